This design comes from an exercise in tuning for small area on the open sky130 flow, not from production work. Only simulation tests tie the RTL to the original design; equivalence was not proved. The runs stand in the order in which they began. Some may have run side by side, so a run need not build on the results above it, and the first need not be the original design. Not every run is shown, and edits may drop behaviour that the tests do not exercise. The flow treats the clock pin as an ideal source, which a real chip does not have.

--- config.mk ---
export PLATFORM = sky130hd
export DESIGN_NAME = ctrl_microondas
export DESIGN_NICKNAME = ctrl_microondas
export VERILOG_FILES = /design/flow/design.v
export SDC_FILE = /design/flow/constraint.sdc
export NUM_CORES = 4
export LEC_CHECK = 0
export CAP_MARGIN = 20
export CORE_MARGIN = 2
export CORE_UTILIZATION = 40
export SLEW_MARGIN = 20
--- constraint.sdc ---
create_clock -name core_clock -period 10.0 [get_ports {clock}]
set_input_delay 2.0000 -clock core_clock [delete_from_list [all_inputs] [get_ports {clock}]]
set_output_delay 2.0000 -clock core_clock [all_outputs]
set_load 0.01 [all_outputs]
--- design.v ---
module edge_detector
  #(parameter DEBOUNCE = 130000)
(
  input clock, reset, din,
  output reg rising
);
  reg [16:0] contador;
  reg [1:0] EA;
  always @(posedge clock or posedge reset)
  begin
    if (reset == 1'b1) begin
	  EA <= 2'd0;
      rising <= 1'b0;
	  contador <= 17'd0;
    end
    else begin
      case (EA)
        2'd0 : begin
          if (din == 1'b1) begin
            contador <= 17'd0;
			EA <= 2'd1;
			rising <= 1'b1;
          end
        end
        2'd1 : begin
	      EA <= 2'd2;
	      rising <= 1'b0;
        end	
        default : begin
          if (din == 1'b0 && contador > DEBOUNCE) begin  
            EA <= 2'd0;
		  end
		  else begin
		    contador <= contador + 1;
          end
        end
      endcase
    end
  end
endmodule
module dspl_drv_NexysA7 
#(parameter HALF_MS_COUNT = 50000)
(
  input clock, reset,
  input [5:0] d1, d2, d3, d4, d5, d6, d7, d8,
  output reg [7:0] an, dec_cat
);
  reg ck_1KHz;
  reg [2:0] dig_selection;
  reg [4:0] selected_dig;
  reg [31:0] count_50K;
  wire ck_1KHz_rise = (count_50K == HALF_MS_COUNT-1) && (ck_1KHz == 1'b0);
  always @(posedge clock or posedge reset)
  begin
    if (reset == 1'b1) begin
      ck_1KHz   <= 1'b0;
      count_50K <= 32'd0;
    end
    else begin
      if (count_50K == HALF_MS_COUNT-1) begin
        ck_1KHz   <= ~ck_1KHz;
        count_50K <= 32'd0;
      end
      else begin
        count_50K <= count_50K + 1;
      end
    end
  end
  always @(posedge clock or posedge reset)
  begin
    if (reset == 1'b1) begin
      dig_selection <= 3'd0;
      selected_dig  <= 5'd0;
      an            <= 8'b11111111;  
    end
    else if (ck_1KHz_rise) begin
      if (dig_selection == 3'b111) begin
        dig_selection <= 3'd0;
      end
      else begin
        dig_selection <= dig_selection + 1;
      end
      case (dig_selection)
        3'd0 : begin
          selected_dig <= d1[4:0];
          an <= {7'b1111111, ~d1[5]};
        end
        3'd1 : begin
          selected_dig <= d2[4:0];
          an <= {6'b111111, ~d2[5], 1'b1};
        end
        3'd2 : begin
          selected_dig <= d3[4:0];
          an <= {5'b11111, ~d3[5], 2'b11};
        end
        3'd3 : begin
          selected_dig <= d4[4:0];
          an <= {4'b1111, ~d4[5], 3'b111};
        end
        3'd4 : begin
          selected_dig <= d5[4:0];
          an <= {3'b111, ~d5[5], 4'b1111};
        end
        3'd5 : begin
          selected_dig <= d6[4:0];
          an <= {2'b11, ~d6[5], 5'b11111};
        end
        3'd6 : begin
          selected_dig <= d7[4:0];
          an <= {1'b1, ~d7[5], 6'b111111};
        end
        default : begin
          selected_dig <= d8[4:0];
          an <= {~d8[5], 7'b1111111};
        end
      endcase
    end
  end
  always @*
  begin
    case (selected_dig[4:1])
      4'h0 : dec_cat[7:1] = 7'b0000001;
      4'h1 : dec_cat[7:1] = 7'b1001111;
      4'h2 : dec_cat[7:1] = 7'b0010010;
      4'h3 : dec_cat[7:1] = 7'b0000110;
      4'h4 : dec_cat[7:1] = 7'b1001100;
      4'h5 : dec_cat[7:1] = 7'b0100100;
      4'h6 : dec_cat[7:1] = 7'b0100000;
      4'h7 : dec_cat[7:1] = 7'b0001111;
      4'h8 : dec_cat[7:1] = 7'b0000000;
      4'h9 : dec_cat[7:1] = 7'b0000100;
      4'hA : dec_cat[7:1] = 7'b0001000;
      4'hB : dec_cat[7:1] = 7'b1100000;
      4'hC : dec_cat[7:1] = 7'b0110001;
      4'hD : dec_cat[7:1] = 7'b1000010;
      4'hE : dec_cat[7:1] = 7'b0110000;
      default : dec_cat[7:1] = 7'b0111000;
    endcase
    dec_cat[0] = ~selected_dig[0];
  end
endmodule
module timer
  #(parameter HALF_MS_CONT = 50000000,
    parameter HALF_MS_COUNT = 50000,
    parameter DEBOUNCE = 130000)
(
  input start,
  input pause,
  input stop,
  input [6:0] min,  
  input [6:0] sec,  
  input reset,
  input clock,
  output [7:0] an,   
  output [7:0] dec_cat,  
  output done 
);
    wire start_ed;
    wire pause_ed;
    wire stop_ed;
    wire [3:0] uni_min, dez_min, uni_seg, dez_seg;
    reg clk_1;
    reg [31:0] cont_50K;
    wire clk_1_rise = (cont_50K == HALF_MS_CONT-1) && (clk_1 == 1'b0);
    reg [6:0] min_left, sec_left;
    reg [1:0] EA;
  edge_detector #(.DEBOUNCE(DEBOUNCE)) startf (.clock(clock), .reset(reset), .din(start), .rising(start_ed));  
  edge_detector #(.DEBOUNCE(DEBOUNCE)) pausef (.clock(clock), .reset(reset), .din(pause), .rising(pause_ed));
  edge_detector #(.DEBOUNCE(DEBOUNCE)) stopf (.clock(clock), .reset(reset), .din(stop), .rising(stop_ed));
    always @(posedge clock or posedge reset)
    begin
      if (reset == 1'b1) begin  
        clk_1   <= 1'b0;
        cont_50K <= 32'd0;  
      end
      else begin
        if (cont_50K == HALF_MS_CONT-1) begin
          clk_1  <= ~clk_1;  
          cont_50K <= 32'd0;  
       end
      else begin
        if (EA == 2'd1 || EA == 2'd0) begin
        cont_50K <= cont_50K + 1;  
        end
      end
    end
end
always @(posedge clock or posedge reset)
begin
  if (reset == 1) begin
    EA <= 2'd00;  
  end
  else begin
    case (EA)
      2'd0:  
        begin
          if (start_ed == 1) begin  
            EA <= 2'd1;  
          end
        end
      2'd1:  
        begin
          if (stop_ed == 1 || (min_left == 7'd0 && sec_left == 7'd0)) begin  
            EA <= 2'd00;  
          end
          else if (pause_ed == 1) begin  
            EA <= 2'd02;  
          end
        end
      2'd2:  
        begin
          if (pause_ed == 1 || start_ed == 1) begin  
            EA <= 2'd01;  
          end
          else if (stop_ed == 1) begin  
            EA <= 2'd00;  
          end
        end
    endcase
  end
end
assign done = (EA == 2'd0) ? 1'b1 : 1'b0;
assign uni_min = (min_left%10);
assign dez_min = (min_left/10);
assign uni_seg = (sec_left%10);
assign dez_seg = (sec_left/10);
always @(posedge clock or posedge reset) begin
  if(reset)begin    
    min_left <= 7'd0;
    sec_left <= 7'd0;
  end
  else if (clk_1_rise) begin
    if(EA == 2'd0)begin
      if(min > 7'd99)begin
        min_left <= 7'd99;
        sec_left <= 7'd59;
      end
      else begin
        min_left <= min;
      end
      if(sec > 7'd59)begin
       sec_left <= 7'd59;
      end
      else begin
       sec_left <= sec;
      end
    end
    else if(EA == 2'd1)begin
      if(sec_left == 7'd0)begin
          min_left <= min_left - 1;  
          sec_left <= 7'd59;
        end
      else begin
       sec_left <=sec_left - 1;  
      end
    end
  end
end 
  dspl_drv_NexysA7 #(.HALF_MS_COUNT(HALF_MS_COUNT)) driver (.reset(reset), .clock(clock), .d1({1'b1,uni_seg[3:0],1'b0}), .d2({1'b1,dez_seg[3:0],1'b0}), .d3({1'b1,uni_min[3:0],1'b0}), .d4({1'b1,dez_min[3:0],1'b0}), .d5(6'd0), .d6(6'd0), .d7(6'd0), .d8(6'd0), .an(an), .dec_cat(dec_cat));
endmodule                                                  
module ctrl_microondas
(
  input start,
  input stop,
  input pause,
  input porta,
  input mais,
  input menos,
  input potencia,
  input [1:0] min_mode,
  input sec_mode,
  input reset,
  input clock,
  output [7:0] an,
  output [7:0] dec_cat,  
  output [2:0] potencia_rgb
);
  localparam HALF_S_COUNT  = 500;  
  localparam HALF_MS_COUNT = 5;    
  localparam DEBOUNCE      = 13;   
  wire start_ed;
  wire pause_ed;
  wire stop_ed;
  wire mais_ed;
  wire menos_ed;
  wire [7:0]an_s;  
  wire [7:0]dec_cat_timer, dec_cat_pot;
  wire done_ed;
  reg [1:0] EA;
  reg [6:0] min, sec;
  reg [1:0] sel_potencia;
  reg [1:0]porta_pause;
  timer #(.HALF_MS_CONT(HALF_S_COUNT), .HALF_MS_COUNT(HALF_MS_COUNT), .DEBOUNCE(DEBOUNCE)) timepp (.clock(clock), .stop(stop_ed), .pause(porta_pause[0]),.start(start_ed), .reset(reset), .done(done_ed), .min(min), .sec(sec), .an(an_s), .dec_cat(dec_cat_timer));  
  assign an = an_s;
  edge_detector #(.DEBOUNCE(DEBOUNCE)) startf (.clock(clock), .reset(reset), .din(start), .rising(start_ed));  
  edge_detector #(.DEBOUNCE(DEBOUNCE)) pausef (.clock(clock), .reset(reset), .din(pause), .rising(pause_ed));
  edge_detector #(.DEBOUNCE(DEBOUNCE)) stopf (.clock(clock), .reset(reset), .din(stop), .rising(stop_ed));
  edge_detector #(.DEBOUNCE(DEBOUNCE)) menosf (.clock(clock), .reset(reset), .din(menos), .rising(menos_ed));
  edge_detector #(.DEBOUNCE(DEBOUNCE)) maisf (.clock(clock), .reset(reset), .din(mais), .rising(mais_ed));
   always @(posedge clock or posedge reset)begin
   if(reset == 1)begin 
    porta_pause <= 1'b0;
   end 
   else if(pause_ed == 1 || porta == 1)begin  
        porta_pause <= 1'b1;
   end
   else begin
        porta_pause <= 1'b0;
   end
   end
  always @(posedge clock or posedge reset)begin
  if(reset == 1)begin
   EA <= 2'd0;
  end
  else begin
    case(EA)
      2'd0:  
        begin
          if(start_ed == 1)begin  
            EA <= 2'd3;
          end
        end
      2'd1:  
        begin
          if(porta_pause == 1'b1)begin  
            EA <= 2'd2;  
          end
          else if(stop_ed == 1 || done_ed == 1 )begin   
              EA <= 2'd0;  
          end
        end
      2'd2:  
        begin
          if(start_ed == 1 || porta_pause == 1 )begin  
            EA <= 2'd1;  
          end
        end
      2'd3:  
      begin
          if(done_ed == 0)begin  
            EA <= 2'd1;  
          end 
          else begin
            EA <= 2'd3;  
          end
       end
       default: begin
            EA <= 2'd0;  
       end 
    endcase
    end
  end
always@(posedge clock or posedge reset) begin
if(reset == 1)begin  
     min <= 7'd0;
     sec <= 7'd0;
end
else if( EA == 2'd1)begin  
    min <= 7'd0;
     sec <= 7'd0;
end
else begin
if(potencia == 0)begin  
if(min_mode[1])begin  
    if(mais_ed == 1)begin  
        if(min >= 7'd90) begin  
            min <= 7'd99;  
            sec <= 7'd59;  
        end
        else begin 
        min <= min + 7'd10;  
        end
    end
    else if(menos_ed == 1)begin   
      min <= min - 10;  
    end
end 
else if(min_mode[0])begin  
    if(mais_ed == 1)begin  
      min <= min + 1;  
    end
    else if(menos_ed == 1)begin   
        if(min == 7'd0)begin  
        min <= 7'd0;
        end
      min <= min - 1;
    end
end
else if(sec_mode == 1)begin  
  if(mais_ed == 1)begin  
       if(sec >= 7'd59) begin  
          sec <= 7'd59;  
        end
      sec <= sec + 10;  
    end
    else if(menos_ed == 1)begin   
        if(sec == 7'd0)begin  
        sec <= 7'd0;  
        end
      sec <= sec - 10;  
    end
  end
else if(sec_mode == 0)begin  
   if(mais_ed == 1)begin  
      sec <= sec + 1;  
    end
        else if(menos_ed == 1)begin   
         sec <= sec - 1;  
        end
      end
    end
  end
end
assign dec_cat_pot = (sel_potencia == 2'd0) ?  8'b11101111:
                      (sel_potencia == 2'd1) ? 8'b11111101:
                      8'b01111111 ;
always @(posedge clock or posedge reset)begin
    if(reset == 1)begin
      sel_potencia <= 2'd0;  
    end
    else begin
    if(potencia == 1 && EA == 2'd0)begin
      case(sel_potencia)
        2'd0:
          begin
            if(mais_ed == 1)begin
              sel_potencia <= 2'd1;
            end 
            else if(menos_ed == 1)begin
              sel_potencia <= 2'd0; 
            end
          end
        2'd1:
          begin
            if(mais_ed == 1)begin
              sel_potencia <= 2'd2;
            end
            else if(menos_ed == 1)begin
              sel_potencia <= 2'd0;   
            end
          end
        2'd2:
          begin
            if(mais_ed == 1)begin
              sel_potencia <= 2'd2;
            end
            else if(menos_ed == 1)begin
              sel_potencia <= 2'd1; 
            end
          end
        endcase
    end
  end 
end
assign dec_cat = (an_s[5] == 0) ? dec_cat_pot :
                  dec_cat_timer;
assign potencia_rgb = (EA == 2'd0 || EA == 2'd2 || porta_pause == 1'b1) ? 3'b000:  
                      (sel_potencia == 2'd0) ? 3'b001:  
                      (sel_potencia == 2'd1) ? 3'b010:  
                      3'b100;  
endmodule
--- run.sh ---
#!/bin/bash
# synth_recipe.tcl (not shown) runs the flow's synth.tcl, then flattens the netlist and writes it again
# the make line also repeats each setting of config.mk as NAME=value (left out here)
make -C /OpenROAD-flow-scripts/flow DESIGN_CONFIG=/design/flow/config.mk WORK_HOME=/design/flow/orfs CLKGATE_MAP_FILE= SYNTH_SCRIPT=/design/flow/synth_recipe.tcl finish
==> results of run 1 <==
-- synth_stat cells (4+ instances only) --
library cell	number	area share, %
a211oi_1	8	0.39
a21o_1	10	0.49
a21oi_1	78	2.6
a31oi_1	16	0.66
and2_1	6	0.25
and3_1	45	1.8
buf_4	6	0.29
clkbuf_1	47	1.2
dfrtp_1	268	44
dfstp_2	4	0.69
ha_1	56	4.6
inv_1	82	2.0
mux2_2	4	0.29
mux2i_1	15	0.98
nand2_1	119	2.9
nand2b_1	8	0.33
nand3_1	107	3.5
nand4_1	39	1.6
nor2_1	246	6.0
nor2b_1	16	0.66
nor3_1	42	1.4
nor3b_1	12	0.59
nor4_1	31	1.3
nor4b_1	8	0.46
o211ai_1	11	0.54
o21a_1	4	0.20
o21ai_0	97	3.2
o22a_1	4	0.23
o22ai_1	6	0.25
o31ai_1	6	0.29
or2_2	4	0.16
or3_1	16	0.66
or4_1	4	0.20
xnor2_1	92	5.3
xor2_1	101	5.8
-- worst max-delay path by stage --
| stage | startpoint | end | slack (ns) | cells past startpoint |
|---|---|---|---|---|
| detailed placement | timepp.driver.dig_selection[0] | timepp.driver.selected_dig[3] | 5.14 | 17 |
| global route | timepp.driver.dig_selection[0] | timepp.driver.selected_dig[3] | 4.73 | 17 |
| finish | timepp.driver.dig_selection[0] | timepp.driver.selected_dig[3] | 5.10 | 17 |
| global placement | timepp.driver.dig_selection[0] | timepp.driver.selected_dig[3] | 5.34 | 17 |
| floorplan | reset | EA[0] | 0.51 | 1 |
| CTS | timepp.driver.dig_selection[0] | timepp.driver.selected_dig[3] | 5.12 | 17 |
-- layout make-up --
type | instances | area [um2]
Timing Repair Buffer | 32 | 312.8
Clock buffer | 42 | 865.8
Inverter | 84 | 322.8
Multi-Input combinational cell | 1278 | 7890
Tap cell | 511 | 639.4
Clock inverter | 14 | 235.2
Sequential cell | 272 | 6812
Fill cell | 3653 | 20590
-- through the flow --
step / setup slack [ns] / cell area (um2)
global route: 4.728 / 17080
detailed placement: 5.141 / 15970
global placement: 5.339 / 15970
finish: 5.096 / 17080
CTS: 5.118 / 17070
floorplan: 0.5112 / 15290
-- kinds of logic (layout without fill, tap and decap cells) --
group	count (synthesis)	in the layout	share of synthesized area [%]
AND/OR/NAND/NOR	722	722	22.96
buffers and inverters	145	172	3.881
adder cells (fa/ha/maj)	59	59	4.979
AO/OA/AOI/OAI	277	277	10.89
multiplexers	22	22	1.621
flip-flops	272	272	44.58
XOR/XNOR	193	193	11.06
other	1	5	0.02454
-- metal layers --
metal | part of all wire, % | up-vias | track usage (%)
li1 | - | 5868 | -
met4 | 2.1 | 0 | 3.896
met3 | 3.3 | 53 | 2.667
met1 | 49 | 5611 | 21.72
met2 | 46 | 134 | 26.92
met5 | 0 | - | 0
-- registers in the layout, indices dropped and copies added (netlist names), 3 cells and up --
register / flops
timepp.stopf.contador: 17
timepp.driver.dig_selection: 3
timepp.driver.count_50K: 32
min: 7
stopf.contador: 17
timepp.pausef.contador: 17
timepp.min_left: 7
timepp.driver.selected_dig: 4
timepp.sec_left: 7
maisf.contador: 17
sec: 7
timepp.startf.contador: 17
timepp.driver.an: 4
timepp.cont_50K: 32
startf.contador: 17
menosf.contador: 17
pausef.contador: 17
==> out/metrics.csv, run 1 <==
metric,value,unit
routed_wl,30.47,mm
critical_path_required,10.46,ns
worst_hold_slack,0.4406,ns
rr_worst_depth,17,
holdPathEnd,stopf.rising,
tritoncts,built,
status,timing/DRC/antenna clean,
first_iter_violations,638,
path_buf_inv,1,
clk_pin_slew_worst_paths,0.06,ns
die_w,199.4,um
syn_inst,1691,
antenna_found_initial,0,
ys_types,79,
timing.rr.start,timepp.driver.dig_selection[0],
vias,11666,
start_kind,register,
worstMarginPinSlew,1.042,ns
dp_hpwl,20.70,mm
via_per_inst,5.224,
min_path_type,reg2reg,
yosysWarnings,4,
cp_top_family,compound AO/OA/AOI/OAI gates,
regToRegEndpoint,timepp.driver.selected_dig[3],
insertion_delay,0.58,ns
cts_hold_buf,0,
maxSlewHeadroom,29.78,%
finalSetupViolations,0,
crit_top_cell,ha_1,
initial_core_util,40.57,%
cts_made_buffers,30,
maxCapViolCount,0,
critPathMaxFanout,8,
setup-tns-final,0,ns
period_share,49.04,%
final_cell_mix,"268 x dfrtp_1, 246 x nor2_1, 119 x nand2_1",
critPathKind,reg2reg,
hold_start,stopf.EA[0],
post_drt_wl_per_cell,13.64,um
synth-seq-area-share,44.58,%
ys.flop_type,dfrtp_1,
rsz0062_at_grt,false,
place.port_buffers,25,
crit_slowest_cell,nor2b_1,
mostFrequentLayoutCell,dfrtp_1,
worstSetupEndpointType,register,
ios,31,
synth-edff-count,0,
rrSetupSlack,5.10,ns
clock.fmax,203.9,MHz
h-tree-depth,1,
ant_nets,0,
coreArea,37670,um2
drive_above_1_share,5.052,%
syn_area_per_cell,9.036,um2
syn2layout_area_growth,11.77,%
slew_viol_final,0,
path_cells,inv_1 -> ha_1 -> nor2b_1 -> mux2_4 -> ha_1 -> nor3_1 -> nor3_1 -> o32a_1 -> o21ai_0 -> o31ai_1 -> ha_1 -> a21boi_0 -> a31oi_1 -> o21ai_0 -> a211oi_2 -> mux2_4 -> o31ai_2,
grt_overflow,0,
drc,0,
place.gp.congestion,0.8398,
syn_area,15280,um2
clock_path_buffers,3,
min_period,4.904,ns
cpPeakStageDelay,0.54,ns
fin_skew,0.02712,ns
nets,1769,
fp-row-count,71,
die_h,199.4,um
grt_usage,16.07,%
cts_setup_buffers,0,
dr.pass1.iters,5,
grt_max_degree,149,
cts_root_buffer,clkbuf_16,
grt_pass1_wl,54.17,mm
die_area,39780,um2
critPathArrivalTime,5.37,ns
cts_resized,0,
ys_async_sr_fraction,100.0,%
stdcell_count,2233,
placedCellCount,2176,
antenna_cells,0,
final_core_util,45.34,%
clkSinkCount,272,
hold_path_depth,1,
hold_viol,0,
ys_seq_elements,272,
grt_pass1_vias,11616,
Power of run 1 is not shown: the default activity estimate is doubtful for this run.
==> run 2, diff against run 1 <==
==> design.v (replaced) <==
module edge_detector
  #(parameter DEBOUNCE = 13)
(
  input clock, reset, din,
  output rising
);
  reg a, c0;
  reg [16:1] chi;
  wire [16:0] cnt = {chi, c0};
  wire leave = ~din & (cnt > DEBOUNCE);
  assign rising = ~a & c0;
  always @(posedge clock or posedge reset)
    if (reset) begin
      a  <= 1'b0;
      c0 <= 1'b0;
    end
    else begin
      a  <= a ? ~leave : c0;
      c0 <= ~c0 & (a ? ~leave : din);
    end
  wire [16:1] inc = chi + {15'd0, c0};
  always @(posedge clock)
    chi <= a ? inc : 16'd0;
endmodule
module dspl_drv_NexysA7
(
  input clock, reset,
  input [3:0] d1, d2, d3, d4,
  output [7:0] an, dec_cat
);
  reg [3:0] div;           
  reg [2:0] dig_selection;
  reg [3:0] selected_dig;
  wire rise = (div == 4'd4);
  always @(posedge clock or posedge reset)
    if (reset) begin
      div           <= 4'd0;
      dig_selection <= 3'd0;
      selected_dig  <= 4'd0;
    end
    else begin
      div <= (div == 4'd9) ? 4'd0 : div + 4'd1;
      if (rise) begin
        dig_selection <= dig_selection + 3'd1;
        case (dig_selection)
          3'd0: selected_dig <= d1;
          3'd1: selected_dig <= d2;
          3'd2: selected_dig <= d3;
          3'd3: selected_dig <= d4;
          default: selected_dig <= 4'd0;
        endcase
      end
    end
  assign an = {4'b1111,
               dig_selection != 3'd4, dig_selection != 3'd3,
               dig_selection != 3'd2, dig_selection != 3'd1};
  reg [6:0] seg;
  always @*
    case (selected_dig)
      4'h0 : seg = 7'b0000001;
      4'h1 : seg = 7'b1001111;
      4'h2 : seg = 7'b0010010;
      4'h3 : seg = 7'b0000110;
      4'h4 : seg = 7'b1001100;
      4'h5 : seg = 7'b0100100;
      4'h6 : seg = 7'b0100000;
      4'h7 : seg = 7'b0001111;
      4'h8 : seg = 7'b0000000;
      4'h9 : seg = 7'b0000100;
      4'hA : seg = 7'b0001000;
      4'hB : seg = 7'b1100000;
      4'hC : seg = 7'b0110001;
      4'hD : seg = 7'b1000010;
      4'hE : seg = 7'b0110000;
      default : seg = 7'b0111000;
    endcase
  assign dec_cat = {seg, 1'b1};
endmodule
module timer
(
  input start,         
  input pause,         
  input stop,          
  input [6:0] min,
  input [6:0] sec,
  input reset,
  input clock,
  output [7:0] an,
  output [7:0] dec_cat,
  output done
);
  reg clk_1;
  reg [8:0] cont;
  reg [6:0] min_left, sec_left;
  reg [1:0] EA;
  wire wrap = (cont == 9'd499);
  wire tick = wrap & ~clk_1;
  always @(posedge clock or posedge reset)
    if (reset) begin
      clk_1 <= 1'b0;
      cont  <= 9'd0;
    end
    else if (wrap) begin
      clk_1 <= ~clk_1;
      cont  <= 9'd0;
    end
    else if (~EA[1])
      cont <= cont + 9'd1;
  always @(posedge clock or posedge reset)
    if (reset)
      EA <= 2'd0;
    else
      case (EA)
        2'd0: if (start) EA <= 2'd1;
        2'd1: if (stop || (min_left == 7'd0 && sec_left == 7'd0)) EA <= 2'd0;
              else if (pause) EA <= 2'd2;
        default: if (pause || start) EA <= 2'd1;
                 else if (stop) EA <= 2'd0;
      endcase
  assign done = (EA == 2'd0);
  always @(posedge clock or posedge reset)
    if (reset) begin
      min_left <= 7'd0;
      sec_left <= 7'd0;
    end
    else if (tick) begin
      if (EA == 2'd0) begin
        min_left <= (min > 7'd99) ? 7'd99 : min;
        sec_left <= (sec > 7'd59) ? 7'd59 : sec;
      end
      else if (EA == 2'd1) begin
        if (sec_left == 7'd0) begin
          min_left <= min_left - 7'd1;
          sec_left <= 7'd59;
        end
        else
          sec_left <= sec_left - 7'd1;
      end
    end
  wire [6:0] uni_min = min_left % 10;
  wire [6:0] dez_min = min_left / 10;
  wire [6:0] uni_seg = sec_left % 10;
  wire [6:0] dez_seg = sec_left / 10;
  dspl_drv_NexysA7 driver (.reset(reset), .clock(clock),
    .d1(uni_seg[3:0]), .d2(dez_seg[3:0]), .d3(uni_min[3:0]), .d4(dez_min[3:0]),
    .an(an), .dec_cat(dec_cat));
endmodule
module ctrl_microondas
(
  input start,
  input stop,
  input pause,
  input porta,
  input mais,
  input menos,
  input potencia,
  input [1:0] min_mode,
  input sec_mode,
  input reset,
  input clock,
  output [7:0] an,
  output [7:0] dec_cat,
  output [2:0] potencia_rgb
);
  localparam DEBOUNCE = 13;   
  wire start_ed, pause_ed, stop_ed, mais_ed, menos_ed;
  wire t_pause_ed, done_ed;
  reg [1:0] EA;
  reg [6:0] min, sec;
  reg [1:0] sel_potencia;
  reg porta_pause;
  reg t_start_ed, t_stop_ed;    
  edge_detector #(.DEBOUNCE(DEBOUNCE)) startf (.clock(clock), .reset(reset), .din(start), .rising(start_ed));
  edge_detector #(.DEBOUNCE(DEBOUNCE)) pausef (.clock(clock), .reset(reset), .din(pause), .rising(pause_ed));
  edge_detector #(.DEBOUNCE(DEBOUNCE)) stopf (.clock(clock), .reset(reset), .din(stop), .rising(stop_ed));
  edge_detector #(.DEBOUNCE(DEBOUNCE)) menosf (.clock(clock), .reset(reset), .din(menos), .rising(menos_ed));
  edge_detector #(.DEBOUNCE(DEBOUNCE)) maisf (.clock(clock), .reset(reset), .din(mais), .rising(mais_ed));
  edge_detector #(.DEBOUNCE(DEBOUNCE)) tpausef (.clock(clock), .reset(reset), .din(porta_pause), .rising(t_pause_ed));
  timer timepp (.clock(clock), .reset(reset), .start(t_start_ed), .pause(t_pause_ed), .stop(t_stop_ed),
                .min(min), .sec(sec), .done(done_ed), .an(an), .dec_cat(dec_cat));
  always @(posedge clock or posedge reset)
    if (reset) begin
      porta_pause <= 1'b0;
      t_start_ed  <= 1'b0;
      t_stop_ed   <= 1'b0;
    end
    else begin
      porta_pause <= pause_ed | porta;
      t_start_ed  <= start_ed;
      t_stop_ed   <= stop_ed;
    end
  always @(posedge clock or posedge reset)
    if (reset)
      EA <= 2'd0;
    else
      case (EA)
        2'd0: if (start_ed) EA <= 2'd3;
        2'd1: if (porta_pause) EA <= 2'd2;
              else if (stop_ed || done_ed) EA <= 2'd0;
        2'd2: if (start_ed || porta_pause) EA <= 2'd1;
        default: if (!done_ed) EA <= 2'd1;
      endcase
  always @(posedge clock or posedge reset)
    if (reset) begin
      min <= 7'd0;
      sec <= 7'd0;
    end
    else if (EA == 2'd1) begin
      min <= 7'd0;
      sec <= 7'd0;
    end
    else if (!potencia) begin
      if (min_mode[1]) begin
        if (mais_ed) begin
          if (min >= 7'd90) begin
            min <= 7'd99;
            sec <= 7'd59;
          end
          else
            min <= min + 7'd10;
        end
        else if (menos_ed)
          min <= min - 7'd10;
      end
      else if (min_mode[0]) begin
        if (mais_ed) min <= min + 7'd1;
        else if (menos_ed) min <= min - 7'd1;
      end
      else if (sec_mode) begin
        if (mais_ed) sec <= sec + 7'd10;
        else if (menos_ed) sec <= sec - 7'd10;
      end
      else begin
        if (mais_ed) sec <= sec + 7'd1;
        else if (menos_ed) sec <= sec - 7'd1;
      end
    end
  always @(posedge clock or posedge reset)
    if (reset)
      sel_potencia <= 2'd0;
    else if (potencia && EA == 2'd0) begin
      if (mais_ed)
        sel_potencia <= (sel_potencia == 2'd0) ? 2'd1 : 2'd2;
      else if (menos_ed)
        sel_potencia <= (sel_potencia == 2'd2) ? 2'd1 : 2'd0;
    end
  assign potencia_rgb = (EA[0] && !porta_pause) ?
                        {sel_potencia[1], sel_potencia == 2'd1, sel_potencia == 2'd0} : 3'b000;
endmodule
==> out/metrics.csv, run 2 <==
metric,value,unit,change
place.port_buffers,25,,unchanged
via_per_inst,5.266,,+0.79%
fin_skew,0.01192,ns,-0.01521 ns
maxSlewHeadroom,36.12,%,+6.3 points
vias,7693,,-34%
finalSetupViolations,0,,unchanged
cp_top_family,buffers and inverters,,
coreArea,24110,um2,-36%
ant_nets,0,,unchanged
hold_viol,0,,unchanged
clock.fmax,225.7,MHz,+11%
ys_seq_elements,166,,-39%
grt_pass1_vias,7213,,-38%
n_fill_cell,2473,,-32%
final_cell_mix,"112 x nor2_1, 96 x dfxtp_1, 86 x nand2_1",,
path_buf_inv,3,,+2
syn_area,9747,um2,-36%
seq_area,3674,um2,-46%
routed_wl,20.16,mm,-34%
drive_above_1_share,5.189,%,+0.14 points
critPathMaxFanout,14,,+6
min_path_type,reg2reg,,
antenna_found_initial,0,,unchanged
synth-seq-area-share,37.69,%,-6.9 points
place.gp.congestion,0.8283,,-1.4%
clkSinkCount,166,,-39%
critPathArrivalTime,2.43,ns,-2.94 ns
cts_setup_buffers,0,,unchanged
h-tree-depth,4,,+3
die_h,160.1,um,-20%
die_w,160.1,um,-20%
ys.flop_type,dfxtp_1,,
dp_hpwl,13.82,mm,-33%
worstSetupEndpointType,output pin,,
post_drt_wl_per_cell,13.80,um,+1.1%
synth-edff-count,0,,unchanged
tritoncts,built,,
syn_inst,1127,,-33%
initial_core_util,40.43,%,-0.13 points
fp-row-count,57,,-20%
maxCapViolCount,0,,unchanged
syn2layout_area_growth,10.36,%,
hold_start,timepp.cont[8],,
synth_largest_area_cell,dfxtp_1,,
cts_resized,0,,unchanged
grt_usage,16.15,%,+0.084 points
ios,31,,unchanged
place_area,10190,um2,-36%
path_cells,inv_1 -> ha_1 -> nor2b_4 -> inv_2 -> clkdlybuf4s50_1,,
clock_path_buffers,2,,-1
nets,1187,,-33%
ys_types,82,,+3.8%
antenna_cells,0,,unchanged
grt_overflow,0,,unchanged
cts_root_buffer,clkbuf_16,,
yosysWarnings,4,,unchanged
cts_hold_buf,0,,unchanged
min_period,4.431,ns,-0.4724 ns
rsz0062_at_grt,false,,
start_kind,register,,
cp-startpoint,timepp.driver.dig_selection[0],,
dr.pass1.iters,4,,-1
synth_most_common_cell,nor2_1,,
first_iter_violations,438,,-31%
setup-tns-final,0,ns,unchanged
slew_viol_final,0,,unchanged
worstMarginPinSlew,0.9582,ns,-0.08409 ns
netlist_top_cells_count,"112 x nor2_1, 96 x dfxtp_1, 86 x nand2_1",,
cpPeakStageDelay,0.53,ns,about the same
mostFrequentLayoutCell,nor2_1,,
drc,0,,unchanged
grt_pass1_wl,34.69,mm,-36%
status,timing/DRC/antenna clean,,
clk_pin_slew_worst_paths,0.07,ns,about the same
ys_async_sr_fraction,42.17,%,-58 points
critical_path_required,8.00,ns,-2.46 ns
crit_slowest_cell,clkdlybuf4s50_1,,
insertion_delay,0.43,ns,-0.15 ns
netlist_top_cells_area,"dfxtp_1 20%, dfrtp_1 18%, ha_1 6.2%",,
grt_max_degree,71,,-52%
die_area,25630,um2,-36%
multiInputGateArea,5685,um2,-28%
synth.top_cell.area_share,19.72,%,-24 points
design_area,10760,um2,-37%
period_share,44.31,%,-4.7 points
syn_area_per_cell,8.648,um2,-4.3%
timing.rr.start,timepp.driver.dig_selection[0],,
cts_made_buffers,17,,-43%
critPathKind,reg2out,,
## run 2: cell count changes after synthesis, moves of 19 or more
cell and change:
nor4_1 -19, o21ai_0 -33, dfrtp_1 -198, inv_1 -40, nand2_1 -33, nand3_1 -64, and2_1 +47, and3_1 -19
xnor2_1 -38, dfxtp_1 +96, a21oi_1 -35, nor2_1 -134, xor2_1 -53
## run 2: worst reg2reg max path, stage by stage, from the launching register on
cell and delay [ns]:
dfrtp_1 0.47, inv_1 0.17, ha_1 0.28, nor2b_4 0.35, inv_2 0.20, a31oi_1 0.46
a21oi_1 0.11, a311oi_1 0.30, a21oi_1 0.09, ha_1 0.30, o311a_1 0.16, a311o_1 0.30
a221oi_2 0.34, mux2_1 0.36, o21ai_1 0.11
## run 2: area by class of cell
class | instances | area share (%)
Inverter | 44 | 1.547
Clock buffer | 19 | 4.118
Timing Repair Buffer | 28 | 2.536
Clock inverter | 13 | 1.024
Sequential cell | 166 | 34.15
Multi-Input combinational cell | 867 | 52.86
Tap cell | 324 | 3.769
## run 2: through the flow
| stage | std cells | setup WS (ns) | utilization, % | hold slack, ns |
|---|---|---|---|---|
| floorplan | 1131 | 6.232 | - | 0.4232 |
| global placement | 1428 | 5.772 | 42.28 | 0.4595 |
| detailed placement | 1428 | 5.699 | 42.28 | 0.4614 |
| CTS | 1460 | 5.574 | 44.57 | 0.4769 |
| global route | 1461 | 5.438 | 44.62 | 0.4988 |
| finish | 1461 | 5.569 | 44.62 | 0.4770 |
## run 2: per-layer routing
| metal | track usage [%] | wire length, um | up-vias |
|---|---|---|---|
| met4 | 4.259 | 216 | 0 |
| met2 | 26.60 | 9289 | 95 |
| met3 | 2.883 | 505 | 15 |
| met1 | 21.95 | 10150 | 3620 |
| met5 | 0 | 0 | - |
| li1 | - | - | 3963 |
## run 2: logic make-up (layout without fill, tap and decap cells)
group / count (synthesis) / count (layout) / synth area share, %
muxes: 26 / 26 / 2.927
and+or+nand+nor: 465 / 465 / 24.62
xor gates and xnor gates: 102 / 102 / 9.166
DFF: 166 / 166 / 37.69
other: 1 / 5 / 0.03847
adders and majority gates: 51 / 51 / 6.778
buffers and inverters: 98 / 104 / 4.185
AOI/OAI and AO/OA: 218 / 218 / 14.60
## run 2: final timing paths
path	to	slack (ns)	cells after the start
setup reg to reg	timepp.driver.selected_dig[2]	5.94	14
hold reg to reg	timepp.cont[8]	0.48	1
hold / removal	timepp.cont[8]	0.48	1
min in group asynchronous	stopf.c0	2.17	3
max in group asynchronous	timepp.cont[4]	7.19	3
setup / recovery	an[1]	5.57	5
Power of run 2 is not shown: the default activity estimate is doubtful for this run.
==> run 3, diff against run 2 <==
--- a/design.v
+++ b/design.v
@@ -1,3 +1,2 @@
 module edge_detector
-  #(parameter DEBOUNCE = 13)
 (
@@ -6,19 +5,26 @@
 );
-  reg a, c0;
-  reg [16:1] chi;
-  wire [16:0] cnt = {chi, c0};
-  wire leave = ~din & (cnt > DEBOUNCE);
-  assign rising = ~a & c0;
-  always @(posedge clock or posedge reset)
-    if (reset) begin
-      a  <= 1'b0;
-      c0 <= 1'b0;
+  reg a;
+  reg [16:0] Ln;    
+  reg old;
+  wire [16:0] L = Ln ^ 17'h0aaaa;
+  wire lo_zero = ~|L[11:0];
+  wire mid_zero = ~|L[15:13];
+  wire wrap = lo_zero & mid_zero & ~L[12];              
+  wire at13 = lo_zero & mid_zero & L[12] & ~L[16];      
+  wire fb = L[16] ^ L[13] ^ wrap;
+  wire leave = ~din & old;
+  assign rising = ~a & L[0];
+  always @(posedge clock or posedge reset)
+    if (reset) begin
+      a     <= 1'b0;
+      Ln[0] <= 1'b0;
     end
     else begin
-      a  <= a ? ~leave : c0;
-      c0 <= ~c0 & (a ? ~leave : din);
-    end
-  wire [16:1] inc = chi + {15'd0, c0};
-  always @(posedge clock)
-    chi <= a ? inc : 16'd0;
+      a     <= a ? ~leave : L[0];
+      Ln[0] <= a ? (fb & ~leave) : (~L[0] & din);
+    end
+  always @(posedge clock) begin
+    Ln[16:1] <= (a ? L[15:0] : 16'd0) ^ 16'h5555;
+    old <= a & ~wrap & (old | at13);
+  end
 endmodule
@@ -83,4 +89,4 @@
   input stop,          
-  input [6:0] min,
-  input [6:0] sec,
+  input [3:0] min_t, min_u,    
+  input [3:0] sec_t, sec_u,
   input reset,
@@ -93,3 +99,4 @@
   reg [8:0] cont;
-  reg [6:0] min_left, sec_left;
+  reg [3:0] mt, mu, su;
+  reg [2:0] st;
   reg [1:0] EA;
@@ -108,2 +115,4 @@
       cont <= cont + 9'd1;
+  wire sec_zero = (st == 3'd0) && (su == 4'd0);
+  wire min_zero = (mt == 4'd0) && (mu == 4'd0);
   always @(posedge clock or posedge reset)
@@ -114,3 +123,3 @@
         2'd0: if (start) EA <= 2'd1;
-        2'd1: if (stop || (min_left == 7'd0 && sec_left == 7'd0)) EA <= 2'd0;
+        2'd1: if (stop || (min_zero && sec_zero)) EA <= 2'd0;
               else if (pause) EA <= 2'd2;
@@ -122,4 +131,4 @@
     if (reset) begin
-      min_left <= 7'd0;
-      sec_left <= 7'd0;
+      mt <= 4'd0; mu <= 4'd0;
+      st <= 3'd0; su <= 4'd0;
     end
@@ -127,20 +136,20 @@
       if (EA == 2'd0) begin
-        min_left <= (min > 7'd99) ? 7'd99 : min;
-        sec_left <= (sec > 7'd59) ? 7'd59 : sec;
+        if (min_t >= 4'd10) begin mt <= 4'd9; mu <= 4'd9; end
+        else begin mt <= min_t; mu <= min_u; end
+        if (sec_t >= 4'd6) begin st <= 3'd5; su <= 4'd9; end
+        else begin st <= sec_t[2:0]; su <= sec_u; end
       end
       else if (EA == 2'd1) begin
-        if (sec_left == 7'd0) begin
-          min_left <= min_left - 7'd1;
-          sec_left <= 7'd59;
+        if (sec_zero) begin
+          st <= 3'd5; su <= 4'd9;
+          if (min_zero) begin mt <= 4'd12; mu <= 4'd7; end
+          else if (mu == 4'd0) begin mt <= mt - 4'd1; mu <= 4'd9; end
+          else mu <= mu - 4'd1;
         end
-        else
-          sec_left <= sec_left - 7'd1;
-      end
-    end
-  wire [6:0] uni_min = min_left % 10;
-  wire [6:0] dez_min = min_left / 10;
-  wire [6:0] uni_seg = sec_left % 10;
-  wire [6:0] dez_seg = sec_left / 10;
+        else if (su == 4'd0) begin st <= st - 3'd1; su <= 4'd9; end
+        else su <= su - 4'd1;
+      end
+    end
   dspl_drv_NexysA7 driver (.reset(reset), .clock(clock),
-    .d1(uni_seg[3:0]), .d2(dez_seg[3:0]), .d3(uni_min[3:0]), .d4(dez_min[3:0]),
+    .d1(su), .d2({1'b0, st}), .d3(mu), .d4(mt),
     .an(an), .dec_cat(dec_cat));
@@ -164,3 +173,2 @@
 );
-  localparam DEBOUNCE = 13;   
   wire start_ed, pause_ed, stop_ed, mais_ed, menos_ed;
@@ -168,3 +176,2 @@
   reg [1:0] EA;
-  reg [6:0] min, sec;
   reg [1:0] sel_potencia;
@@ -172,10 +179,12 @@
   reg t_start_ed, t_stop_ed;    
-  edge_detector #(.DEBOUNCE(DEBOUNCE)) startf (.clock(clock), .reset(reset), .din(start), .rising(start_ed));
-  edge_detector #(.DEBOUNCE(DEBOUNCE)) pausef (.clock(clock), .reset(reset), .din(pause), .rising(pause_ed));
-  edge_detector #(.DEBOUNCE(DEBOUNCE)) stopf (.clock(clock), .reset(reset), .din(stop), .rising(stop_ed));
-  edge_detector #(.DEBOUNCE(DEBOUNCE)) menosf (.clock(clock), .reset(reset), .din(menos), .rising(menos_ed));
-  edge_detector #(.DEBOUNCE(DEBOUNCE)) maisf (.clock(clock), .reset(reset), .din(mais), .rising(mais_ed));
-  edge_detector #(.DEBOUNCE(DEBOUNCE)) tpausef (.clock(clock), .reset(reset), .din(porta_pause), .rising(t_pause_ed));
+  reg [3:0] min_t, min_u, sec_t, sec_u;
+  edge_detector startf (.clock(clock), .reset(reset), .din(start), .rising(start_ed));
+  edge_detector pausef (.clock(clock), .reset(reset), .din(pause), .rising(pause_ed));
+  edge_detector stopf (.clock(clock), .reset(reset), .din(stop), .rising(stop_ed));
+  edge_detector menosf (.clock(clock), .reset(reset), .din(menos), .rising(menos_ed));
+  edge_detector maisf (.clock(clock), .reset(reset), .din(mais), .rising(mais_ed));
+  edge_detector tpausef (.clock(clock), .reset(reset), .din(porta_pause), .rising(t_pause_ed));
   timer timepp (.clock(clock), .reset(reset), .start(t_start_ed), .pause(t_pause_ed), .stop(t_stop_ed),
-                .min(min), .sec(sec), .done(done_ed), .an(an), .dec_cat(dec_cat));
+                .min_t(min_t), .min_u(min_u), .sec_t(sec_t), .sec_u(sec_u),
+                .done(done_ed), .an(an), .dec_cat(dec_cat));
   always @(posedge clock or posedge reset)
@@ -202,36 +211,47 @@
       endcase
-  always @(posedge clock or posedge reset)
-    if (reset) begin
-      min <= 7'd0;
-      sec <= 7'd0;
+  function [7:0] step(input [3:0] t, input [3:0] u, input ten, input up);
+    case ({ten, up})
+      2'b01:  
+        if (t == 4'd12 && u == 4'd7) step = {4'd0, 4'd0};
+        else if (u == 4'd9) step = {t + 4'd1, 4'd0};
+        else step = {t, u + 4'd1};
+      2'b00:  
+        if (t == 4'd0 && u == 4'd0) step = {4'd12, 4'd7};
+        else if (u == 4'd0) step = {t - 4'd1, 4'd9};
+        else step = {t, u - 4'd1};
+      2'b11:  
+        if (t == 4'd12) step = {4'd0, u + 4'd2};
+        else if (t == 4'd11 && u >= 4'd8) step = {4'd0, u - 4'd8};
+        else step = {t + 4'd1, u};
+      default:  
+        if (t != 4'd0) step = {t - 4'd1, u};
+        else if (u <= 4'd1) step = {4'd11, u + 4'd8};
+        else step = {4'd12, u - 4'd2};
+    endcase
+  endfunction
+  wire sel_min = min_mode[1] | min_mode[0];
+  wire ten = min_mode[1] | (~min_mode[0] & sec_mode);
+  wire [3:0] op_t = sel_min ? min_t : sec_t;
+  wire [3:0] op_u = sel_min ? min_u : sec_u;
+  wire [7:0] res = step(op_t, op_u, ten, mais_ed);
+  wire go = (mais_ed | menos_ed) & ~potencia;
+  wire to99 = min_mode[1] & mais_ed & (min_t >= 4'd9);
+  always @(posedge clock or posedge reset)
+    if (reset) begin
+      {min_t, min_u} <= 8'd0;
+      {sec_t, sec_u} <= 8'd0;
     end
     else if (EA == 2'd1) begin
-      min <= 7'd0;
-      sec <= 7'd0;
-    end
-    else if (!potencia) begin
-      if (min_mode[1]) begin
-        if (mais_ed) begin
-          if (min >= 7'd90) begin
-            min <= 7'd99;
-            sec <= 7'd59;
-          end
-          else
-            min <= min + 7'd10;
-        end
-        else if (menos_ed)
-          min <= min - 7'd10;
-      end
-      else if (min_mode[0]) begin
-        if (mais_ed) min <= min + 7'd1;
-        else if (menos_ed) min <= min - 7'd1;
-      end
-      else if (sec_mode) begin
-        if (mais_ed) sec <= sec + 7'd10;
-        else if (menos_ed) sec <= sec - 7'd10;
-      end
-      else begin
-        if (mais_ed) sec <= sec + 7'd1;
-        else if (menos_ed) sec <= sec - 7'd1;
-      end
+      {min_t, min_u} <= 8'd0;
+      {sec_t, sec_u} <= 8'd0;
+    end
+    else if (go) begin
+      if (to99) begin
+        {min_t, min_u} <= {4'd9, 4'd9};
+        {sec_t, sec_u} <= {4'd5, 4'd9};
+      end
+      else if (sel_min)
+        {min_t, min_u} <= res;
+      else
+        {sec_t, sec_u} <= res;
     end
--- a/config.mk
+++ b/config.mk
@@ -10,2 +10,5 @@
 export CORE_UTILIZATION = 40
+export CTS_BUF_LIST = sky130_fd_sc_hd__clkbuf_4 sky130_fd_sc_hd__clkbuf_8
+export CTS_CLUSTER_DIAMETER = 60
+export CTS_CLUSTER_SIZE = 40
 export SLEW_MARGIN = 20
==> out/metrics.csv, run 3 <==
metric,value,unit,change
die_w,143.7,um,-10%
clk_pin_slew_worst_paths,0.09,ns,+0.02 ns
via_per_inst,5.174,,-1.7%
grt_overflow,0,,unchanged
syn_area,7811,um2,-20%
insertion_delay,0.45,ns,+0.02 ns
ys.flop_type,dfxtp_1,,
drive_above_1_share,7.512,%,+2.3 points
mostFrequentLayoutCell,nand2_1,,
cts_hold_buf,0,,unchanged
maxCapViolCount,0,,unchanged
synth-edff-count,0,,unchanged
use_met3,3.266,%,+0.38 points
finalSetupViolations,0,,unchanged
holdPathEnd,tpausef.Ln[15],,
routed_wl,15.56,mm,-23%
clock.fmax,194.3,MHz,-14%
crit_slowest_cell,clkdlybuf4s50_1,,
n_fill_cell,1893,,-23%
cts_resized,0,,unchanged
syn2layout_area_growth,12.09,%,
ios,31,,unchanged
nets,875,,-26%
critical_path_required,10.29,ns,+2.29 ns
syn_inst,823,,-27%
vias,5779,,-25%
hold_start,tpausef.Ln[14],,
yosysWarnings,4,,unchanged
rrSetupSlack,6.97,ns,+1.03 ns
worstMarginPinSlew,0.9563,ns,-0.001922 ns
rr_worst_depth,8,,-6
dr.pass1.iters,5,,+1
drc,0,,unchanged
status,timing/DRC/antenna clean,,
crit_top_cell,o22ai_1,,
grt_pass1_wl,26.10,mm,-25%
regToRegEndpoint,timepp.mt[2],,
place.port_buffers,25,,unchanged
netlist_top_cells_count,"105 x nand2_1, 102 x dfxtp_1, 88 x nor2_1",,
busiest_layer,met2,,
rsz0062_at_grt,false,,
syn_area_per_cell,9.491,um2,+9.7%
worstSetupEndpointType,register,,
critPathMaxFanout,17,,+3
post_drt_wl_per_cell,13.93,um,+0.99%
maxSlewHeadroom,36.25,%,+0.13 points
setup-tns-final,0,ns,unchanged
period_share,51.46,%,+7.1 points
first_iter_violations,265,,-39%
grt_use_met2,24.29,%,-2.3 points
place.gp.congestion,0.8783,,+6.0%
hold_path_depth,1,,unchanged
path_cells,clkdlybuf4s50_1 -> or2_1 -> mux2_2 -> ha_1 -> or3b_2 -> o22ai_1 -> a22oi_1 -> o21ai_0 -> a221oi_1 -> o22ai_1,,
synth-seq-area-share,49.53,%,+12 points
grt_pass1_vias,5467,,-24%
grt_usage,15.81,%,-0.34 points
finalWorstSetupSlack,4.854,ns,-0.7145 ns
final_core_util,45.29,%,+0.66 points
fp-row-count,51,,-11%
antenna_found_initial,0,,unchanged
coreArea,19330,um2,-20%
min_path_type,reg2reg,,
initial_core_util,40.40,%,about the same
cp_top_family,compound AO/OA/AOI/OAI gates,,
min_period,5.146,ns,+0.7145 ns
netlist_top_cells_area,"dfxtp_1 26%, dfrtp_1 23%, nand2_1 5.0%",,
die_area,20660,um2,-19%
synth.top_cell.area_share,26.14,%,+6.4 points
synth_largest_area_cell,dfxtp_1,,
ys_seq_elements,175,,+5.4%
cts_setup_buffers,0,,unchanged
critPathKind,in2reg,,
grt_max_degree,74,,+4.2%
ys_types,81,,-1.2%
timing.rr.start,timepp.cont[0],,
cts_made_buffers,17,,unchanged
ys_async_sr_fraction,41.71,%,-0.45 points
antenna_cells,0,,unchanged
cpPeakStageDelay,0.77,ns,+0.24 ns
cts_root_buffer,clkbuf_8,,
post-place-ws,4.524,ns,-1.175 ns
hold_viol,0,,unchanged
grt_util_met1,21.61,%,-0.34 points
start_kind,primary input,,
tritoncts,built,,
clock_path_buffers,2,,unchanged
h-tree-depth,4,,unchanged
clkSinkCount,175,,+5.4%
die_h,143.7,um,-10%
ant_nets,0,,unchanged
final_cell_mix,"105 x nand2_1, 102 x dfxtp_1, 88 x nor2_1",,
slew_viol_final,0,,unchanged
path_buf_inv,1,,-2
synth_most_common_cell,nand2_1,,
critPathArrivalTime,5.44,ns,+3.01 ns
fin_skew,0.01003,ns,-0.001887 ns
dp_hpwl,11.02,mm,-20%
## run 3: layout make-up
cell class,count,area [um2],share of cell area [%]
sequential,175,3869,44.18
clock inverter,12,225.2,2.572
timing repair buffer,28,272.8,3.115
multi-input combinational,584,3664,41.84
inverter,33,125.1,1.429
tap,265,331.6,3.787
clock buffer,20,269.0,3.072
## run 3: through the flow
step                      cell area, um2  instances  hold WS (ns)
after floorplan                     7826        827        0.3611
after global placement              8262       1085        0.3670
after detailed placement            8262       1085        0.3684
after CTS                           8756       1117        0.3919
after global routing                8756       1117        0.3999
final                               8756       1117        0.3900
## run 3: cells by family after synthesis
group / after synthesis / synth area share, %
and+or+nand+nor: 341 / 21.85
DFF: 175 / 49.53
AOI/OAI and AO/OA: 163 / 14.69
buffers and inverters: 68 / 3.764
xor gates and xnor gates: 34 / 3.812
adders and majority gates: 24 / 3.844
muxes: 17 / 2.467
other: 1 / 0.04801
## run 3: per-layer routing
metal  share of wire (%)  vias up
li1                    -     2911
met1                  49     2729
met2                  45      105
met3                 3.4       34
met4                 2.5        0
met5                   0        -
## run 3: how the worst max path moves through the flow
stage | startpoint | end | slack [ns] | cells after the start
2_1_floorplan | min_mode[1] | sec_t[3] | 5.55 | 10
4_1_cts | min_mode[1] | sec_t[0] | 5.01 | 11
5_1_grt | min_mode[1] | sec_t[3] | 4.69 | 10
3_3_place_gp | min_mode[1] | sec_t[0] | 4.60 | 11
6_report | min_mode[1] | sec_t[3] | 4.85 | 10
3_5_place_dp | min_mode[1] | sec_t[0] | 4.52 | 11
Power of run 3 is not shown: the default activity estimate is doubtful for this run.
==> run 4, diff against run 3 <==
--- a/design.v
+++ b/design.v
@@ -33,3 +33,4 @@
   input clock, reset,
-  input [3:0] d1, d2, d3, d4,
+  input [6:0] min_left,
+  input [5:0] sec_left,
   output [7:0] an, dec_cat
@@ -40,2 +41,6 @@
   wire rise = (div == 4'd4);
+  wire [6:0] val = dig_selection[1] ? min_left : {1'b0, sec_left};
+  wire [3:0] tens = val / 7'd10;
+  wire [3:0] units = val - tens * 7'd10;
+  wire [3:0] digit = dig_selection[2] ? 4'd0 : (dig_selection[0] ? tens : units);
   always @(posedge clock or posedge reset)
@@ -50,9 +55,3 @@
         dig_selection <= dig_selection + 3'd1;
-        case (dig_selection)
-          3'd0: selected_dig <= d1;
-          3'd1: selected_dig <= d2;
-          3'd2: selected_dig <= d3;
-          3'd3: selected_dig <= d4;
-          default: selected_dig <= 4'd0;
-        endcase
+        selected_dig  <= digit;
       end
@@ -89,4 +88,4 @@
   input stop,          
-  input [3:0] min_t, min_u,    
-  input [3:0] sec_t, sec_u,
+  input [6:0] min,
+  input [6:0] sec,
   input reset,
@@ -99,4 +98,4 @@
   reg [8:0] cont;
-  reg [3:0] mt, mu, su;
-  reg [2:0] st;
+  reg [6:0] min_left;
+  reg [5:0] sec_left;    
   reg [1:0] EA;
@@ -115,4 +114,4 @@
       cont <= cont + 9'd1;
-  wire sec_zero = (st == 3'd0) && (su == 4'd0);
-  wire min_zero = (mt == 4'd0) && (mu == 4'd0);
+  wire sec_zero = (sec_left == 6'd0);
+  wire min_zero = (min_left == 7'd0);
   always @(posedge clock or posedge reset)
@@ -131,4 +130,4 @@
     if (reset) begin
-      mt <= 4'd0; mu <= 4'd0;
-      st <= 3'd0; su <= 4'd0;
+      min_left <= 7'd0;
+      sec_left <= 6'd0;
     end
@@ -136,6 +135,4 @@
       if (EA == 2'd0) begin
-        if (min_t >= 4'd10) begin mt <= 4'd9; mu <= 4'd9; end
-        else begin mt <= min_t; mu <= min_u; end
-        if (sec_t >= 4'd6) begin st <= 3'd5; su <= 4'd9; end
-        else begin st <= sec_t[2:0]; su <= sec_u; end
+        min_left <= (min > 7'd99) ? 7'd99 : min;
+        sec_left <= (sec > 7'd59) ? 6'd59 : sec[5:0];
       end
@@ -143,9 +140,7 @@
         if (sec_zero) begin
-          st <= 3'd5; su <= 4'd9;
-          if (min_zero) begin mt <= 4'd12; mu <= 4'd7; end
-          else if (mu == 4'd0) begin mt <= mt - 4'd1; mu <= 4'd9; end
-          else mu <= mu - 4'd1;
+          min_left <= min_left - 7'd1;
+          sec_left <= 6'd59;
         end
-        else if (su == 4'd0) begin st <= st - 3'd1; su <= 4'd9; end
-        else su <= su - 4'd1;
+        else
+          sec_left <= sec_left - 6'd1;
       end
@@ -153,4 +148,3 @@
   dspl_drv_NexysA7 driver (.reset(reset), .clock(clock),
-    .d1(su), .d2({1'b0, st}), .d3(mu), .d4(mt),
-    .an(an), .dec_cat(dec_cat));
+    .min_left(min_left), .sec_left(sec_left), .an(an), .dec_cat(dec_cat));
 endmodule
@@ -179,3 +173,3 @@
   reg t_start_ed, t_stop_ed;    
-  reg [3:0] min_t, min_u, sec_t, sec_u;
+  reg [6:0] min, sec;
   edge_detector startf (.clock(clock), .reset(reset), .din(start), .rising(start_ed));
@@ -187,3 +181,3 @@
   timer timepp (.clock(clock), .reset(reset), .start(t_start_ed), .pause(t_pause_ed), .stop(t_stop_ed),
-                .min_t(min_t), .min_u(min_u), .sec_t(sec_t), .sec_u(sec_u),
+                .min(min), .sec(sec),
                 .done(done_ed), .an(an), .dec_cat(dec_cat));
@@ -211,37 +205,17 @@
       endcase
-  function [7:0] step(input [3:0] t, input [3:0] u, input ten, input up);
-    case ({ten, up})
-      2'b01:  
-        if (t == 4'd12 && u == 4'd7) step = {4'd0, 4'd0};
-        else if (u == 4'd9) step = {t + 4'd1, 4'd0};
-        else step = {t, u + 4'd1};
-      2'b00:  
-        if (t == 4'd0 && u == 4'd0) step = {4'd12, 4'd7};
-        else if (u == 4'd0) step = {t - 4'd1, 4'd9};
-        else step = {t, u - 4'd1};
-      2'b11:  
-        if (t == 4'd12) step = {4'd0, u + 4'd2};
-        else if (t == 4'd11 && u >= 4'd8) step = {4'd0, u - 4'd8};
-        else step = {t + 4'd1, u};
-      default:  
-        if (t != 4'd0) step = {t - 4'd1, u};
-        else if (u <= 4'd1) step = {4'd11, u + 4'd8};
-        else step = {4'd12, u - 4'd2};
-    endcase
-  endfunction
   wire sel_min = min_mode[1] | min_mode[0];
   wire ten = min_mode[1] | (~min_mode[0] & sec_mode);
-  wire [3:0] op_t = sel_min ? min_t : sec_t;
-  wire [3:0] op_u = sel_min ? min_u : sec_u;
-  wire [7:0] res = step(op_t, op_u, ten, mais_ed);
+  wire [6:0] op = sel_min ? min : sec;
+  wire [6:0] k = ten ? (mais_ed ? 7'd10 : -7'd10) : (mais_ed ? 7'd1 : -7'd1);
+  wire [6:0] res = op + k;
   wire go = (mais_ed | menos_ed) & ~potencia;
-  wire to99 = min_mode[1] & mais_ed & (min_t >= 4'd9);
-  always @(posedge clock or posedge reset)
-    if (reset) begin
-      {min_t, min_u} <= 8'd0;
-      {sec_t, sec_u} <= 8'd0;
+  wire to99 = min_mode[1] & mais_ed & (min >= 7'd90);
+  always @(posedge clock or posedge reset)
+    if (reset) begin
+      min <= 7'd0;
+      sec <= 7'd0;
     end
     else if (EA == 2'd1) begin
-      {min_t, min_u} <= 8'd0;
-      {sec_t, sec_u} <= 8'd0;
+      min <= 7'd0;
+      sec <= 7'd0;
     end
@@ -249,9 +223,9 @@
       if (to99) begin
-        {min_t, min_u} <= {4'd9, 4'd9};
-        {sec_t, sec_u} <= {4'd5, 4'd9};
+        min <= 7'd99;
+        sec <= 7'd59;
       end
       else if (sel_min)
-        {min_t, min_u} <= res;
+        min <= res;
       else
-        {sec_t, sec_u} <= res;
+        sec <= res;
     end
==> out/metrics.csv, run 4 <==
metric,value,unit,change
status,timing/DRC/antenna clean,,
critPathKind,in2reg,,
grt_pass1_vias,5067,,-7.3%
maxCapViolCount,0,,unchanged
via_per_inst,5.202,,+0.55%
initial_core_util,40.71,%,+0.31 points
ys_seq_elements,171,,-2.3%
synth-seq-area-share,51.53,%,+2.0 points
synth_most_common_cell,dfxtp_1,,
critPathMaxFanout,11,,-6
vias,5280,,-8.6%
synth.top_cell.area_share,27.92,%,+1.8 points
rsz0062_at_grt,false,,
rr_worst_depth,15,,+7
synth-edff-count,0,,unchanged
ys_types,69,,-15%
worstMarginPinSlew,0.9459,ns,-0.01036 ns
netlist_top_cells_area,"dfxtp_1 28%, dfrtp_1 24%, nand2_1 5.0%",,
syn2layout_area_growth,11.10,%,
maxSlewHeadroom,36.94,%,+0.69 points
ios,31,,unchanged
die_h,139.2,um,-3.1%
routed_wl,13.99,mm,-10%
post_drt_wl_per_cell,13.79,um,-1.1%
mostFrequentLayoutCell,dfxtp_1,,
cpPeakStageDelay,0.67,ns,-0.10 ns
clock.fmax,207.8,MHz,+6.9%
rrSetupSlack,6.18,ns,-0.79 ns
dr.pass1.iters,7,,+2
critPathArrivalTime,5.14,ns,-0.30 ns
worstSetupEndpointType,register,,
cts_made_buffers,17,,unchanged
insertion_delay,0.46,ns,about the same
syn_area,7313,um2,-6.4%
syn_area_per_cell,9.686,um2,+2.1%
first_iter_violations,400,,+51%
regToRegEndpoint,timepp.driver.selected_dig[2],,
critical_path_required,10.32,ns,+0.03 ns
clkSinkCount,171,,-2.3%
nets,811,,-7.3%
period_share,48.12,%,-3.3 points
synth_largest_area_cell,dfxtp_1,,
cts_resized,0,,unchanged
clk_pin_slew_worst_paths,0.09,ns,about the same
slew_viol_final,0,,unchanged
crit_slowest_cell,nor2_1,,
fin_skew,0.01138,ns,+0.001353 ns
hold_viol,0,,unchanged
crit_top_cell,nor2_1,,
drc,0,,unchanged
antenna_cells,0,,unchanged
syn_inst,755,,-8.3%
final_core_util,45.23,%,-0.053 points
grt_pass1_wl,23.92,mm,-8.4%
holdPathEnd,menosf.Ln[15],,
hold_path_depth,1,,unchanged
setup-tns-final,0,ns,unchanged
tritoncts,built,,
path_buf_inv,1,,unchanged
cts_setup_buffers,0,,unchanged
cts_hold_buf,0,,unchanged
ys.flop_type,dfxtp_1,,
netlist_top_cells_count,"102 x dfxtp_1, 97 x nand2_1, 69 x dfrtp_1",,
die_area,19380,um2,-6.2%
cp-startpoint,min_mode[1],,
ant_nets,0,,unchanged
final_cell_mix,"102 x dfxtp_1, 97 x nand2_1, 69 x dfrtp_1",,
place.port_buffers,25,,unchanged
grt_overflow,0,,unchanged
die_w,139.2,um,-3.1%
drive_above_1_share,8.270,%,+0.76 points
fp-row-count,49,,-3.9%
grt_max_degree,70,,-5.4%
path_cells,clkdlybuf4s50_1 -> nor2_1 -> mux2_2 -> ha_1 -> fa_1 -> a21o_1 -> a21oi_1 -> o21ai_0 -> xnor2_1 -> o22a_1 -> nor2_1,,
timing.rr.start,timepp.driver.dig_selection[1],,
min_path_type,reg2reg,,
start_kind,primary input,,
coreArea,17960,um2,-7.1%
h-tree-depth,4,,unchanged
dp_hpwl,9.805,mm,-11%
finalSetupViolations,0,,unchanged
min_period,4.812,ns,-0.3337 ns
hold_start,menosf.Ln[14],,
cts_root_buffer,clkbuf_8,,
antenna_found_initial,0,,unchanged
clock_path_buffers,2,,unchanged
yosysWarnings,4,,unchanged
cp_top_family,simple AND/OR/NAND/NOR gates,,
place.gp.congestion,0.8180,,-6.9%
ys_async_sr_fraction,40.35,%,-1.4 points
grt_usage,14.81,%,-1.0 points
## run 4: cell count changes after synthesis, moves of 6 or more
cell	delta
a22o_1	-6
o21ai_0	-7
nor2b_1	+10
nand2_1	-8
o221a_2	+7
nor2_1	-20
## run 4: worst max path at each step
stage / slack (ns) / endpoint / depth (start not counted)
CTS: 5.25 / sec[6] / 11
global route: 5.07 / sec[6] / 11
floorplan: 5.62 / sec[6] / 11
detailed placement: 4.74 / sec[6] / 11
finish: 5.19 / sec[6] / 11
global placement: 4.86 / sec[6] / 11
## run 4: metrics by stage
step	setup WS (ns)	std cells	cell area, um2	hold slack, ns
after floorplan	5.616	759	7328	0.3611
after global placement	4.862	983	7724	0.3684
after detailed placement	4.742	983	7724	0.3719
after CTS	5.249	1015	8125	0.3978
after global routing	5.068	1015	8125	0.4047
final	5.188	1015	8125	0.3929
## run 4: per-layer routing
layer	up-vias	track usage, %	part of all wire [%]
met2	82	24.35	49
met1	2548	19.21	47
li1	2634	-	-
met4	0	5.901	1.4
met3	16	3.063	3.1
met5	-	0	0
## run 4: cells by family (layout without fill, tap and decap cells)
group	Yosys count	count (layout)	synth area share [%]
simple gates	310	310	21.11
compound gates	136	136	12.83
mux	17	17	2.566
fa+ha+maj	26	26	4.654
xor+xnor	29	29	3.473
flops	171	171	51.53
other cells	1	5	0.05128
buf+inv	65	92	3.781
## run 4: area by class of cell
type                            count  area (um2)
Fill cell                        1677        9838
Sequential cell                   171        3769
Multi-Input combinational cell    523        3283
Tap cell                          229       286.5
Timing Repair Buffer               26       257.7
Clock buffer                       18       247.7
Clock inverter                     14       153.9
Inverter                           34       127.6
## run 4: worst reg2reg max path, stage by stage, from the launching register on
cell	delay, ns
dfrtp_1	0.66
mux2i_1	0.59
inv_2	0.10
nand2_1	0.13
o21ai_0	0.11
a22oi_2	0.25
ha_1	0.31
a221oi_2	0.25
a22oi_1	0.10
o22a_1	0.26
nand2_1	0.08
ha_1	0.16
fa_1	0.41
a21oi_1	0.15
nand3_1	0.09
nand2_1	0.10
Power of run 4 is not shown: the default activity estimate is doubtful for this run.
==> run 5, diff against run 4 <==
==> flow/run.sh (new file) <==
#!/bin/bash
# Own layout flow: the standard ORFS flow with
#  - synthesis: the standard synthesis script, but an area-oriented ABC script
#    for the combinational logic and no separate adder extraction (registers
#    come from the same dfflibmap step, so they keep their names and cells);
#  - port buffers of the smallest buffer cell;
#  - clock tree without dummy loads, from small clock buffers.
# Each tool's full output goes to a log of its own under logs/.
set -euo pipefail
W=$(pwd)
mkdir -p logs
F=$W/flow

# synthesis script: synth_recipe.tcl with synth.tcl's ABC script swapped
sed -e "s|^source \$::env(SCRIPTS_DIR)/synth_preamble.tcl\$|source \$::env(SCRIPTS_DIR)/synth_preamble.tcl\nset abc_args [lreplace \$abc_args 1 1 $F/area.abc]|" \
  "$FLOW_HOME/scripts/synth.tcl" > "$W/synth_own.tcl"
grep -q "area.abc" "$W/synth_own.tcl"
sed -e "s|^source \$::env(SCRIPTS_DIR)/synth.tcl\$|source $W/synth_own.tcl|" "$W/synth_recipe.tcl" > "$W/own_synth.tcl"
grep -q "synth_own.tcl" "$W/own_synth.tcl"

make -C "$FLOW_HOME" DESIGN_CONFIG="$W/config.mk" WORK_HOME="$W/orfs" CLKGATE_MAP_FILE= \
  SYNTH_SCRIPT="$W/own_synth.tcl" ADDER_MAP_FILE= \
  BUFFER_PORTS_ARGS="-buffer_cell sky130_fd_sc_hd__buf_1" \
  CTS_ARGS="$(cat $F/cts_args.txt)" \
  finish > logs/make_finish.log 2>&1

R=$W/orfs/results/sky130hd/ctrl_microondas/base
: # left out here: write the final layout as DEF
==> flow/area.abc (new file) <==
strash
dch -f
map -a
mfs2
strash
dch -f
map -a
topo
==> flow/cts_args.txt (new file) <==
-sink_clustering_enable -repair_clock_nets -dont_use_dummy_load -buf_list {sky130_fd_sc_hd__clkbuf_4 sky130_fd_sc_hd__clkbuf_8}
==> standard.sh (new file) <==
#!/bin/bash
# synth_recipe.tcl (not shown) runs the flow's synth.tcl, then flattens the netlist and writes it again
# the make line also repeats each setting of config.mk as NAME=value (left out here)
make -C /OpenROAD-flow-scripts/flow DESIGN_CONFIG=/design/flow/config.mk WORK_HOME=/design/flow/orfs CLKGATE_MAP_FILE= SYNTH_SCRIPT=/design/flow/synth_recipe.tcl "${@:-finish}"
--- a/config.mk
+++ b/config.mk
@@ -10,5 +10,2 @@
 export CORE_UTILIZATION = 40
-export CTS_BUF_LIST = sky130_fd_sc_hd__clkbuf_4 sky130_fd_sc_hd__clkbuf_8
-export CTS_CLUSTER_DIAMETER = 60
-export CTS_CLUSTER_SIZE = 40
 export SLEW_MARGIN = 20
removed: run.sh
==> out/metrics.csv, run 5 <==
metric,value,unit,change
initial_core_util,40.55,%,-0.16 points
die_w,133.2,um,-4.3%
netlist_top_cells_area,"dfxtp_1 31%, dfrtp_1 26%, nor2_1 8.0%",,
maxSlewHeadroom,32.78,%,-4.2 points
min_path_type,reg2reg,,
dr.pass1.iters,4,,-3
start_kind,primary input,,
critPathArrivalTime,4.69,ns,-0.45 ns
ios,31,,unchanged
routed_wl,12.56,mm,-10%
cts_made_buffers,17,,unchanged
netlist_top_cells_count,"142 x nor2_1, 132 x nand2_1, 102 x dfxtp_1",,
grt_pass1_wl,22.35,mm,-6.6%
finalSetupViolations,0,,unchanged
syn_area_per_cell,8.325,um2,-14%
place.port_buffers,25,,unchanged
ys_seq_elements,171,,unchanged
tritoncts,built,,
antenna_cells,0,,unchanged
post-place-ws,5.228,ns,+0.4859 ns
grt_max_degree,70,,unchanged
via_per_inst,4.733,,-9.0%
clock.fmax,229.8,MHz,+11%
drive_above_1_share,2.962,%,-5.3 points
drt-met1-wl,6.523,mm,about the same
final_cell_mix,"142 x nor2_1, 132 x nand2_1, 102 x dfxtp_1",,
cts_root_buffer,clkbuf_8,,
critPathMaxFanout,14,,+3
ys_types,30,,-57%
antenna_found_initial,0,,unchanged
stdcell_count,1064,,+4.8%
cts_resized,0,,unchanged
critPathKind,in2reg,,
status,timing/DRC/antenna clean,,
synth_most_common_cell,nor2_1,,
dp_hpwl,9.062,mm,-7.6%
clk_pin_slew_worst_paths,0.09,ns,about the same
slew_viol_final,0,,unchanged
insertion_delay,0.44,ns,-0.02 ns
fin_skew,0.02801,ns,+0.01663 ns
syn_area,6676,um2,-8.7%
grt_pass1_vias,4847,,-4.3%
post_drt_wl_per_cell,11.81,um,-14%
die_area,17740,um2,-8.5%
place.gp.congestion,0.8750,,+7.0%
grt_overflow,0,,unchanged
cts_hold_buf,0,,unchanged
h-tree-depth,4,,unchanged
dr_wl_met2,5.498,mm,-20%
grt_usage,15.45,%,+0.64 points
nets,858,,+5.8%
worstMarginPinSlew,1.005,ns,+0.05868 ns
highest_layer,met4,,
setup-tns-final,0,ns,unchanged
synth_largest_area_cell,dfxtp_1,,
period_share,43.52,%,-4.6 points
coreArea,16470,um2,-8.3%
ys_async_sr_fraction,40.35,%,unchanged
ant_nets,0,,unchanged
min_period,4.352,ns,-0.4603 ns
finalWorstSetupSlack,5.648,ns,+0.4603 ns
ys.flop_type,dfxtp_1,,
mostFrequentLayoutCell,nor2_1,,
synth.top_cell.area_share,30.58,%,+2.7 points
placedCellCount,1047,,+6.5%
rsz0062_at_grt,false,,
clkSinkCount,171,,unchanged
drc,0,,unchanged
synth-seq-area-share,56.45,%,+4.9 points
synth-edff-count,0,,unchanged
maxCapViolCount,0,,unchanged
worstSetupEndpointType,register,,
yosysWarnings,4,,unchanged
first_iter_violations,263,,-34%
critical_path_required,10.33,ns,about the same
wl_met3,431,um,+0.70%
clock_path_buffers,2,,unchanged
hold_viol,0,,unchanged
syn_inst,802,,+6.2%
syn2layout_area_growth,8.808,%,
fp-row-count,47,,-4.1%
cts_setup_buffers,0,,unchanged
die_h,133.2,um,-4.3%
vias,5036,,-4.6%
-- run 5: changes by cell type after synthesis, sizes merged, moves of 12 or more --
cell,previous run,this run
clkinv,0,101
clkbuf,21,0
ha,24,0
nor2,69,142
inv,34,0
nor2b,52,0
xnor2,18,3
o21ai,33,81
o22ai,5,17
nand2,97,132
-- run 5: per-stage QoR --
stage / hold WS (ns) / cell area, um2 / util (%)
after floorplan: 0.3660 / 6691 / -
after global placement: 0.3726 / 7030 / 42.70
after detailed placement: 0.3715 / 7030 / 42.70
after CTS: 0.3786 / 7264 / 44.12
after global routing: 0.3844 / 7264 / 44.12
final: 0.3796 / 7264 / 44.12
-- run 5: routing by layer --
layer / up-vias / GRT usage, %
li1: 2703 / -
met1: 2261 / 21.62
met2: 63 / 23.23
met3: 9 / 4.909
met4: 0 / 4.196
met5: - / 0
-- run 5: cell type report --
class	instances	area, um2
Fill cell	1688	9201
Timing Repair Buffer	26	101.3
Tap cell	220	275.3
Clock buffer	17	234.0
Sequential cell	171	3769
Inverter	101	379.1
Multi-Input combinational cell	529	2506
-- run 5: cells by family (layout without fill, tap and decap cells) --
| group | after synthesis | after routing | synth area share, % |
|---|---|---|---|
| simple gates | 351 | 351 | 21.74 |
| flops | 171 | 171 | 56.45 |
| compound gates | 148 | 148 | 12.24 |
| buf+inv | 106 | 144 | 6.241 |
| xor+xnor | 25 | 25 | 3.280 |
| other cells | 1 | 5 | 0.05617 |
-- run 5: path summary, 6_finish.rpt --
check                                from              to  slack, ns  cells past startpoint
min                        tpausef.Ln[12]  tpausef.Ln[13]       0.38                      1
max in group asynchronous           reset    timepp.clk_1       7.61                      3
min in group asynchronous           reset  timepp.cont[5]       1.81                      3
max reg2reg                       maisf.a          min[6]       6.35                     17
min reg2reg                tpausef.Ln[12]  tpausef.Ln[13]       0.38                      1
max                           min_mode[1]          min[6]       5.65                     18
-- run 5: critical path, cell delays in order --
cell	delay, ns
buf_1	0.10
nor2_1	0.59
a21oi_1	0.18
nor2_1	0.16
clkinv_1	0.11
nor3_1	0.23
nor2_1	0.11
a21oi_1	0.21
nand2_1	0.10
nand2_1	0.07
nand3_1	0.08
nand2_1	0.11
nor2_1	0.05
o21ai_0	0.19
xor2_1	0.20
nand2_1	0.08
nand2_1	0.06
o21ai_0	0.07
Power of run 5 is not shown: the default activity estimate is doubtful for this run.
==> run 6, diff against run 5 <==
--- a/design.v
+++ b/design.v
@@ -40,3 +40,3 @@
   reg [3:0] selected_dig;
-  wire rise = (div == 4'd4);
+  wire rise = &div;
   wire [6:0] val = dig_selection[1] ? min_left : {1'b0, sec_left};
@@ -47,3 +47,3 @@
     if (reset) begin
-      div           <= 4'd0;
+      div           <= 4'd11;
       dig_selection <= 3'd0;
@@ -52,3 +52,3 @@
     else begin
-      div <= (div == 4'd9) ? 4'd0 : div + 4'd1;
+      div <= rise ? 4'd6 : div + 4'd1;
       if (rise) begin
@@ -101,15 +101,10 @@
   reg [1:0] EA;
-  wire wrap = (cont == 9'd499);
+  wire wrap = &cont;
   wire tick = wrap & ~clk_1;
-  always @(posedge clock or posedge reset)
-    if (reset) begin
-      clk_1 <= 1'b0;
-      cont  <= 9'd0;
-    end
-    else if (wrap) begin
-      clk_1 <= ~clk_1;
-      cont  <= 9'd0;
-    end
-    else if (~EA[1])
-      cont <= cont + 9'd1;
+  wire [9:0] half_next = {clk_1, cont} + 10'd1;
+  always @(posedge clock or posedge reset)
+    if (reset)
+      {clk_1, cont} <= 10'd12;
+    else if (wrap | ~EA[1])
+      {clk_1, cont} <= half_next | {6'd0, wrap, wrap, 2'd0};
   wire sec_zero = (sec_left == 6'd0);
==> flow/area.abc (replaced) <==
strash
dc2
dch -f
amap
mfs2
strash
dc2
dch -f
amap
topo
==> out/metrics.csv, run 6 <==
metric,value,unit,change
placedCellCount,1000,,-4.5%
grt_usage,15.34,%,-0.10 points
setup-tns-final,0,ns,unchanged
place.gp.congestion,0.8321,,-4.9%
routed_wl,12.46,mm,-0.81%
ios,31,,unchanged
period_share,46.78,%,+3.3 points
insertion_delay,0.44,ns,about the same
clk_pin_slew_worst_paths,0.09,ns,about the same
ys.flop_type,dfxtp_1,,
syn2layout_area_growth,9.051,%,
slew_viol_final,0,,unchanged
cts_root_buffer,clkbuf_8,,
die_w,131.7,um,-1.1%
yosysWarnings,4,,unchanged
cts_hold_buf,0,,unchanged
netlist_top_cells_area,"dfxtp_1 31%, dfrtp_1 25%, nor2_1 9.4%",,
hold_path_depth,1,,unchanged
syn_inst,758,,-5.5%
crit_slowest_cell,nor2_1,,
tritoncts,built,,
clock_path_buffers,2,,unchanged
critPathArrivalTime,4.97,ns,+0.28 ns
critPathMaxFanout,10,,-4
critical_path_required,10.29,ns,-0.04 ns
holdPathEnd,tpausef.Ln[13],,
maxSlewHeadroom,36.95,%,+4.2 points
ys_async_sr_fraction,40.35,%,unchanged
rr_worst_depth,23,,+6
synth-edff-count,0,,unchanged
h-tree-depth,4,,unchanged
min_period,4.678,ns,+0.3263 ns
drc,0,,unchanged
ant_nets,0,,unchanged
initial_core_util,40.93,%,+0.38 points
drive_above_1_share,3.121,%,+0.16 points
grt_pass1_vias,4841,,-0.12%
clkSinkCount,171,,unchanged
regToRegEndpoint,timepp.driver.selected_dig[2],,
dr.pass1.iters,4,,unchanged
vias,4986,,-0.99%
min_path_type,reg2reg,,
worstMarginPinSlew,0.9371,ns,-0.06748 ns
grt_max_degree,70,,unchanged
final_core_util,44.63,%,+0.51 points
die_h,131.7,um,-1.1%
finalSetupViolations,0,,unchanged
synth_most_common_cell,nor2_1,,
seq_area,3775,um2,+0.17%
post_drt_wl_per_cell,12.25,um,+3.8%
fp-row-count,46,,-2.1%
grt_overflow,0,,unchanged
die_area,17350,um2,-2.2%
path_cells,buf_1 -> nor2_1 -> clkinv_1 -> o22ai_1 -> o21ai_0 -> o21ai_0 -> nand2_1 -> o21ai_0 -> nor2b_1 -> nor2_1 -> o22ai_1 -> clkinv_1 -> a22oi_1 -> nor2_1 -> o21ai_0 -> a31oi_1,,
nets,815,,-5.0%
timing.rr.start,timepp.driver.dig_selection[1],,
synth_largest_area_cell,dfxtp_1,,
maxCapViolCount,0,,unchanged
clock.fmax,213.8,MHz,-7.0%
start_kind,primary input,,
cts_made_buffers,17,,unchanged
antenna_cells,0,,unchanged
ys_types,36,,+20%
cpPeakStageDelay,0.46,ns,-0.13 ns
final_cell_mix,"164 x nor2_1, 102 x dfxtp_1, 95 x nand2_1",,
stdcell_count,1017,,-4.4%
hold_viol,0,,unchanged
hold_start,tpausef.Ln[12],,
dp_hpwl,8.997,mm,-0.72%
place.port_buffers,25,,unchanged
status,timing/DRC/antenna clean,,
grt_pass1_wl,22.09,mm,-1.2%
cts_resized,0,,unchanged
synth.top_cell.area_share,31.29,%,+0.71 points
critPathKind,in2reg,,
rsz0062_at_grt,false,,
mostFrequentLayoutCell,nor2_1,,
n_fill_cell,1610,,-4.6%
multiInputGateArea,2397,um2,-4.3%
via_per_inst,4.903,,+3.6%
synth-seq-area-share,57.85,%,+1.4 points
syn_area,6525,um2,-2.3%
cts_setup_buffers,0,,unchanged
first_iter_violations,215,,-18%
antenna_found_initial,0,,unchanged
coreArea,15940,um2,-3.2%
worstSetupEndpointType,register,,
crit_top_cell,o21ai_0,,
syn_area_per_cell,8.608,um2,+3.4%
netlist_top_cells_count,"164 x nor2_1, 102 x dfxtp_1, 95 x nand2_1",,
ys_seq_elements,171,,unchanged
rrSetupSlack,5.39,ns,-0.96 ns
fin_skew,0.03044,ns,+0.002428 ns
==> run 6: layout make-up <==
| cell class | count | share of cell area (%) |
|---|---|---|
| clock buffers | 17 | 3.288 |
| inverters | 88 | 4.642 |
| multi-input cells | 498 | 33.69 |
| flip-flops and latches | 171 | 53.05 |
| well taps | 216 | 3.798 |
| repair buffers | 27 | 1.530 |
==> run 6: cells by family after synthesis <==
group | count (synthesis) | share of synthesized area, %
and+or+nand+nor | 333 | 21.30
DFF | 171 | 57.85
AOI/OAI and AO/OA | 158 | 14.88
buffers and inverters | 93 | 5.638
xor gates and xnor gates | 2 | 0.2685
other | 1 | 0.05747
==> run 6: worst max path at each step <==
stage	from	end	slack [ns]	cells after the start
final	min_mode[1]	min[6]	5.32	16
after detailed placement	min_mode[1]	min[6]	4.96	16
after global routing	timepp.driver.dig_selection[1]	timepp.driver.selected_dig[2]	4.74	23
after CTS	timepp.driver.dig_selection[1]	timepp.driver.selected_dig[2]	5.40	23
after floorplan	min_mode[1]	min[6]	5.44	15
after global placement	min_mode[1]	min[6]	5.04	16
==> run 6: worst max-delay path: cells and delay by family <==
| kind | cells | cell delay [ns] |
|---|---|---|
| compound gates | 8 | 1.47 |
| simple gates | 5 | 0.95 |
| buf+inv | 3 | 0.56 |
==> run 6: stage by stage <==
step                hold slack (ns)  setup WS (ns)  cell area, um2
detailed placement           0.3714          4.958            6882
floorplan                    0.3660          5.443            6540
finish                       0.3706          5.322            7116
global placement             0.3694          5.045            6882
global route                 0.3845          4.743            7116
CTS                          0.3735          5.398            7116
==> run 6: layer usage <==
metal	GRT usage [%]	up-vias	part of all wire [%]
li1	-	2636	-
met1	20.45	2277	51
met2	24.43	63	45
met3	4.321	10	3.4
met4	4.529	0	1.1
met5	0	-	0
Power of run 6 is not shown: the default activity estimate is doubtful for this run.
==> run 7, diff against run 6 <==
--- a/design.v
+++ b/design.v
@@ -1,5 +1,7 @@
 module edge_detector
+  #(parameter DELAYED = 0)    
 (
   input clock, reset, din,
-  output rising
+  output rising,
+  output rising_d      
 );
@@ -12,6 +14,8 @@
   wire wrap = lo_zero & mid_zero & ~L[12];              
+  wire zero = wrap & ~L[16];
   wire at13 = lo_zero & mid_zero & L[12] & ~L[16];      
   wire fb = L[16] ^ L[13] ^ wrap;
-  wire leave = ~din & old;
+  wire leave = DELAYED ? ~din & old & ~zero : ~din & old;
   assign rising = ~a & L[0];
+  assign rising_d = a & zero & ~old;
   always @(posedge clock or posedge reset)
@@ -27,3 +31,3 @@
     Ln[16:1] <= (a ? L[15:0] : 16'd0) ^ 16'h5555;
-    old <= a & ~wrap & (old | at13);
+    old <= DELAYED ? a & ((old & ~zero) | at13) : a & ~wrap & (old | at13);
   end
@@ -123,2 +127,6 @@
   assign done = (EA == 2'd0);
+  wire [5:0] sec_dec = sec_zero ? 6'd59 : sec_left - 6'd1;
+  wire [6:0] min_dec = sec_zero ? min_left - 7'd1 : min_left;
+  wire [5:0] sec_ld = (sec > 7'd59) ? 6'd59 : sec[5:0];
+  wire [6:0] min_ld = (min > 7'd99) ? 7'd99 : min;
   always @(posedge clock or posedge reset)
@@ -128,15 +136,5 @@
     end
-    else if (tick) begin
-      if (EA == 2'd0) begin
-        min_left <= (min > 7'd99) ? 7'd99 : min;
-        sec_left <= (sec > 7'd59) ? 6'd59 : sec[5:0];
-      end
-      else if (EA == 2'd1) begin
-        if (sec_zero) begin
-          min_left <= min_left - 7'd1;
-          sec_left <= 6'd59;
-        end
-        else
-          sec_left <= sec_left - 6'd1;
-      end
+    else if (tick & ~EA[1]) begin
+      min_left <= EA[0] ? min_dec : min_ld;
+      sec_left <= EA[0] ? sec_dec : sec_ld;
     end
@@ -167,10 +165,10 @@
   reg porta_pause;
-  reg t_start_ed, t_stop_ed;    
+  wire t_start_ed, t_stop_ed;    
   reg [6:0] min, sec;
-  edge_detector startf (.clock(clock), .reset(reset), .din(start), .rising(start_ed));
-  edge_detector pausef (.clock(clock), .reset(reset), .din(pause), .rising(pause_ed));
-  edge_detector stopf (.clock(clock), .reset(reset), .din(stop), .rising(stop_ed));
-  edge_detector menosf (.clock(clock), .reset(reset), .din(menos), .rising(menos_ed));
-  edge_detector maisf (.clock(clock), .reset(reset), .din(mais), .rising(mais_ed));
-  edge_detector tpausef (.clock(clock), .reset(reset), .din(porta_pause), .rising(t_pause_ed));
+  edge_detector #(.DELAYED(1)) startf (.clock(clock), .reset(reset), .din(start), .rising(start_ed), .rising_d(t_start_ed));
+  edge_detector pausef (.clock(clock), .reset(reset), .din(pause), .rising(pause_ed), .rising_d());
+  edge_detector #(.DELAYED(1)) stopf (.clock(clock), .reset(reset), .din(stop), .rising(stop_ed), .rising_d(t_stop_ed));
+  edge_detector menosf (.clock(clock), .reset(reset), .din(menos), .rising(menos_ed), .rising_d());
+  edge_detector maisf (.clock(clock), .reset(reset), .din(mais), .rising(mais_ed), .rising_d());
+  edge_detector tpausef (.clock(clock), .reset(reset), .din(porta_pause), .rising(t_pause_ed), .rising_d());
   timer timepp (.clock(clock), .reset(reset), .start(t_start_ed), .pause(t_pause_ed), .stop(t_stop_ed),
@@ -181,4 +179,2 @@
       porta_pause <= 1'b0;
-      t_start_ed  <= 1'b0;
-      t_stop_ed   <= 1'b0;
     end
@@ -186,4 +182,2 @@
       porta_pause <= pause_ed | porta;
-      t_start_ed  <= start_ed;
-      t_stop_ed   <= stop_ed;
     end
--- a/flow/run.sh
+++ b/flow/run.sh
@@ -6,3 +6,4 @@
 #  - port buffers of the smallest buffer cell;
-#  - clock tree without dummy loads, from small clock buffers.
+#  - a clock tree built by hand (clock_tree.tcl, run before CTS): a root
+#    buffer and one leaf buffer per group of nearby registers.
 # Each tool's full output goes to a log of its own under logs/.
@@ -23,2 +24,3 @@
   BUFFER_PORTS_ARGS="-buffer_cell sky130_fd_sc_hd__buf_1" \
+  PRE_CTS_TCL="$F/clock_tree.tcl" \
   CTS_ARGS="$(cat $F/cts_args.txt)" \
==> flow/clock_tree.tcl (new file) <==
# Builds the clock tree by hand before clock_tree_synthesis runs: the
# registers are split into 4 x 3 groups of nearby registers (columns by x,
# then rows by y), and each group gets one clock buffer placed at its
# centre, driven from one root buffer. That root buffer, between the
# port and these buffers is the port's only load; clock_tree_synthesis is
# told to leave these nets alone.
set ngroup_x 4
set ngroup_y 3
set bufcell sky130_fd_sc_hd__clkbuf_8
set rootcell sky130_fd_sc_hd__clkbuf_8
set block [ord::get_db_block]
set clknet [$block findNet clock]
set sinks {}
foreach it [$clknet getITerms] {
  set inst [$it getInst]
  set bb [$inst getBBox]
  lappend sinks [list $it [expr {([$bb xMin] + [$bb xMax]) / 2}] [expr {([$bb yMin] + [$bb yMax]) / 2}]]
}
proc split_list {l n} {
  set out {}
  set len [llength $l]
  for {set i 0} {$i < $n} {incr i} {
    lappend out [lrange $l [expr {$i * $len / $n}] [expr {($i + 1) * $len / $n - 1}]]
  }
  return $out
}
set groups {}
foreach col [split_list [lsort -integer -index 1 $sinks] $ngroup_x] {
  foreach g [split_list [lsort -integer -index 2 $col] $ngroup_y] {
    lappend groups $g
  }
}
set master [[ord::get_db] findMaster $bufcell]
# the root buffer, at the centre of the registers, is the clock port's only load
set sx 0; set sy 0
foreach s $sinks { incr sx [lindex $s 1]; incr sy [lindex $s 2] }
set root [odb::dbInst_create $block [[ord::get_db] findMaster $rootcell] clkbuf_own_root]
set rootnet [odb::dbNet_create $block clknet_own_root]
$rootnet setSigType CLOCK
[$root findITerm A] connect $clknet
[$root findITerm X] connect $rootnet
$root setLocation [expr {$sx / [llength $sinks]}] [expr {$sy / [llength $sinks]}]
$root setPlacementStatus PLACED
set skip [list clock clknet_own_root]
set k 0
foreach g $groups {
  set sx 0; set sy 0
  foreach s $g { incr sx [lindex $s 1]; incr sy [lindex $s 2] }
  set cx [expr {$sx / [llength $g]}]
  set cy [expr {$sy / [llength $g]}]
  set bi [odb::dbInst_create $block $master clkbuf_own_$k]
  set n [odb::dbNet_create $block clknet_own_$k]
  $n setSigType CLOCK
  foreach s $g {
    set it [lindex $s 0]
    $it disconnect
    $it connect $n
  }
  [$bi findITerm A] connect $rootnet
  lappend skip clknet_own_$k
  [$bi findITerm X] connect $n
  $bi setLocation $cx $cy
  $bi setPlacementStatus PLACED
  puts "clock group $k: [llength $g] registers, buffer at $cx $cy"
  incr k
}
# clock_tree_synthesis leaves these nets as they are
set_cts_config -skip_nets $skip
==> out/metrics.csv, run 7 <==
metric,value,unit,change
status,timing/DRC/antenna clean,,
hold_viol,0,,unchanged
via_per_inst,5.024,,+2.5%
worstSetupEndpointType,register,,
critPathMaxFanout,9,,-1
cts_resized,0,,unchanged
place.gp.congestion,0.8536,,+2.6%
clock.fmax,207.7,MHz,-2.8%
netlist_top_cells_count,"159 x nor2_1, 108 x nand2_1, 102 x dfxtp_1",,
dp_hpwl,8.826,mm,-1.9%
synth_most_common_cell,nor2_1,,
synth.top_cell.area_share,31.38,%,+0.090 points
syn_inst,760,,+0.26%
synth-edff-count,0,,unchanged
cp_top_family,simple AND/OR/NAND/NOR gates,,
antenna_found_initial,0,,unchanged
yosysWarnings,5,,+1
coreArea,15890,um2,-0.36%
slew_viol_final,0,,unchanged
grt_usage,14.48,%,-0.87 points
critical_path_required,10.33,ns,+0.04 ns
first_iter_violations,279,,+30%
mostFrequentLayoutCell,nor2_1,,
drive_above_1_share,2.628,%,-0.49 points
grt_pass1_wl,22.05,mm,-0.19%
min_path_type,reg2reg,,
crit_top_cell,nor2_1,,
path_cells,buf_1 -> nor2_1 -> clkinv_1 -> o22ai_1 -> nand2_1 -> o21a_1 -> nand2_1 -> and3_1 -> nor2_1 -> nor2_1 -> nor2_1 -> a21oi_1 -> and3_1 -> o22ai_1 -> o21ai_0 -> a21oi_1 -> nor2_1 -> a21oi_1 -> a32o_1,,
ys_async_sr_fraction,39.64,%,-0.71 points
place.port_buffers,25,,unchanged
syn2layout_area_growth,8.231,%,
dr.pass1.iters,4,,unchanged
final_cell_mix,"159 x nor2_1, 108 x nand2_1, 102 x dfxtp_1",,
vias,5099,,+2.3%
period_share,48.14,%,+1.4 points
crit_slowest_cell,nor2_1,,
rsz0062_at_grt,false,,
syn_area,6506,um2,-0.29%
post_drt_wl_per_cell,12.24,um,-0.12%
critPathArrivalTime,5.15,ns,+0.18 ns
drc,0,,unchanged
die_area,17300,um2,-0.28%
cts_hold_buf,0,,unchanged
die_h,131.5,um,-0.14%
initial_core_util,40.96,%,about the same
synth_largest_area_cell,dfxtp_1,,
fp-row-count,46,,unchanged
setup-tns-final,0,ns,unchanged
grt_pass1_vias,4874,,+0.68%
nets,813,,-0.25%
start_kind,primary input,,
cts_setup_buffers,0,,unchanged
fin_skew,0.009886,ns,-0.02056 ns
antenna_cells,0,,unchanged
worstMarginPinSlew,0.8771,ns,-0.06001 ns
netlist_top_cells_area,"dfxtp_1 31%, dfrtp_1 24%, nor2_1 9.2%",,
maxCapViolCount,0,,unchanged
ant_nets,0,,unchanged
grt_max_degree,68,,-2.9%
synth-seq-area-share,57.25,%,-0.60 points
min_period,4.814,ns,+0.1354 ns
clk_pin_slew_worst_paths,0.09,ns,about the same
critPathKind,in2reg,,
insertion_delay,0.43,ns,about the same
path_buf_inv,2,,-1
maxSlewHeadroom,41.52,%,+4.6 points
ios,31,,unchanged
ys.flop_type,dfxtp_1,,
grt_overflow,0,,unchanged
cpPeakStageDelay,0.42,ns,-0.04 ns
finalSetupViolations,0,,unchanged
ys_types,42,,+17%
routed_wl,12.42,mm,-0.31%
ys_seq_elements,169,,-1.2%
die_w,131.5,um,-0.14%
syn_area_per_cell,8.561,um2,-0.55%
[run 7: changes by cell type in the layout (fill, tap and decap cells not counted), sizes merged, moves of 5 or more]
| cell | delta |
|---|---|
| o32ai | -9 |
| o21ai | +5 |
| nor2 | -5 |
| nand2 | +13 |
[run 7: metal layers]
| metal | vias to the layer above | global-route usage (%) | part of all wire (%) |
|---|---|---|---|
| met4 | 0 | 3.442 | 2.1 |
| met3 | 21 | 1.427 | 3.7 |
| li1 | 2640 | - | - |
| met1 | 2348 | 20.30 | 49 |
| met2 | 90 | 24.20 | 45 |
| met5 | - | 0 | 0 |
[run 7: area by class of cell]
cell class,instances,area (um2)
Multi-Input combinational cell,506,2444
Sequential cell,169,3725
Tap cell,216,270.3
Buffer,13,178.9
Timing Repair Buffer,27,108.9
Fill cell,1609,8843
Inverter,84,315.3
[run 7: cell families (layout without fill, tap and decap cells)]
group	Yosys count	after routing	share of synthesized area, %
compound gates	160	160	15.12
xor+xnor	2	2	0.2693
buf+inv	89	124	5.423
flops	169	169	57.25
other cells	1	5	0.05764
simple gates	339	339	21.88
[run 7: path summary, 6_finish.rpt]
check	slack, ns	start	endpoint	depth (start not counted)
max	5.19	min_mode[1]	sec[6]	19
min	0.38	stopf.Ln[6]	stopf.Ln[7]	1
max reg2reg	6.01	timepp.driver.dig_selection[1]	timepp.driver.selected_dig[2]	20
min reg2reg	0.38	stopf.Ln[6]	stopf.Ln[7]	1
max in group asynchronous	7.63	reset	menosf.a	3
min in group asynchronous	1.78	reset	sel_potencia[1]	3
[run 7: metrics by stage]
stage,cells,hold WS (ns),util [%],setup slack (ns),cell area (um2)
2_1_floorplan,764,0.3527,-,5.291,6521
3_3_place_gp,1002,0.3606,43.20,4.860,6863
3_5_place_dp,1002,0.3648,43.20,4.781,6863
4_1_cts,1015,0.3648,44.33,4.785,7042
5_1_grt,1015,0.4050,44.33,4.748,7042
6_report,1015,0.3836,44.33,5.186,7042
[run 7: worst reg2reg max path, stage by stage, from the launching register on]
cell,delay [ns]
dfrtp_1,0.56
clkinv_1,0.39
o22ai_1,0.30
nand2_1,0.11
nand2_1,0.11
nor2_1,0.05
a21oi_1,0.16
a21oi_1,0.11
nor2_1,0.19
nor2_1,0.08
a21oi_1,0.23
nor3b_1,0.26
or2_0,0.21
nor2_1,0.07
o31ai_1,0.45
nand2_1,0.16
nand2_1,0.11
clkinv_1,0.06
o21ai_0,0.15
nand3_1,0.09
o21ai_0,0.08
Power of run 7 is not shown: the default activity estimate is doubtful for this run.
==> run 8, diff against run 7 <==
==> flow/area.abc (replaced) <==
strash
dc2
dch -f
amap -F 4 -A 8
mfs2
strash
dc2
dch -f
amap -F 4 -A 8
topo
--- a/flow/clock_tree.tcl
+++ b/flow/clock_tree.tcl
@@ -1,3 +1,3 @@
 # Builds the clock tree by hand before clock_tree_synthesis runs: the
-# registers are split into 4 x 3 groups of nearby registers (columns by x,
+# registers are split into 3 x 3 groups of nearby registers (columns by x,
 # then rows by y), and each group gets one clock buffer placed at its
@@ -6,3 +6,3 @@
 # told to leave these nets alone.
-set ngroup_x 4
+set ngroup_x 3
 set ngroup_y 3
==> out/metrics.csv, run 8 <==
metric,value,unit,change
grt_pass1_wl,23.40,mm,+6.1%
grt_pass1_vias,5096,,+4.6%
synth_most_common_cell,nor2_1,,
fin_skew,0.01154,ns,+0.001658 ns
period_share,47.22,%,-0.92 points
hold_viol,0,,unchanged
place.gp.congestion,0.8607,,+0.83%
grt_usage,15.50,%,+1.0 points
place.port_buffers,25,,unchanged
cts_setup_buffers,0,,unchanged
crit_slowest_cell,nor2_1,,
mostFrequentLayoutCell,nor2_1,,
syn_area,6464,um2,-0.65%
synth-seq-area-share,57.63,%,+0.38 points
ys_types,43,,+2.4%
synth.top_cell.area_share,31.59,%,+0.21 points
grt_overflow,0,,unchanged
clk_pin_slew_worst_paths,0.12,ns,+0.03 ns
min_path_type,reg2reg,,
insertion_delay,0.42,ns,about the same
critPathMaxFanout,9,,unchanged
start_kind,primary input,,
netlist_top_cells_count,"135 x nor2_1, 102 x dfxtp_1, 89 x clkinv_1, 89 x nand2_1, 70 x o21ai_0",,
cp_top_family,compound AO/OA/AOI/OAI gates,,
drive_above_1_share,2.185,%,-0.44 points
maxSlewHeadroom,32.99,%,-8.5 points
worstSetupEndpointType,register,,
syn2layout_area_growth,7.530,%,
finalSetupViolations,0,,unchanged
dr.pass1.iters,5,,+1
grt_util_met1,20.91,%,+0.61 points
ios,31,,unchanged
worstMarginPinSlew,0.9921,ns,+0.1150 ns
drc,0,,unchanged
ant_nets,0,,unchanged
antenna_found_initial,0,,unchanged
dp_hpwl,9.890,mm,+12%
critPathArrivalTime,5.01,ns,-0.14 ns
cts_hold_buf,0,,unchanged
maxCapViolCount,0,,unchanged
busiest_layer,met2,,
post_drt_wl_per_cell,13.53,um,+11%
syn_area_per_cell,8.699,um2,+1.6%
initial_core_util,40.84,%,-0.12 points
ys_async_sr_fraction,39.64,%,unchanged
cpPeakStageDelay,0.43,ns,about the same
routed_wl,13.45,mm,+8.3%
grt_max_degree,68,,unchanged
nets,792,,-2.6%
use_met3,1.852,%,+0.42 points
rsz0062_at_grt,false,,
final_cell_mix,"135 x nor2_1, 102 x dfxtp_1, 89 x nand2_1",,
synth_largest_area_cell,dfxtp_1,,
vias,5184,,+1.7%
status,timing/DRC/antenna clean,,
critical_path_required,10.29,ns,-0.04 ns
die_h,131.1,um,-0.32%
coreArea,15830,um2,-0.36%
ys_seq_elements,169,,unchanged
ys.flop_type,dfxtp_1,,
clock.fmax,211.8,MHz,+1.9%
via_per_inst,5.215,,+3.8%
cts_resized,0,,unchanged
setup-tns-final,0,ns,unchanged
first_iter_violations,346,,+24%
fp-row-count,46,,unchanged
grt_use_met2,27.11,%,+2.9 points
yosysWarnings,5,,unchanged
netlist_top_cells_area,"dfxtp_1 32%, dfrtp_1 24%, nor2_1 7.8%",,
min_period,4.722,ns,-0.09185 ns
critPathKind,in2reg,,
antenna_cells,0,,unchanged
path_cells,buf_1 -> nor2_1 -> clkinv_1 -> o22ai_1 -> o21ai_0 -> o21ai_0 -> o22ai_1 -> o22ai_1 -> a21boi_0 -> nor2_1 -> o221ai_1 -> nor2_1 -> a21oi_1 -> a311oi_1,,
synth-edff-count,0,,unchanged
die_area,17190,um2,-0.63%
syn_inst,743,,-2.2%
path_buf_inv,2,,unchanged
die_w,131.1,um,-0.32%
slew_viol_final,0,,unchanged
## run 8: area by class of cell
class / count / area (um2)
flip-flops and latches: 169 / 3725
inverters: 89 / 334.1
repair buffers: 26 / 101.3
well taps: 216 / 270.3
plain buffers: 10 / 137.6
fillers: 1580 / 8877
multi-input cells: 484 / 2382
## run 8: routing by layer
layer	vias up	wire length (um)
met5	-	0
met4	0	279
met3	19	513
met2	76	6454
met1	2488	6205
li1	2601	-
## run 8: through the flow
step | setup slack (ns) | instance area (um2) | utilization [%] | instances | hold WS (ns)
global route | 4.787 | 6950 | 43.91 | 994 | 0.4111
finish | 5.278 | 6950 | 43.91 | 994 | 0.3928
CTS | 4.889 | 6950 | 43.91 | 994 | 0.3696
global placement | 5.065 | 6813 | 43.04 | 984 | 0.3633
detailed placement | 4.896 | 6813 | 43.04 | 984 | 0.3694
floorplan | 5.533 | 6479 | - | 747 | 0.3527
## run 8: path summary, 6_finish.rpt
| path | start | endpoint | slack [ns] | depth (start not counted) |
|---|---|---|---|---|
| min reg2reg | startf.Ln[14] | startf.Ln[15] | 0.39 | 1 |
| min in group asynchronous | reset | startf.a | 1.81 | 3 |
| max | min_mode[1] | min[6] | 5.28 | 14 |
| max reg2reg | timepp.driver.dig_selection[1] | timepp.driver.selected_dig[3] | 5.38 | 23 |
| max in group asynchronous | reset | timepp.driver.selected_dig[0] | 7.62 | 3 |
| min | startf.Ln[14] | startf.Ln[15] | 0.39 | 1 |
## run 8: kinds of logic after synthesis
group / Yosys count / synth area share [%]
buffers and inverters: 94 / 5.749
XOR/XNOR: 2 / 0.2711
AND/OR/NAND/NOR: 289 / 18.70
AO/OA/AOI/OAI: 188 / 17.60
other: 1 / 0.05802
flip-flops: 169 / 57.63
Power of run 8 is not shown: the default activity estimate is doubtful for this run.
==> run 9, diff against run 8 <==
--- a/flow/clock_tree.tcl
+++ b/flow/clock_tree.tcl
@@ -1,3 +1,3 @@
 # Builds the clock tree by hand before clock_tree_synthesis runs: the
-# registers are split into 3 x 3 groups of nearby registers (columns by x,
+# registers are split into 4 x 3 groups of nearby registers (columns by x,
 # then rows by y), and each group gets one clock buffer placed at its
@@ -6,3 +6,3 @@
 # told to leave these nets alone.
-set ngroup_x 3
+set ngroup_x 4
 set ngroup_y 3
==> out/metrics.csv, run 9 <==
metric,value,unit,change
status,timing/DRC/antenna clean,,
mostFrequentLayoutCell,nor2_1,,
seq_area,3725,um2,unchanged
drc,0,,unchanged
clk_pin_slew_worst_paths,0.09,ns,-0.03 ns
critPathKind,in2reg,,
finalSetupViolations,0,,unchanged
ys_types,43,,unchanged
min_period,4.705,ns,-0.01665 ns
vias,5219,,+0.68%
n_fill_cell,1571,,-0.57%
nets,795,,+0.38%
fin_skew,0.01351,ns,+0.001964 ns
final_cell_mix,"135 x nor2_1, 102 x dfxtp_1, 89 x nand2_1",,
syn_inst,743,,unchanged
place_area,6813,um2,unchanged
netlist_top_cells_count,"135 x nor2_1, 102 x dfxtp_1, 89 x clkinv_1, 89 x nand2_1, 70 x o21ai_0",,
place.gp.congestion,0.8607,,unchanged
synth-seq-area-share,57.63,%,unchanged
coreArea,15830,um2,unchanged
cts_hold_buf,0,,unchanged
syn_area,6464,um2,unchanged
grt_usage,15.49,%,about the same
crit_slowest_cell,nor2_1,,
initial_core_util,40.84,%,unchanged
post_drt_wl_per_cell,13.42,um,-0.83%
final_core_util,44.17,%,+0.26 points
path_buf_inv,2,,unchanged
dp_hpwl,9.890,mm,unchanged
insertion_delay,0.44,ns,+0.02 ns
cp_num_cells,14,,unchanged
critical_path_required,10.30,ns,about the same
cts_setup_buffers,0,,unchanged
place.port_buffers,25,,unchanged
die_w,131.1,um,unchanged
ys.flop_type,dfxtp_1,,
start_kind,primary input,,
critPathMaxFanout,9,,unchanged
setup-tns-final,0,ns,unchanged
grt_max_degree,68,,unchanged
syn2layout_area_growth,8.169,%,
antenna_cells,0,,unchanged
ant_nets,0,,unchanged
fp-row-count,46,,unchanged
grt_overflow,0,,unchanged
slew_viol_final,0,,unchanged
ys_async_sr_fraction,39.64,%,unchanged
cpPeakStageDelay,0.43,ns,about the same
antenna_found_initial,0,,unchanged
ios,31,,unchanged
synth_largest_area_cell,dfxtp_1,,
cts_resized,0,,unchanged
period_share,47.05,%,-0.17 points
dr.pass1.iters,5,,unchanged
design_area,6992,um2,+0.59%
first_iter_violations,299,,-14%
worstSetupEndpointType,register,,
die_area,17190,um2,unchanged
min_path_type,reg2reg,,
routed_wl,13.38,mm,-0.53%
drive_above_1_share,2.561,%,+0.38 points
syn_area_per_cell,8.699,um2,unchanged
hold_viol,0,,unchanged
maxSlewHeadroom,33.60,%,+0.60 points
die_h,131.1,um,unchanged
critPathArrivalTime,5.01,ns,about the same
rsz0062_at_grt,false,,
grt_pass1_vias,5149,,+1.0%
grt_pass1_wl,23.38,mm,about the same
clock.fmax,212.5,MHz,+0.35%
ys_seq_elements,169,,unchanged
path_cells,buf_1 -> nor2_1 -> clkinv_1 -> o22ai_1 -> o21ai_0 -> o21ai_0 -> o22ai_1 -> o22ai_1 -> a21boi_0 -> nor2_1 -> o221ai_1 -> nor2_1 -> a21oi_1 -> a311oi_1,,
cp_top_family,compound AO/OA/AOI/OAI gates,,
yosysWarnings,5,,unchanged
maxCapViolCount,0,,unchanged
synth.top_cell.area_share,31.59,%,unchanged
synth_most_common_cell,nor2_1,,
worstMarginPinSlew,0.9832,ns,-0.008929 ns
rr_worst_depth,23,,unchanged
multiInputGateArea,2382,um2,unchanged
netlist_top_cells_area,"dfxtp_1 32%, dfrtp_1 24%, nor2_1 7.8%",,
synth-edff-count,0,,unchanged
hold_path_depth,1,,unchanged
via_per_inst,5.235,,+0.37%
==> run 9: cell type report <==
| class | count | area share (%) |
|---|---|---|
| buffer | 13 | 2.559 |
| inverter | 89 | 4.778 |
| multi-input combinational | 484 | 34.07 |
| sequential | 169 | 53.27 |
| tap | 216 | 3.865 |
| timing repair buffer | 26 | 1.450 |
==> run 9: cells by family (layout without fill, tap and decap cells) <==
| kind of cell | Yosys count | after routing | synth area share (%) |
|---|---|---|---|
| other cells | 1 | 5 | 0.05802 |
| buf+inv | 94 | 128 | 5.749 |
| xor+xnor | 2 | 2 | 0.2711 |
| simple gates | 289 | 289 | 18.70 |
| compound gates | 188 | 188 | 17.60 |
| flops | 169 | 169 | 57.63 |
==> run 9: through the flow <==
stage / setup slack [ns] / hold WS, ns / instances
2_1_floorplan: 5.533 / 0.3527 / 747
3_3_place_gp: 5.065 / 0.3633 / 984
3_5_place_dp: 4.896 / 0.3694 / 984
4_1_cts: 4.889 / 0.3696 / 997
5_1_grt: 4.791 / 0.3979 / 997
6_report: 5.295 / 0.3873 / 997
==> run 9: metal layers <==
layer	vias to the layer above	global-route usage [%]	wire length [um]
li1	2604	-	-
met1	2501	20.51	6106
met2	92	27.25	6445
met3	22	1.736	488
met4	0	3.744	340
met5	-	0	0
==> run 9: worst paths after layout <==
check,start,to,slack (ns)
worst min-delay path,startf.Ln[14],startf.Ln[15],0.39
worst max register to register,timepp.driver.dig_selection[1],timepp.driver.selected_dig[3],5.37
min in group asynchronous,reset,pausef.Ln[0],1.80
max in group asynchronous,reset,timepp.driver.selected_dig[3],7.64
worst min register to register,startf.Ln[14],startf.Ln[15],0.39
worst max-delay path,min_mode[1],min[6],5.29
==> run 9: worst register-to-register path: cells and delay by family, from the launching register on <==
kind                   cells  cell delay, ns
AOI/OAI and AO/OA         11            2.00
buffers and inverters      4            0.80
DFF                        1            0.56
and+or+nand+nor            8            1.16
Power of run 9 is not shown: the default activity estimate is doubtful for this run.
==> run 10, diff against run 9 <==
--- a/design.v
+++ b/design.v
@@ -201,8 +201,10 @@
   wire to99 = min_mode[1] & mais_ed & (min >= 7'd90);
-  always @(posedge clock or posedge reset)
-    if (reset) begin
-      min <= 7'd0;
-      sec <= 7'd0;
-    end
-    else if (EA == 2'd1) begin
+  reg fresh;
+  always @(posedge clock or posedge reset)
+    if (reset)
+      fresh <= 1'b1;
+    else
+      fresh <= 1'b0;
+  always @(posedge clock)
+    if (fresh || EA == 2'd1) begin
       min <= 7'd0;
--- a/flow/clock_tree.tcl
+++ b/flow/clock_tree.tcl
@@ -1,3 +1,3 @@
 # Builds the clock tree by hand before clock_tree_synthesis runs: the
-# registers are split into 4 x 3 groups of nearby registers (columns by x,
+# registers are split into 3 x 3 groups of nearby registers (columns by x,
 # then rows by y), and each group gets one clock buffer placed at its
@@ -6,3 +6,3 @@
 # told to leave these nets alone.
-set ngroup_x 4
+set ngroup_x 3
 set ngroup_y 3
==> out/metrics.csv, run 10 <==
metric,value,unit,change
start_kind,primary input,,
period_share,46.42,%,-0.63 points
cpPeakStageDelay,0.49,ns,+0.06 ns
drc,0,,unchanged
antenna_cells,0,,unchanged
worstSetupEndpointType,register,,
hold_viol,0,,unchanged
initial_core_util,40.66,%,-0.18 points
dp_hpwl,9.309,mm,-5.9%
grt_pass1_wl,22.45,mm,-4.0%
post_drt_wl_per_cell,12.92,um,-3.7%
die_w,130.8,um,-0.22%
ys_seq_elements,170,,+0.59%
place_area,6784,um2,-0.42%
hold_path_depth,1,,unchanged
ant_nets,0,,unchanged
critPathMaxFanout,10,,+1
hold_start,startf.Ln[6],,
path_buf_inv,2,,unchanged
grt_overflow,0,,unchanged
mostFrequentLayoutCell,nor2_1,,
crit_slowest_cell,nor2_1,,
syn_inst,748,,+0.67%
grt_max_degree,55,,-19%
finalSetupViolations,0,,unchanged
vias,5150,,-1.3%
first_iter_violations,253,,-15%
clock.fmax,215.4,MHz,+1.3%
worstMarginPinSlew,0.7813,ns,-0.2019 ns
netlist_top_cells_count,"149 x nor2_1, 116 x dfxtp_1, 91 x nand2_1",,
synth-edff-count,0,,unchanged
cp_top_family,compound AO/OA/AOI/OAI gates,,
via_per_inst,5.155,,-1.5%
yosysWarnings,5,,unchanged
cts_resized,0,,unchanged
slew_viol_final,0,,unchanged
final_cell_mix,"149 x nor2_1, 116 x dfxtp_1, 91 x nand2_1",,
place.gp.congestion,0.8625,,+0.21%
maxCapViolCount,0,,unchanged
min_period,4.642,ns,-0.06263 ns
critical_path_required,10.32,ns,+0.02 ns
maxSlewHeadroom,47.36,%,+14 points
stdcell_count,999,,+0.20%
placedCellCount,989,,+0.51%
die_area,17120,um2,-0.43%
dr.pass1.iters,5,,unchanged
netlist_top_cells_area,"dfxtp_1 36%, dfrtp_1 19%, nor2_1 8.7%",,
grt_pass1_vias,4944,,-4.0%
holdPathEnd,startf.Ln[7],,
synth_largest_area_cell,dfxtp_1,,
synth_most_common_cell,nor2_1,,
place.port_buffers,25,,unchanged
drive_above_1_share,2.299,%,-0.26 points
coreArea,15830,um2,unchanged
regToRegEndpoint,timepp.driver.selected_dig[1],,
clk_pin_slew_worst_paths,0.11,ns,+0.02 ns
grt_usage,15.34,%,-0.15 points
ys_types,36,,-16%
fp-row-count,46,,unchanged
ios,31,,unchanged
die_h,130.8,um,-0.22%
min_path_type,reg2reg,,
rr_worst_depth,18,,-22%
final_core_util,43.73,%,-0.44 points
ys.flop_type,dfxtp_1,,
ys_async_sr_fraction,31.76,%,-7.9 points
path_cells,buf_1 -> nor2_1 -> clkinv_1 -> a22o_1 -> o21ai_0 -> o21ai_0 -> o21ai_0 -> nor2_1 -> nor2_1 -> o22ai_1 -> o22ai_1 -> o21ai_0 -> a22oi_1 -> nor2_1,,
cts_hold_buf,0,,unchanged
setup-tns-final,0,ns,unchanged
routed_wl,12.91,mm,-3.5%
critPathKind,in2reg,,
synth.top_cell.area_share,36.09,%,+4.5 points
rrSetupSlack,5.97,ns,+0.60 ns
critPathArrivalTime,4.96,ns,-0.05 ns
syn_area_per_cell,8.603,um2,-1.1%
insertion_delay,0.42,ns,-0.02 ns
timing.rr.start,timepp.driver.dig_selection[1],,
cts_setup_buffers,0,,unchanged
syn2layout_area_growth,7.564,%,
syn_area,6435,um2,-0.45%
status,timing/DRC/antenna clean,,
rsz0062_at_grt,false,,
synth-seq-area-share,57.20,%,-0.42 points
antenna_found_initial,0,,unchanged
fin_skew,0.01487,ns,+0.001357 ns
design_area,6922,um2,-1.0%
nets,797,,+0.25%
-- run 10: worst max path at each step --
stage | end | cells after the start | start
after floorplan | sec[6] | 13 | min_mode[1]
after global placement | sec[6] | 14 | min_mode[1]
after detailed placement | min[6] | 15 | min_mode[1]
after CTS | min[6] | 15 | min_mode[1]
after global routing | min[6] | 15 | min_mode[1]
final | sec[6] | 14 | min_mode[1]
-- run 10: worst register-to-register path, stage by stage (launching register included) --
cell and delay (ns):
dfrtp_1 0.55, clkinv_1 0.42, a21oi_1 0.32, nor2b_1 0.11, nor4_1 0.32, nor2_1 0.09
o21ai_0 0.11, nand2_1 0.13, o21ai_0 0.29, nor2_1 0.10, o21ai_0 0.29, nor2b_1 0.23
o31ai_1 0.12, a21oi_1 0.19, clkinv_1 0.13, nand2_1 0.14, o21ai_0 0.10, o221ai_1 0.17
o21ai_0 0.12
-- run 10: metal layers --
layer / track usage [%] / routed length [um] / part of all wire, %
met1: 21.47 / 6332 / 49
met2: 26.35 / 5905 / 46
met4: 3.129 / 228 / 1.8
met3: 1.140 / 442 / 3.4
met5: 0 / 0 / 0
-- run 10: layout make-up --
cell class / count / area (um2)
buffer: 10 / 137.6
fill: 1554 / 8906
tap: 216 / 270.3
sequential: 170 / 3681
inverter: 71 / 266.5
multi-input combinational: 506 / 2465
timing repair buffer: 26 / 101.3
-- run 10: kinds of logic (layout without fill, tap and decap cells) --
family / after synthesis / in the layout / share of synthesized area, %
and+or+nand+nor: 317 / 317 / 21.00
AOI/OAI and AO/OA: 182 / 182 / 16.82
xor gates and xnor gates: 1 / 1 / 0.1361
buffers and inverters: 76 / 107 / 4.725
other: 2 / 6 / 0.1167
DFF: 170 / 170 / 57.20
-- run 10: per-stage QoR --
step                setup WS, ns  hold slack (ns)
floorplan                  5.619           0.3527
CTS                        5.015           0.3680
detailed placement         5.031           0.3673
global route               5.034           0.4034
global placement           5.186           0.3606
finish                     5.358           0.3872
Power of run 10 is not shown: the default activity estimate is doubtful for this run.
==> run 11, diff against run 10 <==
--- a/flow/clock_tree.tcl
+++ b/flow/clock_tree.tcl
@@ -1,3 +1,3 @@
 # Builds the clock tree by hand before clock_tree_synthesis runs: the
-# registers are split into 3 x 3 groups of nearby registers (columns by x,
+# registers are split into 4 x 3 groups of nearby registers (columns by x,
 # then rows by y), and each group gets one clock buffer placed at its
@@ -6,3 +6,3 @@
 # told to leave these nets alone.
-set ngroup_x 3
+set ngroup_x 4
 set ngroup_y 3
==> out/metrics.csv, run 11 <==
metric,value,unit,change
grt_overflow,0,,unchanged
yosysWarnings,5,,unchanged
stdcell_count,1002,,+0.30%
critPathKind,in2reg,,
post-place-ws,5.031,ns,unchanged
worst_hold_slack,0.3853,ns,-0.001887 ns
drive_above_1_share,2.672,%,+0.37 points
insertion_delay,0.43,ns,about the same
grt_pass1_vias,4932,,-0.24%
critical_path_required,10.33,ns,about the same
die_area,17120,um2,unchanged
finalSetupViolations,0,,unchanged
ys_types,36,,unchanged
grt_pass1_wl,22.38,mm,-0.28%
synth_largest_area_cell,dfxtp_1,,
worstMarginPinSlew,0.7866,ns,+0.005257 ns
via_per_inst,5.144,,-0.22%
period_share,46.18,%,-0.24 points
routed_wl,12.91,mm,about the same
syn_area_per_cell,8.603,um2,unchanged
grt_usage,15.27,%,-0.069 points
synth.top_cell.area_share,36.09,%,unchanged
drc,0,,unchanged
grt_max_degree,55,,unchanged
ant_nets,0,,unchanged
clock.fmax,216.5,MHz,+0.53%
min_path_type,reg2reg,,
status,timing/DRC/antenna clean,,
final_cell_mix,"149 x nor2_1, 116 x dfxtp_1, 91 x nand2_1",,
dp_hpwl,9.309,mm,unchanged
slew_viol_final,0,,unchanged
finalWorstSetupSlack,5.382,ns,+0.02445 ns
netlist_top_cells_count,"149 x nor2_1, 116 x dfxtp_1, 91 x nand2_1",,
dr.pass1.iters,4,,-1
mostFrequentLayoutCell,nor2_1,,
fin_skew,0.01057,ns,-0.004299 ns
first_iter_violations,293,,+16%
rsz0062_at_grt,false,,
critPathArrivalTime,4.94,ns,-0.02 ns
worstSetupEndpointType,register,,
critPathMaxFanout,10,,unchanged
antenna_found_initial,0,,unchanged
netlist_top_cells_area,"dfxtp_1 36%, dfrtp_1 19%, nor2_1 8.7%",,
synth-edff-count,0,,unchanged
maxCapViolCount,0,,unchanged
placedCellCount,989,,unchanged
initial_core_util,40.66,%,unchanged
syn2layout_area_growth,8.205,%,
syn_inst,748,,unchanged
n_fill_cell,1548,,-0.39%
syn_area,6435,um2,unchanged
vias,5154,,+0.078%
coreArea,15830,um2,unchanged
hold_viol,0,,unchanged
place.port_buffers,25,,unchanged
clk_pin_slew_worst_paths,0.09,ns,-0.02 ns
cts_resized,0,,unchanged
multiInputGateArea,2465,um2,unchanged
start_kind,primary input,,
antenna_cells,0,,unchanged
ios,31,,unchanged
synth-seq-area-share,57.20,%,unchanged
maxSlewHeadroom,47.01,%,-0.35 points
cts_hold_buf,0,,unchanged
ys_seq_elements,170,,unchanged
ys.flop_type,dfxtp_1,,
seq_area,3681,um2,unchanged
setup-tns-final,0,ns,unchanged
place.gp.congestion,0.8625,,unchanged
die_w,130.8,um,unchanged
die_h,130.8,um,unchanged
ys_async_sr_fraction,31.76,%,unchanged
post_drt_wl_per_cell,12.88,um,-0.31%
synth_most_common_cell,nor2_1,,
min_period,4.618,ns,-0.02445 ns
fp-row-count,46,,unchanged
nets,800,,+0.38%
cts_setup_buffers,0,,unchanged
-- run 11: cell count changes in the layout (fill, tap and decap cells not counted), sizes merged --
| cell | before | now |
|---|---|---|
| clkbuf | 10 | 13 |
-- run 11: path summary, 6_finish.rpt --
check / start / endpoint / slack (ns) / cells past startpoint
worst max-delay path: min_mode[1] / sec[6] / 5.38 / 14
worst min-delay path: stopf.Ln[12] / stopf.Ln[13] / 0.39 / 1
worst max register to register: timepp.driver.dig_selection[1] / timepp.driver.selected_dig[1] / 5.98 / 18
worst min register to register: stopf.Ln[12] / stopf.Ln[13] / 0.39 / 1
max in group asynchronous: reset / startf.a / 7.78 / 3
min in group asynchronous: reset / maisf.a / 1.73 / 3
-- run 11: per-stage QoR --
| stage | cell area [um2] | utilization (%) |
|---|---|---|
| finish | 6963 | 43.99 |
| detailed placement | 6784 | 42.86 |
| floorplan | 6450 | - |
| global route | 6963 | 43.99 |
| CTS | 6963 | 43.99 |
| global placement | 6784 | 42.86 |
-- run 11: logic make-up after synthesis --
| kind of cell | share of synthesized area [%] |
|---|---|
| and+or+nand+nor | 21.00 |
| AOI/OAI and AO/OA | 16.82 |
| DFF | 57.20 |
| buffers and inverters | 4.725 |
| other | 0.1167 |
| xor gates and xnor gates | 0.1361 |
-- run 11: per-layer routing --
metal / vias to the layer above / routed length (um) / GRT usage [%]
met3: 12 / 528 / 1.507
met5: - / 0 / 0
met2: 82 / 5875 / 26.32
met4: 0 / 187 / 2.441
met1: 2440 / 6315 / 21.34
li1: 2620 / - / -
-- run 11: critical path: stages --
cell and delay (ns):
buf_1 0.11, nor2_1 0.48, clkinv_1 0.37, a22o_1 0.30, o21ai_0 0.26, o21ai_0 0.18
o21ai_0 0.30, nor2_1 0.07, nor2_1 0.17, o22ai_1 0.13, o22ai_1 0.17, o21ai_0 0.14
a22oi_1 0.20, nor2_1 0.06
-- run 11: cell type report --
cell class	instances	area share (%)
Inverter	71	3.827
Timing Repair Buffer	26	1.456
Tap cell	216	3.881
Multi-Input combinational cell	506	35.40
Sequential cell	170	52.87
Buffer	13	2.570
Power of run 11 is not shown: the default activity estimate is doubtful for this run.

## separate check: timing with driven ports
In the flow no input, the clock included, has a driving cell. The finished layouts below were timed again as built, in two steps.
Step 1, drivers: a clkbuf_16 drives clock and a buf_2 each remaining input, both assumed.
Step 2 also shifts input and output timing later by t, the mid clock arrival at the registers, as if the neighbouring blocks saw the same clock.
Three values: ideal, step 1, step 2; two values: the first two.
| run | t, ns | slack for setup (ns) | slew at the worst register clock pin (ns) | pins driven straight from the clock port |
|---|---|---|---|---|
| run 1 | 0.615 | 5.096 / 5.096 / 5.096 | 0.07 / 0.07 | 1 |
| run 2 | 0.473 | 5.569 / 5.522 / 5.922 | 0.07 / 0.07 | 1 |
| run 3 | 0.480 | 4.854 / 4.868 / 4.388 | 0.09 / 0.09 | 1 |
| run 4 | 0.488 | 5.188 / 5.205 / 4.717 | 0.10 / 0.10 | 1 |
| run 5 | 0.462 | 5.648 / 5.663 / 5.202 | 0.09 / 0.09 | 1 |
| run 6 | 0.460 | 5.322 / 5.338 / 4.878 | 0.09 / 0.09 | 1 |
| run 7 | 0.468 | 5.186 / 5.203 / 4.735 | 0.09 / 0.09 | 1 |
| run 8 | 0.447 | 5.278 / 5.292 / 4.845 | 0.12 / 0.12 | 1 |
| run 9 | 0.468 | 5.295 / 5.308 / 4.841 | 0.10 / 0.10 | 1 |
| run 10 | 0.444 | 5.358 / 5.369 / 4.925 | 0.12 / 0.12 | 1 |
| run 11 | 0.462 | 5.382 / 5.397 / 4.936 | 0.09 / 0.09 | 1 |
After both steps setup and hold are still met in every run listed. The setup slack of run 4, which loses most, moves by +0.017 ns with the drivers and by -0.471 ns with both steps.
